From an optimization exercise on the open Yosys and OpenROAD flow, aimed at small area; shortcuts taken in it are not production practice. Only simulation tests tie the RTL to the original design; equivalence was not proved. Order is by start time. A run may have started before the one above it ended, and the first run may already hold edits. Not every run is shown, and edits may drop behaviour that the tests do not exercise. Power figures rest on the tool's default switching activity, not on a simulated workload.

==> design/flow/design.v <==
`timescale 1ns / 1ps
module Tcp
	#(
		parameter mac  = 48'h000000000000,
		parameter ip   = 32'h11223344,
		parameter port = 16'd80
	) (
		input CLOCK,
		input rst,          
		input newpkt,
		input dataValid,
		input [7:0] data,
		input rejoin,       
		input [15:0] tcpA_src_port,     tcpB_src_port,      tcpC_src_port,      tcpD_src_port,
		input [31:0] tcpA_src_ip,       tcpB_src_ip,        tcpC_src_ip,        tcpD_src_ip,
		input [15:0] tcpA_dst_port,     tcpB_dst_port,      tcpC_dst_port,      tcpD_dst_port,
		input [31:0] tcpA_dst_ip,       tcpB_dst_ip,        tcpC_dst_ip,        tcpD_dst_ip,
		output reg   outDataMatchA,
		output reg   outDataMatchB,
		output reg   outDataMatchC,
		output reg   outDataMatchD,
		output       tcp_matchA,        tcp_matchB,         tcp_matchC,         tcp_matchD,
		output reg   gappedA,
		output reg   gappedB,
		output reg   gappedC,
		output reg   gappedD,
		output reg [7:0] outData,
		output reg outDataPayload,
		output reg outnewpkt,
		output reg [15:0] tcp_src_port,
		output reg [31:0] tcp_src_ip,
		output reg [15:0] tcp_dst_port,
		output reg [31:0] tcp_dst_ip,
		output [7:0] mss
	);
	localparam  [6:0]  sIDLE      = 6'd000;
	localparam  [6:0]  sETH_MACD0 = 6'd002;
	localparam  [6:0]  sETH_MACD1 = 6'd003;
	localparam  [6:0]  sETH_MACD2 = 6'd004;
	localparam  [6:0]  sETH_MACD3 = 6'd005;
	localparam  [6:0]  sETH_MACD4 = 6'd006;
	localparam  [6:0]  sETH_MACD5 = 6'd007;
	localparam  [6:0]  sETH_MACS0 = 6'd008;
	localparam  [6:0]  sETH_MACS1 = 6'd009;
	localparam  [6:0]  sETH_MACS2 = 6'd010;
	localparam  [6:0]  sETH_MACS3 = 6'd011;
	localparam  [6:0]  sETH_MACS4 = 6'd012;
	localparam  [6:0]  sETH_MACS5 = 6'd013;
	localparam  [6:0]  sETH_BADMAC= 6'd014;
	localparam  [6:0]  sETH_TYPE0 = 6'd015;	 
	localparam  [6:0]  sETH_TYPE1 = 6'd016;	 
	localparam  [6:0]  sETH_802Q1 = 6'd017;	 
	localparam  [6:0]  sETH_802Q2 = 6'd018;	 
	localparam  [6:0]  sETH_802Q3 = 6'd019;	 
	localparam  [6:0]  sETH_TYPE_ERR   = 6'd020;
	localparam  [6:0]  sETH_TYPE_ARP_0 = 6'd021;
	localparam  [6:0]  sETH_TYPE_IPV6  = 6'd022;
	localparam  [6:0]  sIPV4_VER_SZ	= 6'd030;
	localparam  [6:0]  sIPV4_DSCP	= 6'd031;
	localparam  [6:0]  sIPV4_LEN0	= 6'd032;
	localparam  [6:0]  sIPV4_LEN1	= 6'd033;
	localparam  [6:0]  sIPV4_ID0		= 6'd034;
	localparam  [6:0]  sIPV4_ID1		= 6'd035;
	localparam  [6:0]  sIPV4_FRAG0	= 6'd036;
	localparam  [6:0]  sIPV4_FRAG1	= 6'd037;
	localparam  [6:0]  sIPV4_TTL		= 6'd038;
	localparam  [6:0]  sIPV4_PCOL	= 6'd039;
	localparam  [6:0]  sIPV4_CHK0	= 6'd040;
	localparam  [6:0]  sIPV4_CHK1	= 6'd041;
	localparam  [6:0]  sIPV4_IPSRC0	= 6'd042;
	localparam  [6:0]  sIPV4_IPSRC1	= 6'd043;
	localparam  [6:0]  sIPV4_IPSRC2	= 6'd044;
	localparam  [6:0]  sIPV4_IPSRC3	= 6'd045;
	localparam  [6:0]  sIPV4_IPDST0	= 6'd046;
	localparam  [6:0]  sIPV4_IPDST1	= 6'd047;
	localparam  [6:0]  sIPV4_IPDST2	= 6'd048;
	localparam  [6:0]  sIPV4_IPDST3	= 6'd049;
	localparam  [6:0]  sIPV4_OPTION0		= 6'd050;	 
	localparam  [6:0]  sIPV4_OPTION1		= 6'd051;
	localparam  [6:0]  sIPV4_OPTION2		= 6'd052;
	localparam  [6:0]  sIPV4_OPTION3		= 6'd053;
	localparam  [7:0]  IPV4_PCOL_ICMP	= 8'h01;	 
	localparam  [7:0]  IPV4_PCOL_IGMP	= 8'h02;	 
	localparam  [7:0]  IPV4_PCOL_TCP		= 8'h06;	 
	localparam  [7:0]  IPV4_PCOL_UDP		= 8'h11;	 
	localparam  [7:0]  IPV4_PCOL_ENCAP	= 8'h62;	 
	localparam  [7:0]  IPV4_PCOL_OSPF	= 8'h59;	 
	localparam  [6:0]  sICMP0			= 6'd055;
	localparam  [6:0]  sIGMP0			= 6'd056;
	localparam  [6:0]  sUDP0				= 6'd057;
	localparam  [6:0]  sIPV4_TYPE_ERR	= 6'd058;
	localparam  [6:0]  sENCAP0			= 6'd059;
	localparam  [6:0]  sOSPF				= 6'd060;
	localparam  [6:0]  sARP0				= 6'd061;
	localparam  [6:0]  sTCP_SRCP0		= 7'd070;
	localparam  [6:0]  sTCP_SRCP1		= 7'd071;
	localparam  [6:0]  sTCP_DSTP0		= 7'd072;
	localparam  [6:0]  sTCP_DSTP1		= 7'd073;
	localparam  [6:0]  sTCP_SEQ0			= 7'd074;
	localparam  [6:0]  sTCP_SEQ1			= 7'd075;
	localparam  [6:0]  sTCP_SEQ2			= 7'd076;
	localparam  [6:0]  sTCP_SEQ3			= 7'd077;
	localparam  [6:0]  sTCP_ACK0			= 7'd078;
	localparam  [6:0]  sTCP_ACK1			= 7'd079;
	localparam  [6:0]  sTCP_ACK2			= 7'd080;
	localparam  [6:0]  sTCP_ACK3			= 7'd081;
	localparam  [6:0]  sTCP_DATAOFF		= 7'd082;
	localparam  [6:0]  sTCP_FLAGS		= 7'd083;
	localparam  [6:0]  sTCP_WINSZ0		= 7'd084;
	localparam  [6:0]  sTCP_WINSZ1		= 7'd085;
	localparam  [6:0]  sTCP_CHK0			= 7'd086;
	localparam  [6:0]  sTCP_CHK1			= 7'd087;
	localparam  [6:0]  sTCP_URG0			= 7'd088;
	localparam  [6:0]  sTCP_URG1			= 7'd089;
	localparam  [6:0]  sTCP_OPT0			= 7'd090;
	localparam  [6:0]  sTCP_OPT1			= 7'd091;
	localparam  [6:0]  sTCP_OPT2			= 7'd092;
	localparam  [6:0]  sTCP_OPT3			= 7'd093;
	localparam  [6:0]  sTCP_DATA			= 7'd095;
	localparam  [15:0]  SZ_IP_TCP_NOOPTIONS	= 16'd20 + 16'd20;
	reg [7:0] pos;
	reg [12:0] eth_vlan;
	reg runt;
	reg [3:0] IPV4_IHeaderLen; 	 
	reg [15:0] IPV4_Size;
	reg [7:0]  IPV4_Pcol;
	reg tcpFlagSYN;
	reg tcpFlagACK;
	reg tcpFlagRST;
	reg tcpFlagPSH;
	reg tcpFlagFIN;
	reg [15:0] tcpData;
	reg [3:0] tcpDataOff;
	reg [31:0] tcpSeqBuf;
	reg [31:0] tcpSeqA,  tcpSeqB, tcpSeqC, tcpSeqD;
	reg [5:0] msa;  
	reg [5:0] mda;  
	reg [5:0] msb;  
	reg [5:0] mdb;  
	reg [5:0] msc;  
	reg [5:0] mdc;  
	reg [5:0] msd;  
	reg [5:0] mdd;  
	assign tcp_matchA = (& msa) && (& mda);
	assign tcp_matchB = (& msb) && (& mdb);
	assign tcp_matchC = (& msc) && (& mdc);
	assign tcp_matchD = (& msd) && (& mdd);
	reg [7:0] counterEthTypeARP;
	reg [7:0] counterEthTypeIPV6;
	reg [7:0] counterEthTypeIPV4;
	reg [7:0] counterEthTypeErr;
	reg [7:0] counterEthMACNotUs;
	reg [7:0] counterEthIPTypeICMP;
	reg [7:0] counterEthIPTypeIGMP;
	reg [7:0] counterEthIPTypeUDP;
	reg [7:0] counterEthIPTypeTCP;
	reg [7:0] counterEthIPTypeOSPF;
	reg [7:0] counterEthIPTypeErr;
	always @(posedge CLOCK)	begin
		if (rst) begin
			outDataMatchA <= 0;
			outDataMatchB <= 0;
			outDataMatchC <= 0;
			outDataMatchD <= 0;
			gappedA <= 0;
			gappedB <= 0;
			gappedC <= 0;
			gappedD <= 0;
			outData <= 0;
			outDataPayload <= 0;
			outnewpkt <= 0;
			tcp_src_port <= 0;
			tcp_src_ip <= 0;
			tcp_dst_port <= 0;
			tcp_dst_ip <= 0;
			pos <= 0;
			eth_vlan <= 0;
			runt <= 0;
			IPV4_IHeaderLen <= 0;
			IPV4_Size <= 0;
			IPV4_Pcol <= 0;
			tcpFlagSYN <= 0;
			tcpFlagACK <= 0;
			tcpFlagRST <= 0;
			tcpFlagPSH <= 0;
			tcpFlagFIN <= 0;
			tcpData <= 0;
			tcpDataOff <= 0;
			tcpSeqBuf <= 0;
			tcpSeqA <= 0;
			tcpSeqB <= 0;
			tcpSeqC <= 0;
			tcpSeqD <= 0;
			msa <= 0;
			mda <= 0;
			msb <= 0;
			mdb <= 0;
			msc <= 0;
			mdc <= 0;
			msd <= 0;
			mdd <= 0;
			counterEthTypeARP <= 0;
			counterEthTypeIPV6 <= 0;
			counterEthTypeIPV4 <= 0;
			counterEthTypeErr <= 0;
			counterEthMACNotUs <= 0;
			counterEthIPTypeICMP <= 0;
			counterEthIPTypeIGMP <= 0;
			counterEthIPTypeUDP <= 0;
			counterEthIPTypeTCP <= 0;
			counterEthIPTypeOSPF <= 0;
			counterEthIPTypeErr <= 0;
		end else begin
		if (newpkt) begin
			pos <= sETH_MACD0;
		end else if (dataValid) begin
			case (pos)
				sIDLE:	pos <= (newpkt) ? sETH_MACD0 : sIDLE;
				sETH_MACD0:	pos <= sETH_MACD1;
				sETH_MACD1:	pos <= sETH_MACD2;
				sETH_MACD2:	pos <= sETH_MACD3;
				sETH_MACD3:	pos <= sETH_MACD4;
				sETH_MACD4:	pos <= sETH_MACD5;
				sETH_MACD5:	pos <= sETH_MACS0;
				sETH_MACS0:	pos <= sETH_MACS1;
				sETH_MACS1:	pos <= sETH_MACS2;
				sETH_MACS2:	pos <= sETH_MACS3;
				sETH_MACS3:	pos <= sETH_MACS4;
				sETH_MACS4:	pos <= sETH_MACS5;
				sETH_MACS5:	pos <= sETH_TYPE0;
				sETH_TYPE0:
						case (data)
							8'h81: pos <= sETH_802Q1;
							8'h86: pos <= sETH_TYPE_IPV6;
							8'h08: pos <= sETH_TYPE1;
							default: pos <= sETH_TYPE_ERR;
						endcase
				sETH_TYPE_ERR: begin
							pos <= sIDLE;
							counterEthTypeErr <= counterEthTypeErr + 1;
						end
				sETH_TYPE_IPV6: begin
							pos <= sIDLE;
							counterEthTypeIPV6 <= counterEthTypeIPV6 + 1;
						end
				sETH_TYPE1:
						case (data)
							8'h00: pos <= sIPV4_VER_SZ;
							8'h06: pos <= sARP0;
							default: pos <= sETH_TYPE_ERR;
						endcase
				sETH_802Q1: pos <= sETH_802Q2;	 
				sETH_802Q2: begin
								pos <= sETH_802Q3;	 
								eth_vlan[12:9] <= data[3:0];
						end
				sETH_802Q3: begin
								pos <= sETH_TYPE0;	 
								eth_vlan[7:0] <= data[7:0];
						end
				sARP0:		begin
								pos <= sIDLE;
								counterEthTypeARP <= counterEthTypeARP + 1;
						end
				sIPV4_VER_SZ: begin
							pos <= sIPV4_DSCP;
							counterEthTypeIPV4 <= counterEthTypeIPV4 + 1;
							IPV4_IHeaderLen <= data[3:0];
						end
				sIPV4_DSCP:	begin
							pos <= sIPV4_LEN0;
							IPV4_IHeaderLen <= IPV4_IHeaderLen - 1;	 
						end
				sIPV4_LEN0:	begin
							pos <= sIPV4_LEN1;
							IPV4_Size[15:8] <= data;
						end
				sIPV4_LEN1:	begin
							pos <= sIPV4_ID0;
							IPV4_Size[7:0] <= data;
						end
				sIPV4_ID0:	begin
							pos <= sIPV4_ID1;
							IPV4_IHeaderLen <= IPV4_IHeaderLen - 1;	 
						end
				sIPV4_ID1:	begin
							pos <= sIPV4_FRAG0;
						end
				sIPV4_FRAG0:	begin
							pos <= sIPV4_FRAG1;
						end
				sIPV4_FRAG1:	begin
							pos <= sIPV4_TTL;
						end
				sIPV4_TTL:	begin
							pos <= sIPV4_PCOL;
							IPV4_IHeaderLen <= IPV4_IHeaderLen - 1;	 
						end
				sIPV4_PCOL:	begin
							pos <= sIPV4_CHK0;
							IPV4_Pcol <= data;
						end
				sIPV4_CHK0:	begin
							pos <= sIPV4_CHK1;
						end
				sIPV4_CHK1:	begin
							pos <= sIPV4_IPSRC0;
						end
				sIPV4_IPSRC0: begin
							pos <= sIPV4_IPSRC1;
							IPV4_IHeaderLen <= IPV4_IHeaderLen - 1;	 
							msa[0] <= (data == tcpA_src_ip[31:24]);
							msb[0] <= (data == tcpB_src_ip[31:24]);
							msc[0] <= (data == tcpC_src_ip[31:24]);
							msd[0] <= (data == tcpD_src_ip[31:24]);
							tcp_src_ip[31:24] <= data;
						end
				sIPV4_IPSRC1: begin
							pos <= sIPV4_IPSRC2;
							msa[1] <= (data == tcpA_src_ip[23:16]);
							msb[1] <= (data == tcpB_src_ip[23:16]);
							msc[1] <= (data == tcpC_src_ip[23:16]);
							msd[1] <= (data == tcpD_src_ip[23:16]);
							tcp_src_ip[23:16] <= data;
						end
				sIPV4_IPSRC2: begin
							pos <= sIPV4_IPSRC3;
							msa[2] <= (data == tcpA_src_ip[15:8]);
							msb[2] <= (data == tcpB_src_ip[15:8]);
							msc[2] <= (data == tcpC_src_ip[15:8]);
							msd[2] <= (data == tcpD_src_ip[15:8]);
							tcp_src_ip[15:8] <= data;
						end
				sIPV4_IPSRC3: begin
							pos <= sIPV4_IPDST0;
							msa[3] <= (data == tcpA_src_ip[7:0]);
							msb[3] <= (data == tcpB_src_ip[7:0]);
							msc[3] <= (data == tcpC_src_ip[7:0]);
							msd[3] <= (data == tcpD_src_ip[7:0]);
							tcp_src_ip[7:0] <= data;
						end
				sIPV4_IPDST0: begin
							pos <= sIPV4_IPDST1;
							IPV4_IHeaderLen <= IPV4_IHeaderLen - 1;	 
							mda[0] <= (data == tcpA_dst_ip[31:24]);
							mdb[0] <= (data == tcpB_dst_ip[31:24]);
							mdc[0] <= (data == tcpC_dst_ip[31:24]);
							mdd[0] <= (data == tcpD_dst_ip[31:24]);
							tcp_dst_ip[31:24] <= data;
						end
				sIPV4_IPDST1: begin
							pos <= sIPV4_IPDST2;
							mda[1] <= (data == tcpA_dst_ip[23:16]);
							mdb[1] <= (data == tcpB_dst_ip[23:16]);
							mdc[1] <= (data == tcpC_dst_ip[23:16]);
							mdd[1] <= (data == tcpD_dst_ip[23:16]);
							tcp_dst_ip[23:16] <= data;
						end
				sIPV4_IPDST2: begin
							pos <= sIPV4_IPDST3;
							mda[2] <= (data == tcpA_dst_ip[15:8]);
							mdb[2] <= (data == tcpB_dst_ip[15:8]);
							mdc[2] <= (data == tcpC_dst_ip[15:8]);
							mdd[2] <= (data == tcpD_dst_ip[15:8]);
							tcp_dst_ip[15:8] <= data;
						end
				sIPV4_IPDST3: begin
							if (IPV4_IHeaderLen == 0)
								case (IPV4_Pcol)
									IPV4_PCOL_ICMP: pos <= sICMP0;
								  	IPV4_PCOL_IGMP: pos <= sIGMP0;
								  	IPV4_PCOL_TCP: pos <= sTCP_SRCP0;
								  	IPV4_PCOL_UDP: pos <= sUDP0;
								  	IPV4_PCOL_ENCAP: pos <= sIPV4_TYPE_ERR;
								  	IPV4_PCOL_OSPF: pos <= sOSPF;
								   	default: pos <= sIPV4_TYPE_ERR;
								endcase
							else pos <= sIPV4_OPTION0;
							mda[3] <= (data == tcpA_dst_ip[7:0]);
							mdb[3] <= (data == tcpB_dst_ip[7:0]);
							mdc[3] <= (data == tcpC_dst_ip[7:0]);
							mdd[3] <= (data == tcpD_dst_ip[7:0]);
							tcp_dst_ip[7:0] <= data;
						end
				 sIPV4_OPTION0: begin
							pos <= sIPV4_OPTION1;
							IPV4_IHeaderLen <= IPV4_IHeaderLen - 1;	 
						end
				 sIPV4_OPTION1: begin
							pos <= sIPV4_OPTION2;
						end
				 sIPV4_OPTION2: begin
							pos <= sIPV4_OPTION3;
						end
				 sIPV4_OPTION3: begin
							if (IPV4_IHeaderLen == 0)
								case (IPV4_Pcol)
									IPV4_PCOL_ICMP: pos <= sICMP0;
								  	IPV4_PCOL_IGMP: pos <= sIGMP0;
								  	IPV4_PCOL_TCP: pos <= sTCP_SRCP0;
								  	IPV4_PCOL_UDP: pos <= sUDP0;
								  	IPV4_PCOL_ENCAP: pos <= sIPV4_TYPE_ERR;
								  	IPV4_PCOL_OSPF: pos <= sOSPF;
								   	default: pos <= sIPV4_TYPE_ERR;
								endcase
							else pos <= sIPV4_OPTION0;
						end
				sICMP0:	begin
							pos <= sIDLE;
							counterEthIPTypeICMP <= counterEthIPTypeICMP + 1;
						end
				sIGMP0:	begin
							pos <= sIDLE;
							counterEthIPTypeIGMP <= counterEthIPTypeIGMP + 1;
						end
				sUDP0:	begin
							pos <= sIDLE;
							counterEthIPTypeUDP <= counterEthIPTypeUDP + 1;
						end
				sIPV4_TYPE_ERR: begin
							pos <= sIDLE;
							counterEthIPTypeErr <= counterEthIPTypeErr + 1;
						end
				sOSPF: begin
							pos <= sIDLE;
							counterEthIPTypeOSPF <= counterEthIPTypeOSPF + 1;
						end
				sTCP_SRCP0: begin
							pos <= sTCP_SRCP1;
							counterEthIPTypeTCP <= counterEthIPTypeTCP + 1;
							msa[4] <= (data == tcpA_src_port[15:8]);
							msb[4] <= (data == tcpB_src_port[15:8]);
							msc[4] <= (data == tcpC_src_port[15:8]);
							msd[4] <= (data == tcpD_src_port[15:8]);
							tcp_src_port[15:8] <= data;
						end
				sTCP_SRCP1: begin
							pos <= sTCP_DSTP0;
							msa[5] <= (data == tcpA_src_port[7:0]);
							msb[5] <= (data == tcpB_src_port[7:0]);
							msc[5] <= (data == tcpC_src_port[7:0]);
							msd[5] <= (data == tcpD_src_port[7:0]);
							tcp_src_port[7:0] <= data;
						end
				sTCP_DSTP0: begin
							pos <= sTCP_DSTP1;
							mda[4] <= (data == tcpA_dst_port[15:8]);
							mdb[4] <= (data == tcpB_dst_port[15:8]);
							mdc[4] <= (data == tcpC_dst_port[15:8]);
							mdd[4] <= (data == tcpD_dst_port[15:8]);
							tcp_dst_port[15:8] <= data;
						end
				sTCP_DSTP1: begin
							pos <= sTCP_SEQ0;
							mda[5] <= (data == tcpA_dst_port[7:0]);
							mdb[5] <= (data == tcpB_dst_port[7:0]);
							mdc[5] <= (data == tcpC_dst_port[7:0]);
							mdd[5] <= (data == tcpD_dst_port[7:0]);
							tcp_dst_port[7:0] <= data;
						end
				sTCP_SEQ0: begin
							pos <= sTCP_SEQ1;
							tcpSeqBuf[31:24] <= data;
						end
				sTCP_SEQ1: begin
							pos <= sTCP_SEQ2;
							tcpSeqBuf[23:16] <= data;
						end
				sTCP_SEQ2: begin
							pos <= sTCP_SEQ3;
							tcpSeqBuf[15:8] <= data;
						end
				sTCP_SEQ3: begin
							pos <= sTCP_ACK0;
							tcpSeqBuf[7:0] <= data;
						end
				sTCP_ACK0: pos <= sTCP_ACK1;
				sTCP_ACK1: pos <= sTCP_ACK2;
				sTCP_ACK2: pos <= sTCP_ACK3;
				sTCP_ACK3: pos <= sTCP_DATAOFF;
				sTCP_DATAOFF: begin
							pos <= sTCP_FLAGS;
							tcpDataOff <= data[7:4];
						end
				sTCP_FLAGS: begin
							pos <= sTCP_WINSZ0;
							tcpFlagFIN <= data[0];
							tcpFlagSYN <= data[1];
							tcpFlagRST <= data[2];
							tcpFlagPSH <= data[3];
							tcpFlagACK <= data[4];
						end
				sTCP_WINSZ0: pos <= sTCP_WINSZ1;
				sTCP_WINSZ1: pos <= sTCP_CHK0;
				sTCP_CHK0: pos <= sTCP_CHK1;
				sTCP_CHK1: pos <= sTCP_URG0;
				sTCP_URG0: pos <= sTCP_URG1;
				sTCP_URG1: begin
							pos <= (tcpDataOff != 5) ? sTCP_OPT0 : 	 
									(tcpData != 0) ? sTCP_DATA:		 
									sIDLE;
						end
				sTCP_OPT0: begin
							pos <= sTCP_OPT1;
							tcpDataOff <= tcpDataOff - 1;  
						end
				sTCP_OPT1: begin
							pos <= sTCP_OPT2;
						end
				sTCP_OPT2: begin
							pos <= sTCP_OPT3;
						end
				sTCP_OPT3: begin
							pos <= (tcpDataOff != 5) ? sTCP_OPT0 :
									(tcpData != 1) ? sTCP_DATA : 		 
									 sIDLE;
						end
				sTCP_DATA: begin
							pos <= (tcpData != 1) ? sTCP_DATA : sIDLE;	 
						end
			endcase
		end
		if (pos == sIPV4_ID0) begin
			tcpData <= IPV4_Size - SZ_IP_TCP_NOOPTIONS;
		end else if ((pos == sIPV4_OPTION0 || pos == sIPV4_OPTION1 || pos == sIPV4_OPTION2 || pos == sIPV4_OPTION3
					|| pos == sTCP_OPT0 || pos == sTCP_OPT1 || pos == sTCP_OPT2 || pos == sTCP_OPT3
					|| pos == sTCP_DATA ) && dataValid) begin
			tcpData <= tcpData - 1;
		end
		outnewpkt <= dataValid && (
						( (pos == sTCP_URG1) && (tcpData != 0) && (tcpDataOff == 5) ) ||
		           		( (pos == sTCP_OPT3) && (tcpData != 0) && (tcpDataOff == 5) )
		           	);
		outDataMatchA <= dataValid && tcp_matchA && pos == sTCP_DATA;
		outDataMatchB <= dataValid && tcp_matchB && pos == sTCP_DATA;
		outDataMatchC <= dataValid && tcp_matchC && pos == sTCP_DATA;
		outDataMatchD <= dataValid && tcp_matchD && pos == sTCP_DATA;
		outDataPayload <= dataValid && pos == sTCP_DATA;
		outData <= data;
		if (pos == sTCP_WINSZ0) begin
			if (tcpFlagSYN) begin
				if (tcp_matchA) tcpSeqA <= tcpSeqBuf;
				if (tcp_matchB) tcpSeqB <= tcpSeqBuf;
			end else begin
				gappedA <= (tcpSeqBuf != tcpSeqA) && tcp_matchA;
				gappedB <= (tcpSeqBuf != tcpSeqB) && tcp_matchB;
			end
		end
		end  
	end
	assign mss = 8'd0;
endmodule
==> design/flow/run.sh <==
#!/bin/bash
# synth_recipe.tcl (not shown) runs the flow's synth.tcl, then flattens the netlist and writes it again
# the make line also repeats each setting of config.mk as NAME=value (left out here)
make -C /OpenROAD-flow-scripts/flow DESIGN_CONFIG=/design/flow/config.mk WORK_HOME=/design/flow/orfs CLKGATE_MAP_FILE= SYNTH_SCRIPT=/design/flow/synth_recipe.tcl finish
==> design/flow/config.mk <==
export PLATFORM = sky130hd
export DESIGN_NAME = Tcp
export DESIGN_NICKNAME = Tcp
export VERILOG_FILES = /design/flow/design.v
export SDC_FILE = /design/flow/constraint.sdc
export NUM_CORES = 4
export LEC_CHECK = 0
export CAP_MARGIN = 20
export CORE_MARGIN = 2
export CORE_UTILIZATION = 40
export SLEW_MARGIN = 20
==> design/flow/constraint.sdc <==
create_clock -name core_clock -period 5.0 [get_ports {CLOCK}]
set_input_delay 1.0000 -clock core_clock [delete_from_list [all_inputs] [get_ports {CLOCK}]]
set_output_delay 1.0000 -clock core_clock [all_outputs]
set_load 0.01 [all_outputs]
==> results of run 1 <==
## tightest hold or removal path, delay by kind of cell (launching register included)
family | cells | cell delay (ns)
compound gates | 1 | 0.05
flops | 1 | 0.30
simple gates | 1 | 0.05
## synthesized netlist by cell type (4+ instances only)
master	instances	area share, %
and3_1	6	0.20
a211oi_1	16	0.64
nor3_1	73	2.0
xor2_1	237	11
mux2i_1	33	1.8
o21ai_0	32	0.86
nor3b_1	8	0.32
or2_2	5	0.17
nand4_1	80	2.7
buf_2	29	0.78
a31oi_1	5	0.17
inv_1	17	0.34
or3_1	9	0.30
nor2_2	4	0.13
ha_1	8	0.54
buf_1	26	0.52
a311oi_1	4	0.19
nand3_1	57	1.5
buf_4	17	0.68
clkbuf_1	111	2.2
nor2_1	133	2.7
or3b_2	5	0.23
nor2b_1	22	0.74
nand3b_1	9	0.36
a22oi_1	4	0.16
and2_1	8	0.27
a21oi_1	274	7.3
and4_1	4	0.19
nand2b_1	16	0.54
nor4_1	75	2.5
buf_6	5	0.30
nand2_1	435	8.7
xnor2_1	237	11
dfxtp_1	312	33
o211ai_1	5	0.20
## power by group through the flow
stage | logic, uW | clock network, uW | registers [uW]
detailed placement | 1770 | 0 | 2660
global route | 1930 | 2700 | 2620
finish | 1810 | 2570 | 2620
floorplan | 1150 | 0 | 2600
CTS | 1780 | 2610 | 2610
global placement | 1770 | 0 | 2670
## metrics by stage
step | hold slack [ns] | cell area, um2 | utilization, % | setup slack (ns) | instances
after floorplan | 0.432 | 18700 | - | 2.40 | 2408
after global placement | 0.439 | 24200 | 52.2 | 1.42 | 3393
after detailed placement | 0.444 | 24200 | 52.2 | 1.38 | 3393
after CTS | 0.451 | 25300 | 54.7 | 1.51 | 3456
after global routing | 0.470 | 25400 | 54.7 | 1.21 | 3457
final | 0.448 | 25400 | 54.7 | 1.41 | 3460
## per-layer routing
layer	vias up	part of all wire [%]	global-route usage [%]
met2	732	49	54.5
met1	8980	41	38.3
met4	0	3.4	10.5
met3	140	6.3	4.73
li1	8990	-	-
met5	-	0	0
## cells by family (layout without fill, tap and decap cells)
family	count (synthesis)	in the layout	synth area share [%]
XOR/XNOR	474	474	22.2
other	1	14	0.0201
adder cells (fa/ha/maj)	9	9	0.589
flip-flops	312	312	33.4
buffers and inverters	205	646	4.85
AND/OR/NAND/NOR	975	975	24.9
AO/OA/AOI/OAI	389	389	12.2
multiplexers	34	34	1.83
## sequential cells by signal, summed over array words and instances, names as in the netlist, 7 cells and up
| signal | count |
|---|---|
| tcp_dst_ip | 32 |
| tcpSeqA | 32 |
| IPV4_Size | 16 |
| tcp_src_port | 16 |
| tcpData | 16 |
| tcp_dst_port | 16 |
| tcpSeqB | 32 |
| IPV4_Pcol | 8 |
| pos | 7 |
| outData | 8 |
| tcp_src_ip | 32 |
| tcpSeqBuf | 32 |
## worst max path at each step
stage | from | endpoint | slack, ns | depth (start not counted)
floorplan | data[2] | msb[0] | 2.40 | 7
global placement | dataValid | IPV4_Pcol[7] | 1.42 | 7
detailed placement | dataValid | tcpSeqBuf[16] | 1.38 | 7
CTS | pos[6] | pos[0] | 1.51 | 8
global route | pos[6] | pos[0] | 1.21 | 8
finish | pos[6] | pos[0] | 1.41 | 8
## area by class of cell
class,count,area (um2),share of cell area (%)
Clock inverter,11,93.8,0.370
Clock buffer,52,1050,4.15
Timing Repair Buffer,566,5540,21.8
Antenna cell,4,10.0,0.0395
Tap cell,607,759,3.00
Multi-Input combinational cell,1891,11600,45.7
Sequential cell,312,6250,24.6
Inverter,17,63.8,0.252
==> results by group, run 1 <==
Place
  – HPWL after DPL: 56900 um
  – Port Buffers: 511
  – GP Congestion: 1.00

Hold path
  – Worst Hold Path EP: tcp_dst_port[12]
  – HP Class: reg -> reg
  – Hold path depth: 2
  – Hold_sp: tcp_dst_port[12]

Clock tree
  – CTS Buf Count: 36
  – CTS sink cnt: 312
  – Clock latency (worst-skew pair): 0.52 ns
  – Post-CTS setup buffer count: 0
  – Post-CTS resize count: 0
  – H-tree depth: 2
  – CTS tree: done
  – Clock Path Buffers: 3
  – Root Driver: clkbuf_16
  – Post-CTS Hold Buffers: 0
  – Clock-pin slew on the worst setup and hold paths: 0.06 ns

Pwr
  – Maximum vdd drop: 0.000286 V
  – Power per Cell Area: 276 nW/um2
  – Internal power: 4820 uW
  – Sw frac: 31.0%
  – NetSw: 2170 uW
  – Overall power: 6990 uW
  – Clk pwr share: 36.7%
  – Seq pwr share: 37.4%
  – Pleak: 0.00891 uW
  – Comb power frac: 25.8%

Worst setup path
  – Crit Path Max Fanout: 21
  – Number of buffers and inverters on the critical path: 1
  – Type of origin of the critical path: flip-flop
  – RR Startpoint: pos[6]
  – Critical-path top delay cell: dfxtp_1
  – Critical path type: reg -> reg
  – R2r setup slk: 1.41 ns
  – Delay-heaviest family, CP: compound AO/OA/AOI/OAI gates
  – Worst Reg-to-Reg Cells: 8
  – Arrival time at the worst endpoint: 4.01 ns
  – Max stage delay on crit path: 0.77 ns
  – Critical Path RT: 5.42 ns
  – Reg-to-Reg End: pos[0]
  – Crit end category: flip-flop
  – Critical path, cell by cell: buf_4 > or3_1 > a211oi_1 > a311oi_1 > o311ai_0 > nor4_1 > nor4_1 > a211oi_1

Synth
  – Synthesized cell area: 18700 um2
  – Synthesis-stage register bit count: 312
  – YS warnings: 1
  – Post-synth cell types: 83
  – Number of synthesized flops with an enable pin: 0
  – Post-synth ARST share: 0%
  – Ys flop type: dfxtp_1
  – Synthesized area per cell: 7.79 um2
  – Seq/Total Area, Yosys: 33.4%
  – Syn Inst Count: 2399

GRT
  – GRT Overall Usage: 30.9%
  – Vias in the first global route: 18118
  – First-pass GRT wire length: 113000 um
  – Remaining Overflow, GRT: 0
  – Largest net degree at the start of global routing: 180
  – Antenna violations before repair: 1

Cells and area
  – Fillcell total: 4340
  – Leading cell type in the layout, fill and taps excluded: clkdlybuf4s50_1
  – Layout cells sized above 1: 5.62%
  – Synthesis-to-finish area growth: 35.7%
  – Most frequent cells in the layout: clkdlybuf4s50_1 (502), nand2_1 (435), dfxtp_1 (310)
  – Nets: 3229

Route
  – Final wirelength: 77100 um
  – Drt via density: 5.45
  – Vias: 18842
  – WL/cell: 22.3 um
  – DRT iter0 DRCs: 1479
  – Antenna Nets Post-Route: 0
  – Pre-Repair DR Iteration Count: 6
  – # DRC: 0

Timing
  – Clk_skew: 0.0153 ns
  – Final Hold Viols: 0
  – Unrepaired setup endpoints after global routing: false
  – FMAX: 279 MHz
  – Setup Viol. Count Final: 0
  – Minimum clock period: 3.59 ns
  – Worst Tran Pin Value: 1.22 ns
  – Max-Slew Margin vs Limit: 17.8%
  – Final Cycle Share: 71.7%
  – Pins over their slew limit: 0
  – Setup TNS: 0 ns

Floorplanning
  – Rows: 79
  – Core area: 46400 um2
  – Boundary Pins: 523
  – Die Width: 220 um
  – Die height: 220 um
  – Die ar.: 48500 um2
  – Starting density of the core: 40.3%

Status
  – Status: timing/DRC/antenna clean

Flow run
  – Max cap viols: 0
==> run 2: changes to the inputs <==
==> design/flow/design.v (replaced) <==
`timescale 1ns / 1ps
module Tcp
	#(
		parameter mac  = 48'h000000000000,
		parameter ip   = 32'h11223344,
		parameter port = 16'd80
	) (
		input CLOCK,
		input rst,          
		input newpkt,
		input dataValid,
		input [7:0] data,
		input rejoin,       
		input [15:0] tcpA_src_port,     tcpB_src_port,      tcpC_src_port,      tcpD_src_port,
		input [31:0] tcpA_src_ip,       tcpB_src_ip,        tcpC_src_ip,        tcpD_src_ip,
		input [15:0] tcpA_dst_port,     tcpB_dst_port,      tcpC_dst_port,      tcpD_dst_port,
		input [31:0] tcpA_dst_ip,       tcpB_dst_ip,        tcpC_dst_ip,        tcpD_dst_ip,
		output reg   outDataMatchA,
		output reg   outDataMatchB,
		output reg   outDataMatchC,
		output reg   outDataMatchD,
		output       tcp_matchA,        tcp_matchB,         tcp_matchC,         tcp_matchD,
		output reg   gappedA,
		output reg   gappedB,
		output       gappedC,
		output       gappedD,
		output reg [7:0] outData,
		output reg outDataPayload,
		output reg outnewpkt,
		output reg [15:0] tcp_src_port,
		output reg [31:0] tcp_src_ip,
		output reg [15:0] tcp_dst_port,
		output reg [31:0] tcp_dst_ip,
		output [7:0] mss
	);
	localparam [6:0] sIDLE  = 7'd0;
	localparam [6:0] sMAC0  = 7'd1;    
	localparam [6:0] sMAC11 = 7'd12;
	localparam [6:0] sTYPE0 = 7'd13;
	localparam [6:0] sQ1    = 7'd14;
	localparam [6:0] sQ2    = 7'd15;
	localparam [6:0] sQ3    = 7'd16;
	localparam [6:0] sTYPE1 = 7'd17;
	localparam [6:0] sVER   = 7'd18;
	localparam [6:0] sDSCP  = 7'd19;
	localparam [6:0] sLEN0  = 7'd20;
	localparam [6:0] sLEN1  = 7'd21;
	localparam [6:0] sID0   = 7'd22;
	localparam [6:0] sID1   = 7'd23;
	localparam [6:0] sFRAG0 = 7'd24;
	localparam [6:0] sFRAG1 = 7'd25;
	localparam [6:0] sTTL   = 7'd26;
	localparam [6:0] sPCOL  = 7'd27;
	localparam [6:0] sCHK0  = 7'd28;
	localparam [6:0] sCHK1  = 7'd29;
	localparam [6:0] sSRC0  = 7'd30;
	localparam [6:0] sSRC1  = 7'd31;
	localparam [6:0] sSRC2  = 7'd32;
	localparam [6:0] sSRC3  = 7'd33;
	localparam [6:0] sDST0  = 7'd34;
	localparam [6:0] sDST1  = 7'd35;
	localparam [6:0] sDST2  = 7'd36;
	localparam [6:0] sDST3  = 7'd37;
	localparam [6:0] sIO0   = 7'd38;
	localparam [6:0] sIO1   = 7'd39;
	localparam [6:0] sIO2   = 7'd40;
	localparam [6:0] sIO3   = 7'd41;
	localparam [6:0] sSP0   = 7'd42;
	localparam [6:0] sSP1   = 7'd43;
	localparam [6:0] sDP0   = 7'd44;
	localparam [6:0] sDP1   = 7'd45;
	localparam [6:0] sSEQ0  = 7'd46;
	localparam [6:0] sSEQ1  = 7'd47;
	localparam [6:0] sSEQ2  = 7'd48;
	localparam [6:0] sSEQ3  = 7'd49;
	localparam [6:0] sACK0  = 7'd50;
	localparam [6:0] sACK1  = 7'd51;
	localparam [6:0] sACK2  = 7'd52;
	localparam [6:0] sACK3  = 7'd53;
	localparam [6:0] sDOFF  = 7'd54;
	localparam [6:0] sFLAGS = 7'd55;
	localparam [6:0] sWIN0  = 7'd56;
	localparam [6:0] sWIN1  = 7'd57;
	localparam [6:0] sTCK0  = 7'd58;
	localparam [6:0] sTCK1  = 7'd59;
	localparam [6:0] sURG0  = 7'd60;
	localparam [6:0] sURG1  = 7'd61;
	localparam [6:0] sTO0   = 7'd62;
	localparam [6:0] sTO1   = 7'd63;
	localparam [6:0] sTO2   = 7'd64;
	localparam [6:0] sTO3   = 7'd65;
	localparam [6:0] sDATA  = 7'd66;
	reg [6:0]  pos;
	reg [3:0]  cnt;         
	reg        isTCP;       
	reg        syn;
	reg [15:0] tlen;        
	reg [31:0] seqBuf;
	reg [31:0] seqA, seqB;
	reg        seqAv, seqBv;
	reg [11:0] fa, fb, fc, fd;   
	assign tcp_matchA = &fa;
	assign tcp_matchB = &fb;
	assign tcp_matchC = &fc;
	assign tcp_matchD = &fd;
	assign gappedC = 1'b0;
	assign gappedD = 1'b0;
	assign mss = 8'd0;
	wire adv = dataValid & ~newpkt;
	wire [11:0] sel;
	assign sel[0]  = (pos == sSRC0);
	assign sel[1]  = (pos == sSRC1);
	assign sel[2]  = (pos == sSRC2);
	assign sel[3]  = (pos == sSRC3);
	assign sel[4]  = (pos == sDST0);
	assign sel[5]  = (pos == sDST1);
	assign sel[6]  = (pos == sDST2);
	assign sel[7]  = (pos == sDST3);
	assign sel[8]  = (pos == sSP0);
	assign sel[9]  = (pos == sSP1);
	assign sel[10] = (pos == sDP0);
	assign sel[11] = (pos == sDP1);
	wire eqA, eqB, eqC, eqD;
	TcpCmp cmpA (.sel(sel), .data(data), .sip(tcpA_src_ip), .dip(tcpA_dst_ip), .sp(tcpA_src_port), .dp(tcpA_dst_port), .eq(eqA));
	TcpCmp cmpB (.sel(sel), .data(data), .sip(tcpB_src_ip), .dip(tcpB_dst_ip), .sp(tcpB_src_port), .dp(tcpB_dst_port), .eq(eqB));
	TcpCmp cmpC (.sel(sel), .data(data), .sip(tcpC_src_ip), .dip(tcpC_dst_ip), .sp(tcpC_src_port), .dp(tcpC_dst_port), .eq(eqC));
	TcpCmp cmpD (.sel(sel), .data(data), .sip(tcpD_src_ip), .dip(tcpD_dst_ip), .sp(tcpD_src_port), .dp(tcpD_dst_port), .eq(eqD));
	wire cnt5   = (cnt == 4'd5);
	wire tlen40 = (tlen == 16'd40);
	wire tlen41 = (tlen == 16'd41);
	wire inData  = (pos == sDATA);
	wire inWin0  = (pos == sWIN0);
	wire decT    = (pos == sIO0) | (pos == sIO1) | (pos == sIO2) | (pos == sIO3) |
	               (pos == sTO0) | (pos == sTO1) | (pos == sTO2) | (pos == sTO3) | inData;
	always @(posedge CLOCK) begin
		if (rst) begin
			pos <= sIDLE;
		end else if (newpkt) begin
			pos <= sMAC0;
		end else if (dataValid) begin
			case (pos)
				sIDLE:  pos <= sIDLE;
				sTYPE0: pos <= (data == 8'h81) ? sQ1 : (data == 8'h08) ? sTYPE1 : sIDLE;
				sQ3:    pos <= sTYPE0;
				sTYPE1: pos <= (data == 8'h00) ? sVER : sIDLE;
				sDST3, sIO3:
				        pos <= !cnt5 ? sIO0 : isTCP ? sSP0 : sIDLE;
				sURG1:  pos <= !cnt5 ? sTO0 : !tlen40 ? sDATA : sIDLE;
				sTO3:   pos <= !cnt5 ? sTO0 : !tlen41 ? sDATA : sIDLE;
				sDATA:  pos <= !tlen41 ? sDATA : sIDLE;
				default: pos <= pos + 7'd1;
			endcase
		end
	end
	always @(posedge CLOCK) begin
		if (adv) begin
			if (pos == sVER)   cnt <= data[3:0];
			if (pos == sDOFF)  cnt <= data[7:4];
			if (pos == sIO0 || pos == sTO0) cnt <= cnt - 4'd1;
			if (pos == sPCOL)  isTCP <= (data == 8'h06);
			if (pos == sFLAGS) syn <= data[1];
			if (pos == sSEQ0 || pos == sSEQ1 || pos == sSEQ2 || pos == sSEQ3)
				seqBuf <= {seqBuf[23:0], data};
			if (pos == sLEN0)  tlen[15:8] <= data;
			if (pos == sLEN1)  tlen[7:0] <= data;
			if (decT)          tlen <= tlen - 16'd1;
		end
	end
	integer k;
	always @(posedge CLOCK) begin
		for (k = 0; k < 11; k = k + 1)
			if (adv && sel[k]) begin
				fa[k] <= eqA;
				fb[k] <= eqB;
				fc[k] <= eqC;
				fd[k] <= eqD;
			end
		if (rst) begin
			fa[11] <= 1'b0;
			fb[11] <= 1'b0;
			fc[11] <= 1'b0;
			fd[11] <= 1'b0;
		end else if (adv && sel[11]) begin
			fa[11] <= eqA;
			fb[11] <= eqB;
			fc[11] <= eqC;
			fd[11] <= eqD;
		end
	end
	wire [7:0]  dr = rst ? 8'd0 : data;
	wire [11:0] cap = {12{rst}} | ({12{adv}} & sel);
	always @(posedge CLOCK) begin
		if (cap[0])  tcp_src_ip[31:24] <= dr;
		if (cap[1])  tcp_src_ip[23:16] <= dr;
		if (cap[2])  tcp_src_ip[15:8]  <= dr;
		if (cap[3])  tcp_src_ip[7:0]   <= dr;
		if (cap[4])  tcp_dst_ip[31:24] <= dr;
		if (cap[5])  tcp_dst_ip[23:16] <= dr;
		if (cap[6])  tcp_dst_ip[15:8]  <= dr;
		if (cap[7])  tcp_dst_ip[7:0]   <= dr;
		if (cap[8])  tcp_src_port[15:8] <= dr;
		if (cap[9])  tcp_src_port[7:0]  <= dr;
		if (cap[10]) tcp_dst_port[15:8] <= dr;
		if (cap[11]) tcp_dst_port[7:0]  <= dr;
	end
	wire seqNz = |seqBuf;
	always @(posedge CLOCK) begin
		if (inWin0 && syn && tcp_matchA) seqA <= seqBuf;
		if (inWin0 && syn && tcp_matchB) seqB <= seqBuf;
	end
	always @(posedge CLOCK) begin
		if (rst) begin
			seqAv <= 1'b0;
			seqBv <= 1'b0;
			gappedA <= 1'b0;
			gappedB <= 1'b0;
		end else if (inWin0) begin
			if (syn) begin
				if (tcp_matchA) seqAv <= 1'b1;
				if (tcp_matchB) seqBv <= 1'b1;
			end else begin
				gappedA <= tcp_matchA && (seqAv ? (seqBuf != seqA) : seqNz);
				gappedB <= tcp_matchB && (seqBv ? (seqBuf != seqB) : seqNz);
			end
		end
	end
	always @(posedge CLOCK) begin
		if (rst) begin
			outData <= 0;
			outDataPayload <= 0;
			outnewpkt <= 0;
			outDataMatchA <= 0;
			outDataMatchB <= 0;
			outDataMatchC <= 0;
			outDataMatchD <= 0;
		end else begin
			outData <= data;
			outDataPayload <= dataValid && inData;
			outnewpkt <= dataValid && (pos == sURG1 || pos == sTO3) && !tlen40 && cnt5;
			outDataMatchA <= dataValid && inData && tcp_matchA;
			outDataMatchB <= dataValid && inData && tcp_matchB;
			outDataMatchC <= dataValid && inData && tcp_matchC;
			outDataMatchD <= dataValid && inData && tcp_matchD;
		end
	end
endmodule
module TcpCmp (
		input  [11:0] sel,
		input  [7:0]  data,
		input  [31:0] sip,
		input  [31:0] dip,
		input  [15:0] sp,
		input  [15:0] dp,
		output        eq
	);
	wire [7:0] c = ({8{sel[0]}}  & sip[31:24]) | ({8{sel[1]}}  & sip[23:16]) |
	               ({8{sel[2]}}  & sip[15:8])  | ({8{sel[3]}}  & sip[7:0])   |
	               ({8{sel[4]}}  & dip[31:24]) | ({8{sel[5]}}  & dip[23:16]) |
	               ({8{sel[6]}}  & dip[15:8])  | ({8{sel[7]}}  & dip[7:0])   |
	               ({8{sel[8]}}  & sp[15:8])   | ({8{sel[9]}}  & sp[7:0])    |
	               ({8{sel[10]}} & dp[15:8])   | ({8{sel[11]}} & dp[7:0]);
	assign eq = (c == data);
endmodule
==> run 2 against run 1 <==
Non-clock buffer count is 5 lower; combinational power is 57% lower; first-iteration DRC count is 12% lower; critical path type unchanged; highest routed layer is now met5; setup slack worse by 0.57 ns; clock power is 19% lower; critical endpoint is now fa[6]; worst hold slack better by 0.034 ns; utilization is 4.6 points higher; still clean; global-route usage is 2.4 points higher; sequential power is 3% higher; wire length is 16% lower; cell area is 16% lower; largest power group unchanged; die area is 22% lower.
==> results by group, run 2 <==
Status
  – Status: timing/DRC/antenna clean

Place
  – HPWL after DPL: 51200 um
  – Post-DP Area: 20300 um2
  – Port Buffers: 511
  – GP Congestion: 1.04
  – Dpl ws: 0.999 ns
  – Cells after DPL: 2097

Timing
  – Minimum clock period: 4.16 ns
  – Worst Tran Pin Value: 0.999 ns
  – Setup TNS: 0 ns
  – Final WS setup: 0.844 ns
  – Max-Slew Margin vs Limit: 33.2%
  – Setup Viol. Count Final: 0
  – Clk_skew: 0.0216 ns
  – Final Hold Viols: 0
  – Final Cycle Share: 83.1%
  – Unrepaired setup endpoints after global routing: false
  – FMAX: 241 MHz
  – Pins over their slew limit: 0

GRT
  – Largest net degree at the start of global routing: 39
  – First-pass GRT wire length: 90900 um
  – Antenna violations before repair: 5
  – Remaining Overflow, GRT: 0
  – GRT Overall Usage: 33.3%
  – Vias in the first global route: 12799

Worst setup path
  – R2r setup slk: 0.84 ns
  – Critical Path RT: 5.26 ns
  – Cell repeated most along the worst path: buf_4
  – Number of buffers and inverters on the critical path: 3
  – Delay-heaviest family, CP: simple AND/OR/NAND/NOR gates
  – Type of origin of the critical path: flip-flop
  – Max stage delay on crit path: 0.80 ns
  – Crit Path Max Fanout: 11
  – Critical path, cell by cell: inv_1 > ha_1 > buf_4 > nand4bb_1 > nor3_4 > buf_4 > a222oi_1 > o2111a_1 > xor2_1 > o2111ai_1 > nor2_1
  – Arrival time at the worst endpoint: 4.41 ns
  – Critical-path top delay cell: nor3_4
  – Critical path type: reg -> reg
  – Reg-to-Reg End: fa[6]
  – Crit end category: flip-flop
  – Worst Reg-to-Reg Cells: 11
  – RR Startpoint: pos[0]

Pwr
  – Pleak: 0.00709 uW
  – Maximum vdd drop: 0.000248 V
  – Power per Cell Area: 261 nW/um2

Route
  – Final wirelength: 65000 um
  – DRT iter0 DRCs: 1297
  – Vias: 12911
  – # DRC: 0
  – WL/cell: 30.1 um
  – Antenna Nets Post-Route: 0
  – Pre-Repair DR Iteration Count: 5
  – Drt via density: 5.99

Clock tree
  – CTS sink cnt: 287
  – CTS Buf Count: 29
  – H-tree depth: 1
  – Clock Path Buffers: 3
  – Clock-pin slew on the worst setup and hold paths: 0.06 ns
  – Clock latency (worst-skew pair): 0.55 ns
  – Root Driver: clkbuf_16
  – Post-CTS resize count: 0
  – Post-CTS setup buffer count: 0
  – CTS tree: done
  – Post-CTS Hold Buffers: 0

Synth
  – Area share of xor/xnor cells in the synthesized design: 6.68%
  – Commonest cells post-synth: edfxtp_1 (258), xnor2_1 (78), a22oi_1 (57)
  – Post-synth cell types: 84
  – Synthesis-stage register bit count: 287
  – Synth area leaders: edfxtp_1 (53%), xnor2_1 (4.7%), dfxtp_1 (4.0%)
  – Ys flop type: edfxtp_1
  – Compound-Gate Fraction of Synth Area: 12.5%
  – Adder-cell share of the synthesized area: 0.774%
  – Seq/Total Area, Yosys: 57.2%
  – Syn Inst Count: 1151
  – Yosys top cell area share: 53.2%
  – Post-synth ARST share: 0%
  – Mux contribution to synthesized area: 5.79%
  – YS warnings: 1
  – Most common cell in the netlist: edfxtp_1
  – Synth area leader: edfxtp_1
  – Synthesized cell area: 14600 um2
  – Synthesized area per cell: 12.6 um2
  – Simple-Gate Fraction of Synth Area: 13.7%
  – Number of synthesized flops with an enable pin: 258
  – Largest family of logic cells by synthesized area: simple AND/OR/NAND/NOR gates

Cells and area
  – Layout Cells excl Fill: 2155
  – Nets: 2073
  – Leading cell type in the layout, fill and taps excluded: clkdlybuf4s50_1
  – Most frequent cells in the layout: clkdlybuf4s50_1 (511), edfxtp_1 (258), xnor2_1 (78)
  – Synthesis-to-finish area growth: 45.7%
  – Multi-input logic area: 5820 um2
  – Finished Cell Area: 21200 um2
  – Register area: 8330 um2
  – Layout cells sized above 1: 9.82%
  – Fillcell total: 3042
  – Core Util, Final: 59.3%

Floorplanning
  – Die ar.: 37900 um2
  – Die Width: 195 um
  – Die height: 195 um
  – Rows: 69
  – Boundary Pins: 523
  – Starting density of the core: 40.7%
  – Core area: 35700 um2

Hold path
  – HP Class: reg -> reg
  – Worst Hold Path EP: gappedA
  – Hold_sp: gappedA
  – Hold path depth: 2

Flow run
  – Max cap viols: 0
[run 2: tightest hold or removal path, stage by stage, from the launching register on]
cell and delay [ns]:
dfxtp_1 0.31, nand2b_1 0.06, a21oi_1 0.06
[run 2: final cells by class]
cell class / count / area share (%)
flip-flops and latches: 287 / 39.3
repair buffers: 561 / 26.0
clock buffers: 37 / 3.56
diodes: 4 / 0.0472
clock inverters: 17 / 0.755
inverters: 12 / 0.212
well taps: 461 / 2.72
multi-input cells: 776 / 27.4
[run 2: metal layers]
layer	vias to the layer above	GRT usage (%)	part of all wire, %
met5	-	0	0.025
met4	2	11.0	3.7
met3	129	7.11	9.7
met2	803	54.2	46
met1	6397	44.5	40
li1	5580	-	-
[run 2: worst max-delay path by stage]
stage | start | end | slack [ns] | depth (start not counted)
2_1_floorplan | pos[1] | seqBuf[0] | 1.52 | 7
3_3_place_gp | pos[0] | fb[7] | 1.06 | 10
3_5_place_dp | pos[0] | fb[8] | 1.0 | 10
4_1_cts | pos[0] | fb[4] | 0.99 | 10
5_1_grt | pos[0] | fb[10] | 0.74 | 11
6_report | pos[0] | fa[6] | 0.84 | 11
[run 2: metrics by stage]
| step | hold slack, ns | total power [uW] |
|---|---|---|
| after floorplan | 0.459 | 2950 |
| after global placement | 0.466 | 3510 |
| after detailed placement | 0.474 | 3510 |
| after CTS | 0.484 | 5560 |
| after global routing | 0.506 | 5700 |
| final | 0.483 | 5540 |
[run 2: logic make-up after synthesis]
group	Yosys count
compound gates	226
xor+xnor	111
fa+ha+maj	9
buf+inv	97
flops	287
mux	81
other cells	1
simple gates	339
[run 2: report_power, final]
part | total, uW | internal, uW | switching (uW)
Sequential | 2690 | 2660 | 28.1
Clock | 2070 | 1180 | 892
Combinational | 778 | 453 | 325
==> run 3: changes to the inputs <==
--- a/design/flow/design.v
+++ b/design/flow/design.v
@@ -16,8 +16,8 @@
 		input [15:0] tcpA_dst_port,     tcpB_dst_port,      tcpC_dst_port,      tcpD_dst_port,
 		input [31:0] tcpA_dst_ip,       tcpB_dst_ip,        tcpC_dst_ip,        tcpD_dst_ip,
-		output reg   outDataMatchA,
-		output reg   outDataMatchB,
-		output reg   outDataMatchC,
-		output reg   outDataMatchD,
+		output       outDataMatchA,
+		output       outDataMatchB,
+		output       outDataMatchC,
+		output       outDataMatchD,
 		output       tcp_matchA,        tcp_matchB,         tcp_matchC,         tcp_matchD,
 		output reg   gappedA,
@@ -104,4 +104,8 @@
 	assign tcp_matchC = &fc;
 	assign tcp_matchD = &fd;
+	assign outDataMatchA = outDataPayload & tcp_matchA;
+	assign outDataMatchB = outDataPayload & tcp_matchB;
+	assign outDataMatchC = outDataPayload & tcp_matchC;
+	assign outDataMatchD = outDataPayload & tcp_matchD;
 	assign gappedC = 1'b0;
 	assign gappedD = 1'b0;
@@ -230,16 +234,8 @@
 			outDataPayload <= 0;
 			outnewpkt <= 0;
-			outDataMatchA <= 0;
-			outDataMatchB <= 0;
-			outDataMatchC <= 0;
-			outDataMatchD <= 0;
 		end else begin
 			outData <= data;
 			outDataPayload <= dataValid && inData;
 			outnewpkt <= dataValid && (pos == sURG1 || pos == sTO3) && !tlen40 && cnt5;
-			outDataMatchA <= dataValid && inData && tcp_matchA;
-			outDataMatchB <= dataValid && inData && tcp_matchB;
-			outDataMatchC <= dataValid && inData && tcp_matchC;
-			outDataMatchD <= dataValid && inData && tcp_matchD;
 		end
 	end
@@ -254,10 +250,22 @@
 		output        eq
 	);
-	wire [7:0] c = ({8{sel[0]}}  & sip[31:24]) | ({8{sel[1]}}  & sip[23:16]) |
-	               ({8{sel[2]}}  & sip[15:8])  | ({8{sel[3]}}  & sip[7:0])   |
-	               ({8{sel[4]}}  & dip[31:24]) | ({8{sel[5]}}  & dip[23:16]) |
-	               ({8{sel[6]}}  & dip[15:8])  | ({8{sel[7]}}  & dip[7:0])   |
-	               ({8{sel[8]}}  & sp[15:8])   | ({8{sel[9]}}  & sp[7:0])    |
-	               ({8{sel[10]}} & dp[15:8])   | ({8{sel[11]}} & dp[7:0]);
-	assign eq = (c == data);
+	wire [7:0] ne;
+	genvar b;
+	generate
+		for (b = 0; b < 8; b = b + 1) begin : g
+			wire y0, y1, y2, y3;
+			TcpAoi222 m0 (.a1(sel[0]),  .a2(sip[24+b]), .b1(sel[1]),  .b2(sip[16+b]), .c1(sel[2]),  .c2(sip[8+b]), .y(y0));
+			TcpAoi222 m1 (.a1(sel[3]),  .a2(sip[b]),    .b1(sel[4]),  .b2(dip[24+b]), .c1(sel[5]),  .c2(dip[16+b]), .y(y1));
+			TcpAoi222 m2 (.a1(sel[6]),  .a2(dip[8+b]),  .b1(sel[7]),  .b2(dip[b]),    .c1(sel[8]),  .c2(sp[8+b]), .y(y2));
+			TcpAoi222 m3 (.a1(sel[9]),  .a2(sp[b]),     .b1(sel[10]), .b2(dp[8+b]),   .c1(sel[11]), .c2(dp[b]), .y(y3));
+			assign ne[b] = ~(y0 & y1 & y2 & y3) ^ data[b];
+		end
+	endgenerate
+	assign eq = ~|ne;
 endmodule
+module TcpAoi222 (
+		input  a1, a2, b1, b2, c1, c2,
+		output y
+	);
+	assign y = ~((a1 & a2) | (b1 & b2) | (c1 & c2));
+endmodule
==> design/flow/flow/run.sh (new file) <==
#!/bin/bash
# Layout: the standard flow (standard synthesis unchanged), with the
# smallest buffer on every input and output port and a clock tree built from
# clkbuf_4 cells without dummy loads. make's full output goes to
# standard.log in the work folder; ORFS keeps each step's log under orfs/logs.
set -euo pipefail
export BUFFER_PORTS_ARGS="-buffer_cell sky130_fd_sc_hd__buf_1"
export CTS_ARGS="-sink_clustering_enable -repair_clock_nets -dont_use_dummy_load -buf_list sky130_fd_sc_hd__clkbuf_4"
bash standard.sh finish > standard.log 2>&1
==> design/flow/standard.sh (new file) <==
#!/bin/bash
# synth_recipe.tcl (not shown) runs the flow's synth.tcl, then flattens the netlist and writes it again
# the make line also repeats each setting of config.mk as NAME=value (left out here)
make -C /OpenROAD-flow-scripts/flow DESIGN_CONFIG=/design/flow/config.mk WORK_HOME=/design/flow/orfs CLKGATE_MAP_FILE= SYNTH_SCRIPT=/design/flow/synth_recipe.tcl "${@:-finish}"
--- a/design/flow/config.mk
+++ b/design/flow/config.mk
@@ -10,2 +10,4 @@
 export CORE_UTILIZATION = 40
 export SLEW_MARGIN = 20
+export SYNTH_HIERARCHICAL = 1
+export SYNTH_MINIMUM_KEEP_SIZE = 0
removed: design/flow/run.sh
==> run 3 against run 2 <==
Still clean; critical endpoint is now fb[11]; utilization down 9.1 points; setup slack improved by 0.044 ns; cell area down 23%; first-iteration DRC count grew 30%; worst hold slack gained 0.0055 ns; clock power fell by about 30%; maximum frequency is 1.1% higher; combinational power down 52%; highest routed layer unchanged; global-route usage decreased by 1.5 points; sequential power barely moved; final cell count fell by 7.9%; flip-flop and latch count decreased by 4.
==> results by group, run 3 <==
Status
  – Status: timing/DRC/antenna clean

Clock tree
  – Root Driver: clkbuf_4
  – Post-CTS setup buffer count: 0
  – CTS sink cnt: 283
  – CTS Buf Count: 73
  – Clock latency (worst-skew pair): 0.65 ns
  – Post-CTS resize count: 0
  – H-tree depth: 3
  – Clock Path Buffers: 3
  – CTS tree: done
  – Post-CTS Hold Buffers: 0
  – Clock-pin slew on the worst setup and hold paths: 0.06 ns

Synth
  – Post-synth cell types: 69
  – Synthesized cell area: 13100 um2
  – Synthesized area per cell: 13.9 um2
  – Mux contribution to synthesized area: 0.763%
  – Area share of xor/xnor cells in the synthesized design: 7.54%
  – Ys flop type: edfxtp_1
  – Largest family of logic cells by synthesized area: compound AO/OA/AOI/OAI gates
  – Most common cell in the netlist: edfxtp_1
  – Syn Inst Count: 943
  – Number of synthesized flops with an enable pin: 258
  – Synth area leader: edfxtp_1
  – Seq/Total Area, Yosys: 62.8%
  – Synthesis-stage register bit count: 283
  – Yosys top cell area share: 59.0%
  – Post-synth ARST share: 0%
  – YS warnings: 7
  – Synth area leaders: edfxtp_1 (59%), a222oi_1 (9.8%), xor2_1 (4.6%)
  – Compound-Gate Fraction of Synth Area: 13.0%
  – Simple-Gate Fraction of Synth Area: 12.9%
  – Adder-cell share of the synthesized area: 0.858%
  – Commonest cells post-synth: edfxtp_1 (258), a222oi_1 (128), xor2_1 (69)

Floorplanning
  – Die height: 185 um
  – Boundary Pins: 523
  – Rows: 66
  – Die Width: 185 um
  – Core area: 32500 um2
  – Starting density of the core: 40.4%
  – Die ar.: 34300 um2

Worst setup path
  – RR Startpoint: pos[6]
  – Critical path launch point: pos[6]
  – Critical path type: reg -> reg
  – Reg-to-Reg End: fb[11]
  – R2r setup slk: 0.89 ns
  – Critical path endpoint: fb[11]
  – Crit end category: flip-flop
  – Critical Path RT: 5.55 ns
  – Type of origin of the critical path: flip-flop
  – Worst Reg-to-Reg Cells: 10
  – Arrival time at the worst endpoint: 4.67 ns
  – Crit Path Max Fanout: 22

Route
  – Drt via density: 6.03
  – Antenna Nets Post-Route: 0
  – Pre-Repair DR Iteration Count: 11
  – Vias: 11973
  – WL/cell: 28.0 um
  – DRT iter0 DRCs: 1684
  – # DRC: 0
  – Final wirelength: 55600 um

Place
  – GP Congestion: 1.00
  – HPWL after DPL: 42400 um
  – Port Buffers: 511

Pwr
  – Overall power: 4470 uW
  – Pleak: 0.00515 uW
  – Maximum vdd drop: 0.000128 V
  – Power per Cell Area: 274 nW/um2

Timing
  – Setup TNS: 0 ns
  – Setup Viol. Count Final: 0
  – Minimum clock period: 4.11 ns
  – FMAX: 243 MHz
  – Pins over their slew limit: 0
  – Clk_skew: 0.0890 ns
  – Max-Slew Margin vs Limit: 31.0%
  – Final Hold Viols: 0
  – Worst Tran Pin Value: 1.04 ns
  – Unrepaired setup endpoints after global routing: false
  – Final Cycle Share: 82.2%

GRT
  – Gr busiest metal: met2
  – Largest net degree at the start of global routing: 35
  – Remaining Overflow, GRT: 0
  – Met2 Track Usage GR: 48.4%
  – Grt met1 use: 44.0%
  – First-pass GRT wire length: 77500 um
  – GRT Overall Usage: 31.9%
  – Met3 Use GR: 7.51%
  – Antenna violations before repair: 10
  – Vias in the first global route: 11612

Cells and area
  – Layout cells sized above 1: 9.52%
  – Leading cell type in the layout, fill and taps excluded: buf_1
  – Synthesis-to-finish area growth: 24.2%
  – Most frequent cells in the layout: buf_1 (511), edfxtp_1 (258), a222oi_1 (128)
  – Core Util, Final: 50.2%
  – Nets: 1942

Flow run
  – Max cap viols: 0

Hold path
  – Hold_sp: gappedB
  – HP Class: reg -> reg
run 3: cell count changes in the layout (fill, tap and decap cells not counted), sizes merged, moves of 34 or more:
cell | previous run | this run
a22oi | 57 | 0
xor2 | 33 | 69
buf | 50 | 543
a222oi | 6 | 128
mux2i | 56 | 10
clkbuf | 37 | 73
xnor2 | 78 | 44
clkdlybuf4s50 | 511 | 0
run 3: logic make-up (layout without fill, tap and decap cells):
group	Yosys count	in the layout
AOI/OAI and AO/OA	192	192
adders and majority gates	9	9
muxes	10	10
DFF	283	283
other	1	19
buffers and inverters	43	625
and+or+nand+nor	292	292
xor gates and xnor gates	113	113
run 3: worst max-delay path, stage by stage (launching register included):
cell and delay [ns]:
dfxtp_1 0.50, nor3b_1 0.71, and3_2 0.81, buf_4 0.34, a222oi_1 0.18, nand4_1 0.16, xnor2_1 0.12, nand4_1 0.28
nor2_1 0.65, mux2i_1 0.16, nor2_1 0.12
run 3: how the worst min path moves through the flow:
stage | cells past startpoint | endpoint | slack, ns
after CTS | 2 | gappedB | 0.49
after global routing | 2 | gappedB | 0.50
after detailed placement | 2 | gappedB | 0.48
after global placement | 2 | fa[11] | 0.47
final | 2 | gappedB | 0.49
after floorplan | 2 | fa[11] | 0.46
run 3: stage by stage:
| step | worst slack [ns] | hold WS (ns) | instance area, um2 | std cells |
|---|---|---|---|---|
| 2_1_floorplan | 1.56 | 0.460 | 13200 | 952 |
| 3_3_place_gp | 1.17 | 0.474 | 15700 | 1902 |
| 3_5_place_dp | 1.02 | 0.478 | 15700 | 1903 |
| 4_1_cts | 1.01 | 0.489 | 16300 | 1976 |
| 5_1_grt | 0.689 | 0.503 | 16300 | 1983 |
| 6_report | 0.888 | 0.488 | 16300 | 1985 |
run 3: cell type report:
| type | count | area [um2] |
|---|---|---|
| Fill cell | 2989 | 16200 |
| Sequential cell | 283 | 8250 |
| Multi-Input combinational cell | 626 | 4720 |
| Timing Repair Buffer | 543 | 2170 |
| Tap cell | 442 | 553 |
| Clock buffer | 73 | 548 |
| Inverter | 9 | 33.8 |
| Antenna cell | 9 | 22.5 |
run 3: routing by layer:
layer	routed length, um	up-vias	share of wire, %
met5	4	-	0.0072
met4	2160	2	3.9
met3	5240	123	9.4
met2	24800	780	45
met1	23400	5873	42
li1	-	5195	-
run 3: modules after synthesis (local to each module, per instance):
module / area, um2 / cells
Tcp: 11300 / 739
TcpCmp: 136 / 19
TcpAoi222: 10.0 / 1
run 3: where the power goes:
group | switching, uW | internal, uW | leakage, uW
clock network | 777 | 663 | 0.000336
registers | 19.2 | 2640 | 0.00254
logic | 239 | 134 | 0.00227
total | 1030 | 3430 | 0.00515
==> run 4: changes to the inputs <==
--- a/design/flow/design.v
+++ b/design/flow/design.v
@@ -34,62 +34,26 @@
 		output [7:0] mss
 	);
-	localparam [6:0] sIDLE  = 7'd0;
-	localparam [6:0] sMAC0  = 7'd1;    
-	localparam [6:0] sMAC11 = 7'd12;
-	localparam [6:0] sTYPE0 = 7'd13;
-	localparam [6:0] sQ1    = 7'd14;
-	localparam [6:0] sQ2    = 7'd15;
-	localparam [6:0] sQ3    = 7'd16;
-	localparam [6:0] sTYPE1 = 7'd17;
-	localparam [6:0] sVER   = 7'd18;
-	localparam [6:0] sDSCP  = 7'd19;
-	localparam [6:0] sLEN0  = 7'd20;
-	localparam [6:0] sLEN1  = 7'd21;
-	localparam [6:0] sID0   = 7'd22;
-	localparam [6:0] sID1   = 7'd23;
-	localparam [6:0] sFRAG0 = 7'd24;
-	localparam [6:0] sFRAG1 = 7'd25;
-	localparam [6:0] sTTL   = 7'd26;
-	localparam [6:0] sPCOL  = 7'd27;
-	localparam [6:0] sCHK0  = 7'd28;
-	localparam [6:0] sCHK1  = 7'd29;
-	localparam [6:0] sSRC0  = 7'd30;
-	localparam [6:0] sSRC1  = 7'd31;
-	localparam [6:0] sSRC2  = 7'd32;
-	localparam [6:0] sSRC3  = 7'd33;
-	localparam [6:0] sDST0  = 7'd34;
-	localparam [6:0] sDST1  = 7'd35;
-	localparam [6:0] sDST2  = 7'd36;
-	localparam [6:0] sDST3  = 7'd37;
-	localparam [6:0] sIO0   = 7'd38;
-	localparam [6:0] sIO1   = 7'd39;
-	localparam [6:0] sIO2   = 7'd40;
-	localparam [6:0] sIO3   = 7'd41;
-	localparam [6:0] sSP0   = 7'd42;
-	localparam [6:0] sSP1   = 7'd43;
-	localparam [6:0] sDP0   = 7'd44;
-	localparam [6:0] sDP1   = 7'd45;
-	localparam [6:0] sSEQ0  = 7'd46;
-	localparam [6:0] sSEQ1  = 7'd47;
-	localparam [6:0] sSEQ2  = 7'd48;
-	localparam [6:0] sSEQ3  = 7'd49;
-	localparam [6:0] sACK0  = 7'd50;
-	localparam [6:0] sACK1  = 7'd51;
-	localparam [6:0] sACK2  = 7'd52;
-	localparam [6:0] sACK3  = 7'd53;
-	localparam [6:0] sDOFF  = 7'd54;
-	localparam [6:0] sFLAGS = 7'd55;
-	localparam [6:0] sWIN0  = 7'd56;
-	localparam [6:0] sWIN1  = 7'd57;
-	localparam [6:0] sTCK0  = 7'd58;
-	localparam [6:0] sTCK1  = 7'd59;
-	localparam [6:0] sURG0  = 7'd60;
-	localparam [6:0] sURG1  = 7'd61;
-	localparam [6:0] sTO0   = 7'd62;
-	localparam [6:0] sTO1   = 7'd63;
-	localparam [6:0] sTO2   = 7'd64;
-	localparam [6:0] sTO3   = 7'd65;
-	localparam [6:0] sDATA  = 7'd66;
-	reg [6:0]  pos;
+	localparam [4:0] wIDLE = 5'd0;
+	localparam [4:0] wE0   = 5'd1;    
+	localparam [4:0] wE1   = 5'd2;    
+	localparam [4:0] wE2   = 5'd3;    
+	localparam [4:0] wE3   = 5'd4;    
+	localparam [4:0] wVQ   = 5'd5;    
+	localparam [4:0] wTT   = 5'd6;    
+	localparam [4:0] wI0   = 5'd7;    
+	localparam [4:0] wI1   = 5'd8;    
+	localparam [4:0] wI2   = 5'd9;    
+	localparam [4:0] wI3   = 5'd10;   
+	localparam [4:0] wI4   = 5'd11;   
+	localparam [4:0] wIO   = 5'd12;   
+	localparam [4:0] wT0   = 5'd13;   
+	localparam [4:0] wT1   = 5'd14;   
+	localparam [4:0] wT2   = 5'd15;   
+	localparam [4:0] wT3   = 5'd16;   
+	localparam [4:0] wT4   = 5'd17;   
+	localparam [4:0] wTO   = 5'd18;   
+	localparam [4:0] wDATA = 5'd19;   
+	reg [4:0]  w;
+	reg [1:0]  b;
 	reg [3:0]  cnt;         
 	reg        isTCP;       
@@ -112,17 +76,16 @@
 	assign mss = 8'd0;
 	wire adv = dataValid & ~newpkt;
-	wire [11:0] sel;
-	assign sel[0]  = (pos == sSRC0);
-	assign sel[1]  = (pos == sSRC1);
-	assign sel[2]  = (pos == sSRC2);
-	assign sel[3]  = (pos == sSRC3);
-	assign sel[4]  = (pos == sDST0);
-	assign sel[5]  = (pos == sDST1);
-	assign sel[6]  = (pos == sDST2);
-	assign sel[7]  = (pos == sDST3);
-	assign sel[8]  = (pos == sSP0);
-	assign sel[9]  = (pos == sSP1);
-	assign sel[10] = (pos == sDP0);
-	assign sel[11] = (pos == sDP1);
+	wire b0 = (b == 2'd0);
+	wire b1 = (b == 2'd1);
+	wire b2 = (b == 2'd2);
+	wire b3 = (b == 2'd3);
+	wire inI3 = (w == wI3);
+	wire inI4 = (w == wI4);
+	wire inT0 = (w == wT0);
+	wire inT3 = (w == wT3);
+	wire inOpt = (w == wIO) | (w == wTO);
+	wire [11:0] sel = {inT0 & b3, inT0 & b2, inT0 & b1, inT0 & b0,
+	                   inI4 & b3, inI4 & b2, inI4 & b1, inI4 & b0,
+	                   inI3 & b3, inI3 & b2, inI3 & b1, inI3 & b0};
 	wire eqA, eqB, eqC, eqD;
 	TcpCmp cmpA (.sel(sel), .data(data), .sip(tcpA_src_ip), .dip(tcpA_dst_ip), .sp(tcpA_src_port), .dp(tcpA_dst_port), .eq(eqA));
@@ -133,25 +96,37 @@
 	wire tlen40 = (tlen == 16'd40);
 	wire tlen41 = (tlen == 16'd41);
-	wire inData  = (pos == sDATA);
-	wire inWin0  = (pos == sWIN0);
-	wire decT    = (pos == sIO0) | (pos == sIO1) | (pos == sIO2) | (pos == sIO3) |
-	               (pos == sTO0) | (pos == sTO1) | (pos == sTO2) | (pos == sTO3) | inData;
-	always @(posedge CLOCK) begin
-		if (rst) begin
-			pos <= sIDLE;
+	wire inData  = (w == wDATA);
+	wire inWin0  = inT3 & b2;
+	wire decT    = inOpt | inData;
+	always @(posedge CLOCK) begin
+		if (rst) begin
+			w <= wIDLE;
 		end else if (newpkt) begin
-			pos <= sMAC0;
+			w <= wE0;
+			b <= 2'd2;
 		end else if (dataValid) begin
-			case (pos)
-				sIDLE:  pos <= sIDLE;
-				sTYPE0: pos <= (data == 8'h81) ? sQ1 : (data == 8'h08) ? sTYPE1 : sIDLE;
-				sQ3:    pos <= sTYPE0;
-				sTYPE1: pos <= (data == 8'h00) ? sVER : sIDLE;
-				sDST3, sIO3:
-				        pos <= !cnt5 ? sIO0 : isTCP ? sSP0 : sIDLE;
-				sURG1:  pos <= !cnt5 ? sTO0 : !tlen40 ? sDATA : sIDLE;
-				sTO3:   pos <= !cnt5 ? sTO0 : !tlen41 ? sDATA : sIDLE;
-				sDATA:  pos <= !tlen41 ? sDATA : sIDLE;
-				default: pos <= pos + 7'd1;
+			b <= b + 2'd1;
+			case (w)
+				wIDLE: w <= wIDLE;
+				wE0:   if (b3) w <= wE1;
+				wE1:   if (b3) w <= wE2;
+				wE2:   if (b3) w <= wE3;
+				wE3:   if (b2) w <= (data == 8'h81) ? wVQ : (data == 8'h08) ? wTT : wIDLE;
+				wVQ:   if (b1) w <= wE3;
+				wTT:   w <= (data == 8'h00) ? wI0 : wIDLE;
+				wI0:   if (b3) w <= wI1;
+				wI1:   if (b3) w <= wI2;
+				wI2:   if (b3) w <= wI3;
+				wI3:   if (b3) w <= wI4;
+				wI4, wIO:
+				       if (b3) w <= !cnt5 ? wIO : isTCP ? wT0 : wIDLE;
+				wT0:   if (b3) w <= wT1;
+				wT1:   if (b3) w <= wT2;
+				wT2:   if (b3) w <= wT3;
+				wT3:   if (b3) w <= wT4;
+				wT4:   if (b3) w <= !cnt5 ? wTO : !tlen40 ? wDATA : wIDLE;
+				wTO:   if (b3) w <= !cnt5 ? wTO : !tlen41 ? wDATA : wIDLE;
+				wDATA: if (tlen41) w <= wIDLE;
+				default: w <= wIDLE;
 			endcase
 		end
@@ -159,13 +134,13 @@
 	always @(posedge CLOCK) begin
 		if (adv) begin
-			if (pos == sVER)   cnt <= data[3:0];
-			if (pos == sDOFF)  cnt <= data[7:4];
-			if (pos == sIO0 || pos == sTO0) cnt <= cnt - 4'd1;
-			if (pos == sPCOL)  isTCP <= (data == 8'h06);
-			if (pos == sFLAGS) syn <= data[1];
-			if (pos == sSEQ0 || pos == sSEQ1 || pos == sSEQ2 || pos == sSEQ3)
+			if (w == wI0 && b0) cnt <= data[3:0];
+			if (inT3 && b0)     cnt <= data[7:4];
+			if (inOpt && b0) cnt <= cnt - 4'd1;
+			if (w == wI2 && b1) isTCP <= (data == 8'h06);
+			if (inT3 && b1) syn <= data[1];
+			if (w == wT1)
 				seqBuf <= {seqBuf[23:0], data};
-			if (pos == sLEN0)  tlen[15:8] <= data;
-			if (pos == sLEN1)  tlen[7:0] <= data;
+			if (w == wI0 && b2) tlen[15:8] <= data;
+			if (w == wI0 && b3) tlen[7:0] <= data;
 			if (decT)          tlen <= tlen - 16'd1;
 		end
@@ -208,5 +183,15 @@
 		if (cap[11]) tcp_dst_port[7:0]  <= dr;
 	end
-	wire seqNz = |seqBuf;
+	wire [3:0] bsel = {b3, b2, b1, b0};
+	wire neA, neB;
+	TcpSeqByte sbA (.bsel(bsel & {4{seqAv}}), .q(seqA), .d(data), .ne(neA));
+	TcpSeqByte sbB (.bsel(bsel & {4{seqBv}}), .q(seqB), .d(data), .ne(neB));
+	reg diffA, diffB;
+	always @(posedge CLOCK) begin
+		if (adv && w == wT1) begin
+			diffA <= (diffA & ~b0) | neA;
+			diffB <= (diffB & ~b0) | neB;
+		end
+	end
 	always @(posedge CLOCK) begin
 		if (inWin0 && syn && tcp_matchA) seqA <= seqBuf;
@@ -224,6 +209,6 @@
 				if (tcp_matchB) seqBv <= 1'b1;
 			end else begin
-				gappedA <= tcp_matchA && (seqAv ? (seqBuf != seqA) : seqNz);
-				gappedB <= tcp_matchB && (seqBv ? (seqBuf != seqB) : seqNz);
+				gappedA <= tcp_matchA && diffA;
+				gappedB <= tcp_matchB && diffB;
 			end
 		end
@@ -237,5 +222,5 @@
 			outData <= data;
 			outDataPayload <= dataValid && inData;
-			outnewpkt <= dataValid && (pos == sURG1 || pos == sTO3) && !tlen40 && cnt5;
+			outnewpkt <= dataValid && ((w == wT4 || w == wTO) && b3) && !tlen40 && cnt5;
 		end
 	end
@@ -270,2 +255,26 @@
 	assign y = ~((a1 & a2) | (b1 & b2) | (c1 & c2));
 endmodule
+module TcpSeqByte (
+		input  [3:0]  bsel,
+		input  [31:0] q,
+		input  [7:0]  d,
+		output        ne
+	);
+	wire [7:0] x;
+	genvar i;
+	generate
+		for (i = 0; i < 8; i = i + 1) begin : g
+			wire y0, y1;
+			TcpAoi22 m0 (.a1(bsel[0]), .a2(q[24+i]), .b1(bsel[1]), .b2(q[16+i]), .y(y0));
+			TcpAoi22 m1 (.a1(bsel[2]), .a2(q[8+i]),  .b1(bsel[3]), .b2(q[i]),    .y(y1));
+			assign x[i] = ~(y0 & y1) ^ d[i];
+		end
+	endgenerate
+	assign ne = |x;
+endmodule
+module TcpAoi22 (
+		input  a1, a2, b1, b2,
+		output y
+	);
+	assign y = ~((a1 & a2) | (b1 & b2));
+endmodule
==> design/flow/flow/run.sh (replaced) <==
#!/bin/bash
# Layout: the standard flow (standard synthesis unchanged), with
#  - the smallest buffer (buf_1) on every input and output port,
#  - a clock tree of clkbuf_4 cells in clusters of at most 10 sinks, without
#    dummy loads,
#  - power recovery (downsizing of gates off the critical paths) after global
#    routing.
# make's full output goes to standard.log in the work folder; ORFS keeps each
# step's own log under orfs/logs.
set -euo pipefail
export BUFFER_PORTS_ARGS="-buffer_cell sky130_fd_sc_hd__buf_1"
export CTS_ARGS="-sink_clustering_enable -repair_clock_nets -dont_use_dummy_load -buf_list sky130_fd_sc_hd__clkbuf_4 -sink_clustering_size 10 -sink_clustering_max_diameter 50"
export RECOVER_POWER=100
bash standard.sh finish > standard.log 2>&1
==> run 4 against run 3 <==
Now fails the layout checks on capacitance limit, slew limit; clock skew shrank 0.0085 ns; synthesized cell count shrank 4.3%; die area shrank 2.0%.
==> results by group, run 4 <==
Status
  – Status: failed layout checks
  – Violated layout checks: capacitance limit, slew limit

Floorplanning
  – Rows: 65
  – Die ar.: 33600 um2
  – Starting density of the core: 40.7%
  – Die height: 183 um
  – Core area: 31600 um2
  – Die Width: 183 um
  – Boundary Pins: 523

GRT
  – Vias in the first global route: 10911
  – Antenna violations before repair: 4
  – GRT Overall Usage: 31.4%
  – Remaining Overflow, GRT: 0
  – Largest net degree at the start of global routing: 35
  – First-pass GRT wire length: 74700 um

Timing
  – Setup Viol. Count Final: 0
  – Max-Slew Margin vs Limit: -42.5%
  – Clk_skew: 0.0805 ns
  – Worst Tran Pin Value: 2.14 ns
  – Final Hold Viols: 0
  – Final Cycle Share: 84.4%
  – Final WS setup: 0.778 ns
  – Pins over their slew limit: 103
  – Minimum clock period: 4.22 ns
  – Setup TNS: 0 ns
  – Unrepaired setup endpoints after global routing: false
  – FMAX: 237 MHz

Synth
  – YS warnings: 7
  – Ys flop type: edfxtp_1
  – Synth area leader: edfxtp_1
  – Synthesized area per cell: 14.3 um2
  – Syn Inst Count: 902
  – Number of synthesized flops with an enable pin: 262
  – Most common cell in the netlist: edfxtp_1
  – Post-synth ARST share: 0%
  – Yosys top cell area share: 61.2%
  – Synthesized cell area: 12900 um2
  – Synthesis-stage register bit count: 285
  – Commonest cells post-synth: edfxtp_1 (262), a222oi_1 (128), nor2_1 (59)
  – Seq/Total Area, Yosys: 64.8%
  – Post-synth cell types: 64
  – Synth area leaders: edfxtp_1 (61%), a222oi_1 (10%), dfxtp_1 (3.6%)

Place
  – HPWL after DPL: 41600 um
  – GP Congestion: 0.984
  – Port Buffers: 511
  – Dpl ws: 1.27 ns

Worst setup path
  – Crit Path Max Fanout: 19
  – Worst Reg-to-Reg Cells: 12
  – Crit end category: flip-flop
  – Critical path type: reg -> reg
  – RR Startpoint: w[1]
  – Arrival time at the worst endpoint: 4.79 ns
  – Critical Path RT: 5.57 ns
  – R2r setup slk: 0.78 ns
  – Type of origin of the critical path: flip-flop
  – Reg-to-Reg End: fa[11]

Pwr
  – Pleak: 0.00457 uW
  – Power per Cell Area: 262 nW/um2
  – Maximum vdd drop: 0.000105 V

Clock tree
  – CTS sink cnt: 285
  – Post-CTS setup buffer count: 0
  – Clock Path Buffers: 3
  – Root Driver: clkbuf_4
  – Post-CTS Hold Buffers: 0
  – CTS Buf Count: 36
  – H-tree depth: 2
  – Clock latency (worst-skew pair): 0.67 ns
  – CTS tree: done
  – Post-CTS resize count: 0
  – Clock-pin slew on the worst setup and hold paths: 0.11 ns

Cells and area
  – Synthesis-to-finish area growth: 21.5%
  – Most frequent cells in the layout: buf_1 (505), edfxtp_1 (262), a222oi_1 (128)
  – Layout cells sized above 1: 7.54%
  – Leading cell type in the layout, fill and taps excluded: buf_1
  – Nets: 1867

Route
  – Final wirelength: 54200 um
  – Pre-Repair DR Iteration Count: 11
  – WL/cell: 29.1 um
  – Drt via density: 6.25
  – DRT iter0 DRCs: 1513
  – # DRC: 0
  – Vias: 11659
  – Antenna Nets Post-Route: 0

Hold path
  – Hold path depth: 0
  – HP Class: reg -> reg
  – Hold_sp: seqBuf[27]
  – Worst Hold Path EP: seqB[27]

Flow run
  – Max cap viols: 3
run 4: per-stage QoR:
step / total power (uW) / area (um2) / util (%) / std cells / hold WS (ns)
final: 4100 / 15600 / 49.4 / 1866 / 0.428
after global routing: 4240 / 15600 / 49.3 / 1863 / 0.456
after CTS: 4120 / 15700 / 49.6 / 1861 / 0.437
after detailed placement: 3120 / 15400 / 48.8 / 1825 / 0.435
after global placement: 3120 / 15400 / 48.8 / 1825 / 0.427
after floorplan: 2860 / 12900 / - / 911 / 0.421
run 4: per-module statistics from Yosys, one instance, submodules excluded:
| module | flip-flops and latches | copies in the design | cells inside | area (um2) |
|---|---|---|---|---|
| TcpAoi22 | 0 | 32 | 1 | 12.5 |
| Tcp | 285 | 1 | 624 | 10400 |
| TcpSeqByte | 0 | 2 | 21 | 121 |
| TcpAoi222 | 0 | 128 | 1 | 10.0 |
| TcpCmp | 0 | 4 | 19 | 136 |
run 4: worst max path at each step:
stage                       from      to  slack, ns  cells after the start
after floorplan           newpkt   diffA       0.78                      3
after CTS                   w[1]  fc[11]       1.24                     10
after detailed placement    w[1]  fc[11]       1.27                     10
after global placement      w[1]  fc[11]       1.32                     10
after global routing        w[1]  fa[11]       0.63                     12
final                       w[1]  fa[11]       0.78                     12
run 4: logic make-up (layout without fill, tap and decap cells):
group                      Yosys count  after routing  synth area share (%)
AOI/OAI and AO/OA                  241            241                  16.9
xor gates and xnor gates            49             49                  3.34
adders and majority gates            9              9                 0.876
buffers and inverters               36            584                  1.45
DFF                                285            285                  64.8
muxes                                8              8                 0.642
other                                1             15                0.0292
and+or+nand+nor                    273            273                  12.0
run 4: routing by layer:
metal	track usage (%)	wire, um	vias to the layer above
met1	38.1	20400	5688
li1	-	-	5002
met3	5.82	4430	151
met4	21.7	4120	2
met2	51.0	25300	816
met5	0	16	-
run 4: layout make-up:
| cell class | instances | area (um2) |
|---|---|---|
| fillers | 2941 | 16000 |
| flip-flops and latches | 285 | 8330 |
| multi-input cells | 590 | 4390 |
| repair buffers | 539 | 2090 |
| well taps | 402 | 503 |
| clock buffers | 36 | 270 |
| inverters | 9 | 33.8 |
| diodes | 5 | 12.5 |
run 4: worst max-delay path: stages, from the launching register on:
cell      delay [ns]
dfxtp_1         0.73
nor2b_1         0.37
nand3_1         0.27
nor2_4          0.68
clkbuf_1        0.54
a222oi_1        0.23
nand4_1         0.16
xnor2_1         0.20
nand4_1         0.14
nor2_1          0.11
clkbuf_1        0.46
nand2_1         0.12
a21oi_1         0.14
run 4: power breakdown:
group	internal (uW)	switching, uW	leakage, uW
Combinational	134	258	0.00189
Clock	333	695	0.000166
Sequential	2650	23.8	0.00252
Total	3120	976	0.00457
==> run 5: changes to the inputs <==
==> design/flow/flow/run.sh (replaced) <==
#!/bin/bash
# Layout: the standard flow (standard synthesis unchanged), with
#  - the smallest buffer (buf_1) on every input and output port,
#  - a clock tree of clkbuf_4 cells in clusters of at most 10 sinks, without
#    dummy loads.
# make's full output goes to standard.log in the work folder; ORFS keeps each
# step's own log under orfs/logs.
set -euo pipefail
export BUFFER_PORTS_ARGS="-buffer_cell sky130_fd_sc_hd__buf_1"
export CTS_ARGS="-sink_clustering_enable -repair_clock_nets -dont_use_dummy_load -buf_list sky130_fd_sc_hd__clkbuf_4 -sink_clustering_size 10 -sink_clustering_max_diameter 50"
bash standard.sh finish > standard.log 2>&1
==> run 5 against run 4 <==
Now clean on timing, DRC and antenna; non-clock buffer count did not move; sequential power is essentially flat; register-to-register slack better by 0.45 ns; critical path depth fell by 2; die area unchanged; via count shrank 0.77%; worst hold slack lost 0.0020 ns; final cell count is the same; largest power group unchanged; global-route usage unchanged; synthesized cell count unchanged; clock power about the same.
==> results by group, run 5 <==
Synth
  – Number of synthesized flops with an enable pin: 262
  – Ys flop type: edfxtp_1
  – Commonest cells post-synth: edfxtp_1 (262), a222oi_1 (128), nor2_1 (59)
  – Synthesized area per cell: 14.3 um2
  – YS warnings: 7
  – Most common cell in the netlist: edfxtp_1
  – Synth area leader: edfxtp_1
  – Synth area leaders: edfxtp_1 (61%), a222oi_1 (10%), dfxtp_1 (3.6%)
  – Post-synth cell types: 64
  – Post-synth ARST share: 0%
  – Syn Inst Count: 902
  – Synthesized cell area: 12900 um2
  – Seq/Total Area, Yosys: 64.8%
  – Synthesis-stage register bit count: 285
  – Yosys top cell area share: 61.2%

Clock tree
  – CTS Buf Count: 36
  – Clock latency (worst-skew pair): 0.67 ns
  – Clock-pin slew on the worst setup and hold paths: 0.11 ns
  – Clock Path Buffers: 3
  – CTS sink cnt: 285
  – Post-CTS resize count: 0
  – CTS tree: done
  – Post-CTS Hold Buffers: 0
  – Post-CTS setup buffer count: 0
  – H-tree depth: 2
  – Root Driver: clkbuf_4

Cells and area
  – Most frequent cells in the layout: buf_1 (511), edfxtp_1 (262), a222oi_1 (128)
  – Nets: 1867
  – Layout Cells excl Fill: 1866
  – Synthesis-to-finish area growth: 22.2%
  – Core Util, Final: 49.7%
  – Leading cell type in the layout, fill and taps excluded: buf_1
  – Fillcell total: 2922
  – Layout cells sized above 1: 9.94%

Worst setup path
  – Crit end category: flip-flop
  – RR Startpoint: w[1]
  – Delay-heaviest family, CP: simple AND/OR/NAND/NOR gates
  – Crit Path Max Fanout: 19
  – Cell repeated most along the worst path: nand4_1
  – Critical path type: reg -> reg
  – Arrival time at the worst endpoint: 4.34 ns
  – Critical-path top delay cell: dfxtp_1
  – Reg-to-Reg End: fc[11]
  – Critical path, cell by cell: nor2b_1 > nand3_1 > nor2_4 > a222oi_1 > nand4_1 > xnor2_1 > nand4_1 > nor2_1 > nand2_1 > a21oi_1
  – Max stage delay on crit path: 0.77 ns
  – Number of buffers and inverters on the critical path: 0
  – Type of origin of the critical path: flip-flop
  – R2r setup slk: 1.23 ns
  – Critical Path RT: 5.57 ns
  – Worst Reg-to-Reg Cells: 10

Route
  – Final wirelength: 54100 um
  – Vias: 11569
  – Pre-Repair DR Iteration Count: 12
  – WL/cell: 29.0 um
  – Antenna Nets Post-Route: 0
  – Drt via density: 6.20
  – # DRC: 0
  – DRT iter0 DRCs: 1535

Floorplanning
  – Core area: 31600 um2
  – Starting density of the core: 40.7%
  – Die Width: 183 um
  – Rows: 65
  – Die height: 183 um
  – Die ar.: 33600 um2
  – Boundary Pins: 523

GRT
  – Remaining Overflow, GRT: 0
  – First-pass GRT wire length: 74700 um
  – Vias in the first global route: 10911
  – Largest net degree at the start of global routing: 35
  – Antenna violations before repair: 4
  – GRT Overall Usage: 31.4%

Flow run
  – Max cap viols: 0

Status
  – Status: timing/DRC/antenna clean

Timing
  – Setup TNS: 0 ns
  – Final Cycle Share: 75.4%
  – FMAX: 265 MHz
  – Max-Slew Margin vs Limit: 25.9%
  – Pins over their slew limit: 0
  – Minimum clock period: 3.77 ns
  – Clk_skew: 0.0813 ns
  – Setup Viol. Count Final: 0
  – Unrepaired setup endpoints after global routing: false
  – Final Hold Viols: 0
  – Worst Tran Pin Value: 1.11 ns

Place
  – Port Buffers: 511
  – Cells after DPL: 1825
  – GP Congestion: 0.984
  – HPWL after DPL: 41600 um

Pwr
  – Clk pwr share: 25.1%
  – Power per Cell Area: 261 nW/um2
  – Internal power: 3130 uW
  – NetSw: 979 uW
  – Seq pwr share: 65.2%
  – Sw frac: 23.9%
  – Comb power frac: 9.7%
  – Maximum vdd drop: 0.000106 V
  – Pleak: 0.00466 uW

Hold path
  – Worst Hold Path EP: seqB[27]
  – Hold_sp: seqBuf[27]
  – Hold path depth: 0
  – HP Class: reg -> reg
[run 5: cell counts after synthesis]
Identical to the previous run, type by type.
[run 5: through the flow]
stage	total power (uW)	worst slack, ns	instance area [um2]	hold WS (ns)
3_5_place_dp	3120	1.27	15400	0.435
4_1_cts	4120	1.24	15700	0.437
6_report	4100	1.23	15700	0.426
5_1_grt	4250	0.979	15700	0.456
2_1_floorplan	2860	0.785	12900	0.421
3_3_place_gp	3120	1.32	15400	0.427
[run 5: modules after synthesis, one instance, submodules excluded]
module,area [um2],flops+latches,cells
Tcp,10400,285,624
TcpSeqByte,121,0,21
TcpAoi222,10.0,0,1
TcpAoi22,12.5,0,1
TcpCmp,136,0,19
[run 5: kinds of logic after synthesis]
| family | share of synthesized area, % |
|---|---|
| buffers and inverters | 1.45 |
| AO/OA/AOI/OAI | 16.9 |
| XOR/XNOR | 3.34 |
| AND/OR/NAND/NOR | 12.0 |
| multiplexers | 0.642 |
| flip-flops | 64.8 |
| other | 0.0292 |
| adder cells (fa/ha/maj) | 0.876 |
[run 5: power groups by stage]
stage          sequential, uW  combinational, uW  clock (uW)
2_1_floorplan            2760               95.5           0
3_3_place_gp             2730                389           0
3_5_place_dp             2730                391           0
4_1_cts                  2680                393        1050
5_1_grt                  2680                423        1140
6_report                 2680                398        1030
[run 5: layout make-up]
type                       count  area, um2  area share (%)
timing repair buffer         539       2130            13.5
antenna                        5       12.5          0.0796
tap                          402        503            3.20
clock buffer                  36        270            1.72
multi-input combinational    590       4440            28.3
inverter                       9       33.8           0.215
sequential                   285       8330            53.0
[run 5: worst max path at each step]
stage               cells after the start  endpoint  slack, ns    from
finish                                 10    fc[11]       1.23    w[1]
global route                           10    fc[11]       0.98    w[3]
CTS                                    10    fc[11]       1.24    w[1]
detailed placement                     10    fc[11]       1.27    w[1]
global placement                       10    fc[11]       1.32    w[1]
floorplan                               3     diffA       0.78  newpkt
[run 5: metal layers]
metal | track usage, % | vias up | share of wire, %
met2 | 51.0 | 720 | 46
li1 | - | 4996 | -
met3 | 5.82 | 145 | 7.4
met5 | 0 | - | 0.030
met1 | 38.1 | 5706 | 38
met4 | 21.7 | 2 | 7.7
==> run 6: changes to the inputs <==
--- a/design/flow/design.v
+++ b/design/flow/design.v
@@ -265,16 +265,9 @@
 	generate
 		for (i = 0; i < 8; i = i + 1) begin : g
-			wire y0, y1;
-			TcpAoi22 m0 (.a1(bsel[0]), .a2(q[24+i]), .b1(bsel[1]), .b2(q[16+i]), .y(y0));
-			TcpAoi22 m1 (.a1(bsel[2]), .a2(q[8+i]),  .b1(bsel[3]), .b2(q[i]),    .y(y1));
-			assign x[i] = ~(y0 & y1) ^ d[i];
+			wire y0;
+			TcpAoi222 m (.a1(bsel[0]), .a2(q[24+i]), .b1(bsel[1]), .b2(q[16+i]), .c1(bsel[2]), .c2(q[8+i]), .y(y0));
+			assign x[i] = ~(y0 & ~(bsel[3] & q[i])) ^ d[i];
 		end
 	endgenerate
 	assign ne = |x;
 endmodule
-module TcpAoi22 (
-		input  a1, a2, b1, b2,
-		output y
-	);
-	assign y = ~((a1 & a2) | (b1 & b2));
-endmodule
==> run 6 against run 5 <==
Clock-buffer cell count rose by 2; via count up 1.9%; non-clock buffer count increased by 4; critical endpoint is now fa[7]; largest cell class unchanged; highest routed layer unchanged.
==> results by group, run 6 <==
Clock tree
  – CTS tree: done
  – Post-CTS Hold Buffers: 0
  – Post-CTS setup buffer count: 0
  – Post-CTS resize count: 0
  – H-tree depth: 2
  – Clock Path Buffers: 3
  – Clock latency (worst-skew pair): 0.66 ns
  – CTS Buf Count: 38
  – Root Driver: clkbuf_4
  – CTS sink cnt: 285
  – Clock-pin slew on the worst setup and hold paths: 0.10 ns

Synth
  – Synthesized area per cell: 14.4 um2
  – Yosys top cell area share: 62.1%
  – Syn Inst Count: 882
  – Ys flop type: edfxtp_1
  – Commonest cells post-synth: edfxtp_1 (262), a222oi_1 (144), nor2_1 (59)
  – Synthesized cell area: 12700 um2
  – Seq/Total Area, Yosys: 65.7%
  – Synthesis-stage register bit count: 285
  – YS warnings: 7
  – Most common cell in the netlist: edfxtp_1
  – Post-synth cell types: 64
  – Post-synth ARST share: 0%
  – Number of synthesized flops with an enable pin: 262
  – Synth area leaders: edfxtp_1 (62%), a222oi_1 (11%), xnor2_1 (4.0%)
  – Synth area leader: edfxtp_1

GRT
  – Antenna violations before repair: 15
  – Gr busiest metal: met2
  – GRT Overall Usage: 33.3%
  – Grt met1 use: 44.4%
  – Met3 Use GR: 9.17%
  – Remaining Overflow, GRT: 0
  – Largest net degree at the start of global routing: 35
  – First-pass GRT wire length: 78500 um
  – Vias in the first global route: 11146
  – Met2 Track Usage GR: 51.7%

Hold path
  – Hold_sp: seqBuf[26]
  – Hold path depth: 0
  – HP Class: reg -> reg
  – Worst Hold Path EP: seqA[26]

Worst setup path
  – Critical path type: reg -> reg
  – Reg-to-Reg End: fa[7]
  – Critical path, cell by cell: nand2_1 > nor2_1 > and2_1 > buf_4 > a222oi_1 > nand4_1 > xnor2_1 > nand4_1 > nor2_1
  – Critical-path top delay cell: dfxtp_1
  – RR Startpoint: w[3]
  – Type of origin of the critical path: flip-flop
  – Worst Reg-to-Reg Cells: 9
  – Delay-heaviest family, CP: simple AND/OR/NAND/NOR gates
  – Crit end category: flip-flop
  – Crit Path Max Fanout: 22
  – Max stage delay on crit path: 0.78 ns
  – R2r setup slk: 1.08 ns
  – Number of buffers and inverters on the critical path: 1
  – Critical Path RT: 5.27 ns
  – Arrival time at the worst endpoint: 4.19 ns

Timing
  – Final WS setup: 1.08 ns
  – Final Hold Viols: 0
  – Unrepaired setup endpoints after global routing: false
  – Setup Viol. Count Final: 0
  – Setup TNS: 0 ns
  – Max-Slew Margin vs Limit: 33.9%
  – Final Cycle Share: 78.4%
  – Pins over their slew limit: 0
  – FMAX: 255 MHz
  – Minimum clock period: 3.92 ns
  – Clk_skew: 0.0996 ns
  – Worst Tran Pin Value: 0.991 ns

Route
  – WL/cell: 30.5 um
  – DRT iter0 DRCs: 2177
  – # DRC: 0
  – Antenna Nets Post-Route: 0
  – Pre-Repair DR Iteration Count: 10
  – Final wirelength: 56700 um
  – Drt via density: 6.34
  – Vias: 11792

Cells and area
  – Fillcell total: 2935
  – Leading cell type in the layout, fill and taps excluded: buf_1
  – Nets: 1853
  – Finished Cell Area: 15600 um2
  – Layout cells sized above 1: 8.03%
  – Synthesis-to-finish area growth: 23.3%
  – Most frequent cells in the layout: buf_1 (510), edfxtp_1 (262), a222oi_1 (144)

Floorplanning
  – Rows: 65
  – Die Width: 182 um
  – Starting density of the core: 40.4%
  – Core area: 31400 um2
  – Die ar.: 33100 um2
  – Boundary Pins: 523
  – Die height: 182 um

Place
  – GP Congestion: 0.895
  – Post-DP Area: 15300 um2
  – Port Buffers: 511
  – Dpl ws: 1.35 ns
  – HPWL after DPL: 42000 um

Pwr
  – Maximum vdd drop: 0.000159 V
  – Power per Cell Area: 267 nW/um2
  – Pleak: 0.00469 uW
  – Overall power: 4170 uW

Flow run
  – Max cap viols: 0

Status
  – Status: timing/DRC/antenna clean
run 6: cell types whose count changed after synthesis, moves of 16 or more:
cell | before | now
and3_1 | 17 | 1
a22oi_2 | 32 | 0
a222oi_1 | 128 | 144
xnor2_1 | 42 | 58
a21oi_1 | 48 | 32
a21boi_0 | 0 | 16
run 6: cell type report:
type	instances	area (um2)	area share [%]
Multi-Input combinational cell	570	4250	27.2
Timing Repair Buffer	543	2200	14.1
Tap cell	402	503	3.22
Antenna cell	12	30.0	0.192
Clock buffer	38	285	1.83
Sequential cell	285	8330	53.3
Inverter	9	33.8	0.216
run 6: logic make-up after synthesis:
group	share of synthesized area, %
flip-flops	65.7
adder cells (fa/ha/maj)	0.889
XOR/XNOR	4.49
buffers and inverters	1.47
multiplexers	0.652
AO/OA/AOI/OAI	15.6
other	0.0296
AND/OR/NAND/NOR	11.2
run 6: Yosys stat by module (local to each module, per instance):
module,copies in the design,cells inside,flops+latches,cell area [um2]
Tcp,1,624,285,10400
TcpSeqByte,2,19,0,146
TcpCmp,4,19,0,136
TcpAoi222,144,1,0,10.0
run 6: report_power, final:
group / internal (uW) / leakage [uW] / total (uW) / switching (uW)
Sequential: 2650 / 0.00252 / 2670 / 19.6
Combinational: 141 / 0.00200 / 407 / 266
Clock: 351 / 0.000175 / 1090 / 736
Total: 3150 / 0.00469 / 4170 / 1020
run 6: layer usage:
metal	vias up	part of all wire (%)	wire length [um]
met5	-	0.071	40
met4	6	4.3	2440
met3	150	11	6500
met2	895	45	25600
met1	5813	39	22100
li1	4928	-	-
run 6: per-stage QoR:
stage,hold slack [ns],cells,util [%]
floorplan,0.421,891,-
global placement,0.422,1808,48.7
detailed placement,0.431,1809,48.8
CTS,0.432,1847,49.7
global route,0.466,1856,49.8
finish,0.434,1859,49.8
run 6: worst max path at each step:
stage / from / cells after the start / slack (ns) / endpoint
after floorplan: newpkt / 3 / 0.78 / diffA
after global placement: w[3] / 11 / 1.38 / fa[11]
after detailed placement: w[3] / 11 / 1.35 / fa[11]
after CTS: w[3] / 9 / 1.28 / fa[7]
after global routing: w[3] / 11 / 0.84 / fa[11]
final: w[3] / 9 / 1.08 / fa[7]
==> run 7: changes to the inputs <==
--- a/design/flow/design.v
+++ b/design/flow/design.v
@@ -85,5 +85,5 @@
 	wire inT3 = (w == wT3);
 	wire inOpt = (w == wIO) | (w == wTO);
-	wire [11:0] sel = {inT0 & b3, inT0 & b2, inT0 & b1, inT0 & b0,
+	wire [11:0] sel = {12{adv}} & {inT0 & b3, inT0 & b2, inT0 & b1, inT0 & b0,
 	                   inI4 & b3, inI4 & b2, inI4 & b1, inI4 & b0,
 	                   inI3 & b3, inI3 & b2, inI3 & b1, inI3 & b0};
@@ -146,27 +146,20 @@
 		end
 	end
+	wire [7:0]  dr = rst ? 8'd0 : data;
+	wire [11:0] cap = {12{rst}} | sel;
+	wire eqAr = eqA & ~rst;
+	wire eqBr = eqB & ~rst;
+	wire eqCr = eqC & ~rst;
+	wire eqDr = eqD & ~rst;
 	integer k;
 	always @(posedge CLOCK) begin
-		for (k = 0; k < 11; k = k + 1)
-			if (adv && sel[k]) begin
-				fa[k] <= eqA;
-				fb[k] <= eqB;
-				fc[k] <= eqC;
-				fd[k] <= eqD;
+		for (k = 0; k < 12; k = k + 1)
+			if (cap[k]) begin
+				fa[k] <= eqAr;
+				fb[k] <= eqBr;
+				fc[k] <= eqCr;
+				fd[k] <= eqDr;
 			end
-		if (rst) begin
-			fa[11] <= 1'b0;
-			fb[11] <= 1'b0;
-			fc[11] <= 1'b0;
-			fd[11] <= 1'b0;
-		end else if (adv && sel[11]) begin
-			fa[11] <= eqA;
-			fb[11] <= eqB;
-			fc[11] <= eqC;
-			fd[11] <= eqD;
-		end
-	end
-	wire [7:0]  dr = rst ? 8'd0 : data;
-	wire [11:0] cap = {12{rst}} | ({12{adv}} & sel);
+	end
 	always @(posedge CLOCK) begin
 		if (cap[0])  tcp_src_ip[31:24] <= dr;
==> run 7 against run 6 <==
Utilization barely moved; cell area fell by 0.18%; global-route usage fell by 4.0 points; synthesized cell count fell by 2.9%; non-clock buffer count rose by 5; sequential share of layout area rose by 0.35 points; critical path depth rose by 3; final cell count fell by 1.3%; combinational power fell by 4%; largest power group unchanged; setup slack got worse by 0.0040 ns; critical endpoint is now fb[9]; clock skew fell by 0.0047 ns; largest cell class unchanged; via count fell by 4.6%.
==> results by group, run 7 <==
Route
  – Antenna Nets Post-Route: 0
  – DRT iter0 DRCs: 1660
  – # DRC: 0
  – Final wirelength: 49800 um
  – Pre-Repair DR Iteration Count: 13
  – Vias: 11255
  – WL/cell: 27.2 um
  – Drt via density: 6.14

Timing
  – Clk_skew: 0.0949 ns
  – Final Hold Viols: 0
  – Minimum clock period: 3.92 ns
  – Pins over their slew limit: 0
  – Setup Viol. Count Final: 0
  – Setup TNS: 0 ns
  – Final Cycle Share: 78.4%
  – Unrepaired setup endpoints after global routing: false
  – FMAX: 255 MHz
  – Max-Slew Margin vs Limit: 25.5%
  – Worst Tran Pin Value: 1.11 ns

Cells and area
  – Nets: 1832
  – Most frequent cells in the layout: buf_1 (511), edfxtp_1 (266), a222oi_1 (144)
  – Fillcell total: 2819
  – Synthesis-to-finish area growth: 23.7%
  – Layout cells sized above 1: 8.22%
  – Leading cell type in the layout, fill and taps excluded: buf_1
  – Core Util, Final: 49.8%

Place
  – HPWL after DPL: 36400 um
  – GP Congestion: 1.17
  – Port Buffers: 511

Floorplanning
  – Starting density of the core: 40.3%
  – Die Width: 182 um
  – Die height: 182 um
  – Rows: 65
  – Core area: 31300 um2
  – Die ar.: 33000 um2
  – Boundary Pins: 523

Worst setup path
  – Arrival time at the worst endpoint: 4.40 ns
  – Worst Reg-to-Reg Cells: 12
  – Crit Path Max Fanout: 25
  – Critical path launch point: w[2]
  – Critical Path RT: 5.48 ns
  – Crit end category: flip-flop
  – Critical path type: reg -> reg
  – R2r setup slk: 1.08 ns
  – Reg-to-Reg End: fb[9]
  – Type of origin of the critical path: flip-flop
  – Critical path endpoint: fb[9]
  – RR Startpoint: w[2]

Synth
  – Ys flop type: edfxtp_1
  – Synth area leaders: edfxtp_1 (63%), a222oi_1 (11%), xnor2_1 (4.0%)
  – YS warnings: 7
  – Commonest cells post-synth: edfxtp_1 (266), a222oi_1 (144), xnor2_1 (58)
  – Synthesized area per cell: 14.7 um2
  – Synthesized cell area: 12600 um2
  – Most common cell in the netlist: edfxtp_1
  – Synth area leader: edfxtp_1
  – Number of synthesized flops with an enable pin: 266
  – Post-synth ARST share: 0%
  – Syn Inst Count: 856
  – Post-synth cell types: 58
  – Seq/Total Area, Yosys: 66.4%
  – Synthesis-stage register bit count: 285
  – Yosys top cell area share: 63.4%

Status
  – Status: timing/DRC/antenna clean

Pwr
  – Power per Cell Area: 267 nW/um2
  – Maximum vdd drop: 0.000117 V
  – Overall power: 4160 uW
  – Pleak: 0.00483 uW

Clock tree
  – H-tree depth: 2
  – Clock latency (worst-skew pair): 0.66 ns
  – CTS Buf Count: 38
  – Root Driver: clkbuf_4
  – CTS tree: done
  – Clock Path Buffers: 3
  – CTS sink cnt: 285
  – Post-CTS setup buffer count: 0
  – Post-CTS Hold Buffers: 0
  – Clock-pin slew on the worst setup and hold paths: 0.10 ns
  – Post-CTS resize count: 0

GRT
  – GRT Overall Usage: 29.3%
  – Antenna violations before repair: 12
  – First-pass GRT wire length: 70300 um
  – Vias in the first global route: 11079
  – Remaining Overflow, GRT: 0
  – Largest net degree at the start of global routing: 35

Hold path
  – Hold path depth: 0
  – HP Class: reg -> reg

Flow run
  – Max cap viols: 0
==> run 7: critical path: stages, from the launching register on <==
cell      delay (ns)
dfxtp_1         0.31
buf_4           0.19
nor2b_1         0.42
nand3_1         0.43
nor2_4          0.81
buf_4           0.33
a222oi_1        0.10
nand4_1         0.27
xnor2_1         0.17
nand4_1         0.13
nor2_1          0.26
nor2b_1         0.17
buf_4           0.17
==> run 7: cells by family after synthesis <==
kind of cell,after synthesis,share of synthesized area [%]
adder cells (fa/ha/maj),9,0.893
buffers and inverters,36,1.42
XOR/XNOR,64,4.45
flip-flops,285,66.4
AO/OA/AOI/OAI,217,15.5
multiplexers,11,0.883
other,1,0.0297
AND/OR/NAND/NOR,233,10.5
==> run 7: through the flow <==
step	instance area, um2	hold slack, ns	setup slack, ns	instances
final	15600	0.405	1.08	1834
after global routing	15600	0.427	0.859	1830
after CTS	15600	0.404	1.21	1826
after detailed placement	15300	0.432	0.852	1788
after global placement	15300	0.423	0.895	1788
after floorplan	12600	0.421	0.788	865
==> run 7: layer usage <==
metal	track usage [%]	wire, um	up-vias
met5	0	111	-
met4	12.6	2260	8
met3	8.58	5590	151
met2	47.8	23100	879
met1	36.4	18800	5365
li1	-	-	4852
==> run 7: area by class of cell <==
cell class	instances	area (um2)	share of cell area [%]
antenna	8	20.0	0.128
clock buffer	38	285	1.83
inverter	9	33.8	0.217
multi-input combinational	544	4190	26.9
sequential	285	8370	53.6
tap	402	503	3.22
timing repair buffer	548	2200	14.1
==> run 7: worst min path at each step <==
| stage | from | endpoint | slack [ns] |
|---|---|---|---|
| 4_1_cts | seqBuf[25] | seqB[25] | 0.40 |
| 3_3_place_gp | seqBuf[25] | seqA[25] | 0.42 |
| 3_5_place_dp | seqBuf[25] | seqB[25] | 0.43 |
| 6_report | seqBuf[25] | seqB[25] | 0.41 |
| 2_1_floorplan | seqBuf[24] | seqA[24] | 0.42 |
| 5_1_grt | seqBuf[25] | seqB[25] | 0.43 |
==> run 7: per-module statistics from Yosys, one instance, submodules excluded <==
module	flops+latches	area (um2)	cells inside
Tcp	285	10300	598
TcpSeqByte	0	146	19
TcpAoi222	0	10.0	1
TcpCmp	0	136	19
==> run 7: where the power goes <==
group          internal (uW)  switching (uW)  leakage, uW
sequential              2680            23.3      0.00263
combinational            139             253      0.00202
clock                    350             713     0.000175

==> afterwards: timing with drivers on the ports <==
Ports are ideal in the flow. The routed layouts listed here were re-timed in OpenROAD. Step 1: set_driving_cell puts a clkbuf_16 on CLOCK and a buf_2 on each other input, an assumption about the parent block. Step 2, shift: input delay + t, output delay - t, t = (earliest + latest rising clock arrival at the registers) / 2. This alone moves slack from input paths to output paths. Slacks: no drivers / after step 1 / after step 2; pairs: no drivers / after step 1.
run | shift t [ns] | setup slack, ns | slew at the worst register clock pin (ns)
run 1 | 0.568 | 1.413 / 1.413 / 1.253 | 0.06 / 0.06
run 2 | 0.595 | 0.844 / 0.844 / 0.844 | 0.06 / 0.06
run 3 | 0.670 | 0.888 / 0.888 / 0.888 | 0.07 / 0.07
run 4 | 0.683 | 0.778 / 0.778 / 0.778 | 0.11 / 0.11
run 5 | 0.684 | 1.228 / 1.228 / 1.228 | 0.11 / 0.11
run 6 | 0.654 | 1.082 / 1.082 / 1.082 | 0.11 / 0.11
run 7 | 0.660 | 1.078 / 1.078 / 0.660 | 0.11 / 0.11
For run 7, which loses most, drivers alone change the setup slack by 0.000 ns; drivers and shift together by -0.418 ns.
